From an optimization exercise on the open Yosys and OpenROAD flow, aimed at small area; shortcuts taken in it are not production practice.
Where RTL was checked, it was by simulation tests only, not by an equivalence proof against the original.
Runs are listed by start time; runs that overlapped did not see each other's results, and the first one shown may already differ from the original design.
The series may have gaps, and a smaller design here may also do less where the tests do not look.
No functional check of the RTL was part of runs 2 and 4.

--- design/flow/run.sh ---
#!/bin/bash
# synth_recipe.tcl (not shown) runs the flow's synth.tcl, then flattens the netlist and writes it again
# the make line also repeats each setting of config.mk as NAME=value (left out here)
make -C /OpenROAD-flow-scripts/flow DESIGN_CONFIG=/design/flow/config.mk WORK_HOME=/design/flow/orfs CLKGATE_MAP_FILE= SYNTH_SCRIPT=/design/flow/synth_recipe.tcl finish
--- design/flow/config.mk ---
export PLATFORM = sky130hd
export DESIGN_NAME = PROCESSOR
export DESIGN_NICKNAME = PROCESSOR
export VERILOG_FILES = /design/flow/design.v
export SDC_FILE = /design/flow/constraint.sdc
export NUM_CORES = 4
export LEC_CHECK = 0
export CAP_MARGIN = 20
export CORE_MARGIN = 2
export CORE_UTILIZATION = 40
export SLEW_MARGIN = 20
--- design/flow/constraint.sdc ---
create_clock -name core_clock -period 12.0 [get_ports {clock}]
set_input_delay 2.4000 -clock core_clock [delete_from_list [all_inputs] [get_ports {clock}]]
set_output_delay 2.4000 -clock core_clock [all_outputs]
set_load 0.01 [all_outputs]
--- design/flow/design.v ---
module IFU(
    input clock,reset,
    input [31:0] Instruction_In,
    output [31:0] PC_Out,
    output [31:0] Instruction_Code
);
reg [31:0] PC;
    assign PC_Out = PC;
    assign Instruction_Code = Instruction_In;
    always @(posedge clock, posedge reset)
    begin
        if(reset == 1)  
        PC <= 0;
        else
        PC <= PC+4;   
    end
endmodule
module CONTROL(
    input [6:0] funct7,
    input [2:0] funct3,
    input [6:0] opcode,
    output reg [3:0] alu_control,
    output reg regwrite_control
);
    always @(*) begin
        if (opcode == 7'b0110011) begin  
            regwrite_control = 1;
            case (funct3)
                0: begin
                    if(funct7 == 0)
                    alu_control = 4'b0010;  
                    else if(funct7 == 32)
                    alu_control = 4'b0100;  
                    else
                    alu_control = 4'b0000;  
                end
                1: alu_control = 4'b0011;  
                2: alu_control = 4'b1000;  
                3: alu_control = 4'b1001;  
		4: alu_control = 4'b0111;  
                5: begin
                    if (funct7 == 32) begin
                        alu_control = 4'b1010;  
                    end else if(funct7 == 0) begin
                        alu_control = 4'b0101;  
                    end else begin
                        alu_control = 4'b0000;  
                    end
                end   
                6: alu_control = 4'b0001;  
                7: alu_control = 4'b0000;  
                default: alu_control = 4'b0000;  
            endcase
        end else begin
            alu_control = 0;
            regwrite_control = 0;
        end
    end
endmodule
module REG_FILE(
    input [4:0] read_reg_num1,
    input [4:0] read_reg_num2,
    input [4:0] write_reg,
    input [31:0] write_data,
    output reg [31:0] read_data1,
    output reg [31:0] read_data2,
    input regwrite,
    input clock,
    input reset
);
    reg [31:0] reg_memory [31:0];
    integer i;
    wire [31:0]actual_read1;
    wire [31:0]actual_read2;
    assign actual_read1 = (regwrite && (write_reg == read_reg_num1)) ? write_data : reg_memory[read_reg_num1];
    assign actual_read2 = (regwrite && (write_reg == read_reg_num2)) ? write_data : reg_memory[read_reg_num2];
    always @(posedge clock or posedge reset)
    begin
        if (reset) begin
            for (i = 0; i < 32; i = i + 1) begin
                reg_memory[i] <= i*i;
            end
            read_data1 <= 0;
            read_data2 <= 0;
        end
        else begin
            if (regwrite && (write_reg !=0)) begin
                reg_memory[write_reg] <= write_data;
            end
            read_data1 <= (read_reg_num1 == 0) ? 0 : actual_read1;
            read_data2 <= (read_reg_num2 == 0) ? 0 : actual_read2;
        end
    end
endmodule
module ALU (
    input [31:0] in1,in2, 
    input[3:0] alu_control,
    output reg [31:0] alu_result,
    output reg zero_flag
);
    always @(*)
    begin
        case(alu_control)
        4'b0000: alu_result = in1&in2; 
        4'b0001: alu_result = in1|in2; 
        4'b0010: alu_result = in1+in2; 
        4'b0100: alu_result = in1-in2; 
        4'b1000: alu_result = ($signed(in1) < $signed(in2)) ? 1 : 0;  
        4'b1001: alu_result = (in1 < in2) ? 1 : 0; 
        4'b1010: alu_result = $signed(in1)>>>in2[4:0]; 
        4'b0011: alu_result = in1<<in2[4:0]; 
        4'b0101: alu_result = in1>>in2[4:0]; 
        4'b0111: alu_result = in1^in2; 
        default: alu_result = 0;
        endcase
        zero_flag = (alu_result == 0) ? 1'b1 : 1'b0;
    end
endmodule
module DATAPATH(
    input [4:0]read_reg_num1,
    input [4:0]read_reg_num2,
    input [4:0]write_reg,
    input [3:0]alu_control,
    input regwrite,
    input clock,
    input reset,
    output zero_flag,
    output [31:0] result,
    output result_valid
);
    wire [31:0]read_data1;
    wire [31:0]read_data2;
    wire [31:0]write_data;
    reg [3:0] alu_control_reg;  
    reg       regwrite_reg;       
    reg [4:0] write_reg_reg;    
    always @(posedge clock or posedge reset) begin
        if (reset) begin
            alu_control_reg <= 0;
            regwrite_reg <=0;
            write_reg_reg <=0;
        end else begin
            alu_control_reg <= alu_control;
            regwrite_reg <= regwrite;
            write_reg_reg <= write_reg;
        end
    end
    REG_FILE reg_file_module(
    .read_reg_num1(read_reg_num1),
    .read_reg_num2(read_reg_num2),
    .write_reg(write_reg_reg),  
    .write_data(write_data),
    .read_data1(read_data1),
    .read_data2(read_data2),
    .regwrite(regwrite_reg),  
    .clock(clock),
    .reset(reset)
    );
    ALU alu_module(
        .in1(read_data1), 
        .in2(read_data2), 
        .alu_control(alu_control_reg),  
        .alu_result(write_data), 
        .zero_flag(zero_flag)
    );
    assign result = write_data;
    assign result_valid = regwrite_reg;
endmodule
`timescale 1ns/1ns
module PROCESSOR( 
    input clock, 
    input reset,
    input [31:0] instruction,
    output [31:0] pc,
    output result_valid,
    output [31:0] result,
    output zero
);
    wire [31:0] instruction_code;
    wire [3:0] alu_control;
    wire regwrite;
    IFU IFU_module(
        .clock(clock), 
        .reset(reset), 
        .Instruction_In(instruction),
        .PC_Out(pc),
        .Instruction_Code(instruction_code)
        );
    CONTROL control_module(
        .funct7(instruction_code[31:25]), 
        .funct3(instruction_code[14:12]), 
        .opcode(instruction_code[6:0]), 
        .alu_control(alu_control), 
        .regwrite_control(regwrite) 
        );
    DATAPATH datapath_module(
        .read_reg_num1(instruction_code[19:15]), 
        .read_reg_num2(instruction_code[24:20]), 
        .write_reg(instruction_code[11:7]), 
        .alu_control(alu_control), 
        .regwrite(regwrite), 
        .clock(clock), 
        .reset(reset), 
        .zero_flag(zero),
        .result(result),
        .result_valid(result_valid)
        );
endmodule
==> impl_metrics.csv, run 1 <==
group,metric,value,unit
placement,io_buffers,97,
critical_path,worstSetupEndpoint,"zero",
job,drv_cap,0,
sta,setup_tns,0,ns
yosys,yosysSeqAreaShare,45.62,%
yosys,synth-xor-area-share,0.6815,%
critical_path,path_cells,"buf_4 -> mux4_2 -> mux4_2 -> o21ai_1 -> a22oi_1 -> nor4_4 -> buf_4 -> nand4_1 -> nor4_1 -> nand4_1 -> nor4_2 -> clkdlybuf4s50_1",
yosys,ys.warnings.count,6,
critical_path,cp.arrival,7.40,ns
critical_path,max_stage_delay,1.02,ns
clock_network,post_cts_buffers,0,
critical_path,required,9.60,ns
detailed_routing,routed_wl,326400,um
clock_network,hold_buffers,0,
critical_path,worstReg2RegStart,"datapath_module.reg_file_module.read_data2[4]$_DFF_PP0_",
sta,tightestPinTransition,1.254,ns
sta,relSlewSlack,16.23,%
yosys,synth-main-ff-cell,"dfrtp_1",
detailed_routing,viasPerCell,7.160,
yosys,synth_top_family_by_area,"compound AO/OA/AOI/OAI gates",
die,ios,100,
die,die_x,392.6,um
global_route,antenna_found_initial,20,
layout,largest_reg_flops,992,
detailed_routing,drt-initial-drc-count,10800,
detailed_routing,wl_per_cell,37.94,um
clock_network,cts_tree,"done",
critical_path,cp.depth,12,
yosys,synth.most_common_cell,"dfrtp_1",
global_route,top_usage_layer,"met2",
yosys,synth_edf_count,0,
detailed_routing,route.detailed.drc,0,
layout,nNetsFinal,6606,
layout,fill_cells,14570,
yosys,ys_ff_latch,1096,
sta,hold_slack,0.4919,ns
sta,skew,0.08719,ns
critical_path,path_class,"flop to output pin",
run_status,status,"no timing/DRC/antenna violations",
clock_network,numCtsBuffers,116,
placement,gp_congestion,1.066,
yosys,synth_area_leaders,"dfrtp_1 (41%), a22oi_1 (6.2%), o21ai_0 (5.3%), a21oi_1 (5.3%), nand2_1 (4.5%)",
critical_path,worst_setup_path_start_kind,"flop",
yosys,synth.distinct_cells,103,
placement,hpwlAfterDp,192200,um
yosys,synth_compound_area_share,27.54,%
die,core_area,0.1500,sq mm
sta,hold_viol,0,
yosys,synth_fa_ha_area_share,2.159,%
layout,drive_above_1_share,11.92,%
global_route,use_met3,15.98,%
critical_path,crit_path_end_kind,"output pin",
layout,top_register,"datapath_module.reg_file_module.reg_memory",
die,die_h,392.6,um
critical_path,cp.buffers_inverters,3,
clock_network,cts_max_path_buffers,3,
yosys,synth_area_per_cell,8.992,sq um
sta,setup_viol,0,
critical_path,path_max_fanout,56,
critical_path,crit_slowest_cell,"dfrtp_4",
yosys,synth_simple_gate_area_share,14.39,%
yosys,synth_async_sr_flop_share,100.0,%
global_route,grtUsageMet2,58.58,%
detailed_routing,antenna_left,0,
detailed_routing,dr.pass1.iters,15,
critical_path,reg2reg_slack,5.85,ns
global_route,grt_max_degree,172,
global_route,use_met1,52.68,%
sta,maxSlewViolCount,0,
clock_network,cts.sinks,1096,
global_route,grt.overflow.total,0,
yosys,yosys.area.top_type_share,41.22,%
clock_network,clk_pin_slew,0.06,ns
clock_network,htreeDepth,3,
worst_hold_path,hold_path.class,"flop to flop",
layout,area.growth.synth_to_final,12.40,%
placement,pre_cts_ws,3.098,ns
clock_network,clk-insertion-delay-late,0.81,ns
die,initial_core_util,40.28,%
sta,fin_crit,9.804,ns
yosys,netlist_instances,6717,
die,rows,142,
global_route,track_usage,41.58,%
yosys,synth_top_area_cell,"dfrtp_1",
placement,placed_cells,8365,
yosys,synthMuxAreaShare,4.495,%
detailed_routing,num_vias,61600,
global_route,grt_pass1_vias,57830,
yosys,synth_commonest_cells,"dfrtp_1 (995), nand2_1 (718), nor2_1 (690), o21ai_0 (635), a21oi_1 (634)",
critical_path,critical_path.top_delay_family,"simple AND/OR/NAND/NOR gates",
clock_network,cts.repair.resized,0,
clock_network,root_buffer,"clkbuf_16",
critical_path,reg2reg_depth,14,
sta,fmax,102.0,MHz
sta,grt_setup_unrepaired,"no",
yosys,netlist_area,0.06040,sq mm
layout,reg_top3,"datapath_module.reg_file_module.reg_memory (992), datapath_module.reg_file_module.read_data1 (32), datapath_module.reg_file_module.read_data2 (32)",
sta,timing.final.ws_setup,2.196,ns
critical_path,worstSetupStartpoint,"datapath_module.reg_file_module.read_data2[0]$_DFF_PP0_",
critical_path,r2r_end,"datapath_module.reg_file_module.read_data2[30]$_DFF_PP0_",
die,die-area,0.1541,sq mm
sta,final.period_utilization,81.70,%
global_route,grt_pass1_wl,452700,um
layout,final_cells,8603,
==> cell usage in the layout (no fill, tap or decap), types with 101 or more instances in the layout <==
| cell | count |
|---|---|
| dfstp_2 | 101 |
| nand2_1 | 703 |
| ha_1 | 101 |
| dfrtp_1 | 990 |
| a22oi_1 | 499 |
| o21ai_0 | 635 |
| a221oi_1 | 217 |
| nand3_1 | 132 |
| buf_4 | 185 |
| inv_1 | 132 |
| nand4_1 | 152 |
| clkbuf_16 | 117 |
| nor2_1 | 622 |
| a21oi_1 | 630 |
| a22o_1 | 172 |
==> per-stage QoR <==
| step | utilization [%] | cell area [sq um] |
|---|---|---|
| 2_1_floorplan | - | 60410 |
| 3_3_place_gp | 42.47 | 63690 |
| 3_5_place_dp | 42.48 | 63700 |
| 4_1_cts | 45.21 | 67800 |
| 5_1_grt | 45.24 | 67850 |
| 6_report | 45.28 | 67890 |
==> kinds of logic after synthesis <==
group / count (synthesis)
other: 1
DFF: 1096
xor gates and xnor gates: 47
buffers and inverters: 796
muxes: 192
AOI/OAI and AO/OA: 2517
and+or+nand+nor: 1965
adders and majority gates: 103
==> worst register-to-register path: cells and delay by family (launching register included) <==
| family | cells | cell delay [ns] |
|---|---|---|
| adder cells (fa/ha/maj) | 1 | 0.75 |
| AND/OR/NAND/NOR | 1 | 0.13 |
| buffers and inverters | 4 | 1.20 |
| AO/OA/AOI/OAI | 8 | 3.41 |
| flip-flops | 1 | 0.44 |
==> worst min-delay path by stage <==
stage                      end  cells after the start  from  slack (ns)
after global placement    flop                      2  flop        0.47
after global routing      flop                      2  flop        0.50
after CTS                 flop                      2  flop        0.49
after floorplan           flop                      2  flop        0.46
after detailed placement  flop                      2  flop        0.48
final                     flop                      2  flop        0.49
==> cell type report <==
class	instances	area, sq um	area share (%)
multi-input combinational	4826	30610	45.08
sequential	1096	27560	40.60
clock buffer	162	3367	4.959
timing repair buffer	290	2527	3.723
tap	2016	2522	3.715
clock inverter	55	734.5	1.082
inverter	139	525.5	0.7740
antenna	19	47.55	0.07003
==> layer usage <==
layer | up-vias | wire length [um]
met3 | 1756 | 47310
met2 | 5386 | 132100
li1 | 24430 | -
met4 | 31 | 27340
met5 | - | 378
met1 | 30000 | 119300
Power of run 1 is not shown: the default activity estimate is doubtful for this run.
==> run 2: changes to the inputs <==
==> design/flow/design.v (replaced) <==
module IFU(
    input clock,
    input reset,
    output [31:0] pc
);
    reg [31:2] pc_q;
    assign pc = {pc_q, 2'b00};
    always @(posedge clock or posedge reset) begin
        if (reset) pc_q <= 30'd0;
        else       pc_q <= pc_q + 30'd1;
    end
endmodule
module CONTROL(
    input [31:0] instruction,
    output is_rtype,
    output [2:0] op3,
    output alt
);
    wire [2:0] f3 = instruction[14:12];
    wire [6:0] f7 = instruction[31:25];
    wire f7_ok = (f7 == 7'b0000000) || (f7 == 7'b0100000);
    wire to_and = ((f3 == 3'd0) || (f3 == 3'd5)) && !f7_ok;
    assign is_rtype = (instruction[6:0] == 7'b0110011);
    assign op3 = to_and ? 3'd7 : f3;
    assign alt = instruction[30];
endmodule
module RF_AO22(input a1, input a2, input b1, input b2, output y);
    assign y = (a1 & a2) | (b1 & b2);
endmodule
module RF_AOI222(input a1, input a2, input b1, input b2, input c1, input c2, output y);
    assign y = ~((a1 & a2) | (b1 & b2) | (c1 & c2));
endmodule
module RF_NAND2(input a, input b, output y);
    assign y = ~(a & b);
endmodule
module RF_RDBIT(input [31:1] sel, input [31:1] d, output y);
    wire [10:0] p;
    genvar j;
    generate
        for (j = 0; j < 10; j = j + 1) begin : g
            RF_AOI222 c(.a1(sel[3*j+1]), .a2(d[3*j+1]), .b1(sel[3*j+2]), .b2(d[3*j+2]),
                        .c1(sel[3*j+3]), .c2(d[3*j+3]), .y(p[j]));
        end
    endgenerate
    RF_NAND2 c31(.a(sel[31]), .b(d[31]), .y(p[10]));
    assign y = ~(&p);
endmodule
module REG_FILE(
    input clock,
    input init,
    input we,
    input [4:0] wa,
    input [31:0] wd,
    input [4:0] ra1,
    input [4:0] ra2,
    output [31:0] rd1,
    output [31:0] rd2
);
    wire [31:0] wd0 = wd & {32{~init}};
    wire [31:0] wd1 = wd | {32{init}};
    wire [31:1] sel1, sel2;
    wire [31:0] q [1:31];
    genvar i, b;
    generate
        for (i = 1; i < 32; i = i + 1) begin : x
            localparam [31:0] RV = i * i;
            wire wsel = init | (we && (wa == i));
            wire nsel = ~wsel;
            reg [31:0] r;
            wire [31:0] d;
            for (b = 0; b < 32; b = b + 1) begin : bt
                RF_AO22 m(.a1(wsel), .a2(RV[b] ? wd1[b] : wd0[b]), .b1(nsel), .b2(r[b]), .y(d[b]));
            end
            always @(posedge clock) r <= d;
            assign q[i] = r;
            assign sel1[i] = (ra1 == i);
            assign sel2[i] = (ra2 == i);
        end
        for (b = 0; b < 32; b = b + 1) begin : rb
            wire [31:1] col;
            for (i = 1; i < 32; i = i + 1) begin : c
                assign col[i] = q[i][b];
            end
            RF_RDBIT p1(.sel(sel1), .d(col), .y(rd1[b]));
            RF_RDBIT p2(.sel(sel2), .d(col), .y(rd2[b]));
        end
    endgenerate
endmodule
module ALU(
    input [31:0] a,
    input [31:0] b,
    input [2:0] op3,
    input alt,
    output reg [31:0] y,
    output zero
);
    wire sub = alt | op3[1];
    wire [33:0] s = {1'b0, a, 1'b1} + {1'b0, b ^ {32{sub}}, sub};
    wire [31:0] sum = s[32:1];
    wire cout = s[33];
    wire slt = (a[31] ^ b[31]) ? a[31] : sum[31];
    wire sltu = ~cout;
    wire left = ~op3[2];
    reg [31:0] a_rev, sr_rev;
    integer k;
    always @(*) for (k = 0; k < 32; k = k + 1) a_rev[k] = a[31-k];
    wire [31:0] x = left ? a_rev : a;
    wire fill = alt & a[31] & ~left;
    wire [63:0] xs = {{32{fill}}, x} >> b[4:0];
    wire [31:0] sr = xs[31:0];
    always @(*) for (k = 0; k < 32; k = k + 1) sr_rev[k] = sr[31-k];
    always @(*) begin
        case (op3)
            3'd0: y = sum;
            3'd1: y = sr_rev;
            3'd2: y = {31'd0, slt};
            3'd3: y = {31'd0, sltu};
            3'd4: y = a ^ b;
            3'd5: y = sr;
            3'd6: y = a | b;
            default: y = a & b;
        endcase
    end
    assign zero = (y == 32'd0);
endmodule
module DATAPATH(
    input clock,
    input reset,
    input is_rtype,
    input [2:0] op3,
    input alt,
    input [4:0] rs1,
    input [4:0] rs2,
    input [4:0] rd,
    output [31:0] result,
    output result_valid,
    output zero
);
    reg valid_q;
    reg init_q;
    always @(posedge clock or posedge reset) begin
        if (reset) begin
            valid_q <= 1'b0;
            init_q  <= 1'b1;
        end else begin
            valid_q <= is_rtype;
            init_q  <= 1'b0;
        end
    end
    reg [4:0] rs1_q, rs2_q, rd_q;
    reg [2:0] op3_q;
    reg alt_q;
    always @(posedge clock) begin
        rs1_q <= rs1;
        rs2_q <= rs2;
        rd_q  <= rd;
        op3_q <= op3;
        alt_q <= alt;
    end
    wire [31:0] a, b;
    REG_FILE rf(
        .clock(clock), .init(init_q),
        .we(valid_q), .wa(rd_q), .wd(result),
        .ra1(rs1_q), .ra2(rs2_q), .rd1(a), .rd2(b)
    );
    ALU alu(.a(a), .b(b), .op3(op3_q), .alt(alt_q), .y(result), .zero(zero));
    assign result_valid = valid_q;
endmodule
`timescale 1ns/1ns
module PROCESSOR(
    input clock,
    input reset,
    input [31:0] instruction,
    output [31:0] pc,
    output result_valid,
    output [31:0] result,
    output zero
);
    wire is_rtype, alt;
    wire [2:0] op3;
    IFU ifu(.clock(clock), .reset(reset), .pc(pc));
    CONTROL ctl(.instruction(instruction), .is_rtype(is_rtype), .op3(op3), .alt(alt));
    DATAPATH dp(
        .clock(clock), .reset(reset),
        .is_rtype(is_rtype), .op3(op3), .alt(alt),
        .rs1(instruction[19:15]), .rs2(instruction[24:20]), .rd(instruction[11:7]),
        .result(result), .result_valid(result_valid), .zero(zero)
    );
endmodule
--- a/design/flow/config.mk
+++ b/design/flow/config.mk
@@ -9,3 +9,5 @@
 export CORE_MARGIN = 2
 export CORE_UTILIZATION = 40
 export SLEW_MARGIN = 20
+export SYNTH_HIERARCHICAL = 1
+export SYNTH_MINIMUM_KEEP_SIZE = 0
==> impl_metrics.csv, run 2 <==
group,metric,value,unit
clock_network,cts_tree,"done",
layout,largest_reg_flops,992,
placement,placed_cells,6016,
sta,skew,0.05478,ns
layout,nNetsFinal,4728,
yosys,netlist_instances,4322,
layout,layout_commonest_cell,"dfxtp_1",
global_route,track_usage,36.81,%
clock_network,post_cts_buffers,0,
worst_hold_path,hold_path.class,"flop to flop",
layout,multi_input_area,0.02638,sq mm
detailed_routing,dr.pass1.iters,14,
detailed_routing,wl_per_cell,37.31,um
yosys,netlist_area,0.04723,sq mm
clock_network,cts_max_path_buffers,3,
detailed_routing,antenna_left,0,
yosys,ys_ff_latch,1043,
yosys,synth-main-ff-cell,"dfxtp_1",
layout,final_cell_mix,"dfxtp_1 (1010), a22o_1 (1000), a222oi_1 (641)",
layout,reg_top3,"dp.rf.x.r (992), ifu.pc_q (30)",
clock_network,numCtsBuffers,108,
yosys,synth_simple_gate_area_share,9.021,%
yosys,yosys.area.top_type_share,42.85,%
layout,fill_cells,10770,
global_route,grt_pass1_wl,330300,um
yosys,synthMuxAreaShare,3.020,%
clock_network,hold_buffers,0,
run_status,status,"no timing/DRC/antenna violations",
clock_network,clk_pin_slew,0.06,ns
clock_network,cts.sinks,1043,
sta,maxSlewViolCount,0,
critical_path,path_max_fanout,32,
die,initial_core_util,40.16,%
die,core_area,0.1176,sq mm
critical_path,path_class,"flop to output pin",
sta,setup_tns,0,ns
critical_path,crit_path_end_kind,"output pin",
yosys,synth_top_family_by_area,"compound AO/OA/AOI/OAI gates",
sta,fin_crit,11.44,ns
placement,io_buffers,97,
yosys,synth-xor-area-share,1.447,%
critical_path,cp.arrival,9.04,ns
yosys,synth_edf_count,0,
clock_network,clk-insertion-delay-late,0.73,ns
detailed_routing,routed_wl,232600,um
global_route,antenna_found_initial,28,
critical_path,required,9.60,ns
global_route,grt.overflow.total,0,
clock_network,root_buffer,"clkbuf_16",
yosys,synth.distinct_cells,100,
sta,tightestPinTransition,1.195,ns
yosys,synth.most_common_cell,"dfxtp_1",
die,ios,100,
clock_network,htreeDepth,3,
clock_network,cts.repair.resized,0,
sta,fmax,87.42,MHz
detailed_routing,route.detailed.drc,0,
yosys,synth_top_area_cell,"dfxtp_1",
critical_path,worst_setup_path_start_kind,"flop",
yosys,synth_area_per_cell,10.93,sq um
sta,grt_setup_unrepaired,"no",
yosys,synth_commonest_cells,"dfxtp_1 (1011), a22o_1 (1000), a222oi_1 (641), nand2_1 (171), nand4_1 (148)",
die,rows,126,
sta,final.period_utilization,95.32,%
layout,drive_above_1_share,12.27,%
yosys,yosysSeqAreaShare,44.55,%
yosys,synth_async_sr_flop_share,3.068,%
job,drv_cap,0,
critical_path,reg2reg_slack,3.81,ns
yosys,synth_area_leaders,"dfxtp_1 (43%), a22o_1 (19%), a222oi_1 (14%), ha_1 (2.6%), nand4_1 (2.0%)",
layout,area.growth.synth_to_final,18.34,%
placement,gp_congestion,1.024,
sta,hold_viol,0,
global_route,grt_max_degree,48,
yosys,ys.warnings.count,10,
layout,final_cells,6233,
yosys,synth_compound_area_share,37.68,%
die,die_x,347.6,um
die,die_h,347.6,um
layout,finalCoreUtilization,47.52,%
sta,relSlewSlack,20.14,%
detailed_routing,viasPerCell,7.668,
sta,setup_viol,0,
layout,top_register,"dp.rf.x.r",
die,die-area,0.1208,sq mm
detailed_routing,drt-initial-drc-count,11010,
placement,hpwlAfterDp,146800,um
layout,final-seq-area,0.02105,sq mm
global_route,grt_pass1_vias,44960,
yosys,synth_fa_ha_area_share,2.649,%
detailed_routing,num_vias,47790,
run 2: cell types whose count changed in the layout (fill, tap and decap cells not counted), moves of 533 or more:
cell | previous run | this run
a21oi_1 | 630 | 80
dfxtp_1 | 0 | 1010
o21ai_0 | 635 | 44
dfrtp_1 | 990 | 31
nor2_1 | 622 | 89
a222oi_1 | 63 | 641
a22o_1 | 172 | 1000
run 2: cell families after synthesis:
family | count (synthesis)
xor gates and xnor gates | 78
other | 2
adders and majority gates | 100
buffers and inverters | 180
AOI/OAI and AO/OA | 2030
and+or+nand+nor | 802
muxes | 87
DFF | 1043
run 2: per-layer routing:
metal | vias to the layer above | wire [um] | track usage (%)
met5 | - | 235 | 0
met4 | 32 | 18620 | 24.94
li1 | 19570 | - | -
met1 | 23200 | 85670 | 46.83
met2 | 4083 | 94130 | 52.53
met3 | 908 | 33910 | 12.35
run 2: per-module statistics from Yosys (local to each module, per instance), excerpt:
module / times used / cells / flops+latches / cell area, sq um
ALU: 1 / 995 / 0 / 7294
RF_RDBIT: 64 / 4 / 0 / 23.77
RF_AO22: 992 / 1 / 0 / 8.758
RF_NAND2: 64 / 1 / 0 / 3.754
DATAPATH: 1 / 23 / 21 / 439.2
RF_AOI222: 640 / 1 / 0 / 10.01
run 2: layout make-up:
type / instances / share of cell area (%)
Clock inverter: 59 / 1.460
Multi-Input combinational cell: 3100 / 47.20
Clock buffer: 142 / 5.460
Inverter: 77 / 0.5171
Antenna cell: 12 / 0.05373
Timing Repair Buffer: 264 / 4.218
Tap cell: 1536 / 3.439
Sequential cell: 1043 / 37.66
run 2: worst max-delay path: stages (launching register included):
cell and delay [ns]:
dfxtp_1 0.51, or3_1 0.59, nor2_4 0.85, a222oi_1 0.28, nand4_1 0.26, or3_2 0.65
buf_4 0.41, mux4_2 0.67, mux2i_1 0.62, mux4_2 0.40, nor3_1 0.06, a2111oi_0 0.68
a21oi_1 0.29, nor4_1 0.28, nand4_1 0.23, nor4_1 0.68, nand2_1 0.17, nor2_1 0.14
clkdlybuf4s50_1 0.53
run 2: worst paths after layout:
check                      cells after the start                    from                  endpoint
max in group asynchronous                      3                   reset     ifu.pc_q[4]$_DFF_PP0_
min                                            1  ifu.pc_q[31]$_DFF_PP0_    ifu.pc_q[31]$_DFF_PP0_
max reg2reg                                   19     dp.rs2_q[0]$_DFF_P_  dp.rf.x[6].r[31]$_DFF_P_
min reg2reg                                    1  ifu.pc_q[31]$_DFF_PP0_    ifu.pc_q[31]$_DFF_PP0_
min in group asynchronous                      2                   reset      dp.valid_q$_DFF_PP0_
max                                           18     dp.rs2_q[0]$_DFF_P_                      zero
run 2: per-stage QoR:
step	hold slack, ns	setup WS [ns]	instance area (sq um)
finish	0.4857	0.5610	55890
global route	0.5045	0.3625	55870
CTS	0.4958	0.8166	55750
detailed placement	0.4753	1.627	51880
global placement	0.4725	1.582	51790
floorplan	0.4599	2.677	47230
Power of run 2 is not shown: the default activity estimate is doubtful for this run.
==> run 3: changes to the inputs <==
--- a/design/flow/design.v
+++ b/design/flow/design.v
@@ -5,24 +5,49 @@
 );
     reg [31:2] pc_q;
     assign pc = {pc_q, 2'b00};
+    wire [31:2] nxt;
+    wire [31:3] t;             
+    assign nxt[2] = ~pc_q[2];
+    assign t[3] = pc_q[2];
+    genvar i;
+    generate
+        for (i = 3; i < 31; i = i + 1) begin : inc
+            C_HA h(.a(pc_q[i]), .b(t[i]), .s(nxt[i]), .c(t[i+1]));
+        end
+    endgenerate
+    assign nxt[31] = pc_q[31] ^ t[31];
     always @(posedge clock or posedge reset) begin
         if (reset) pc_q <= 30'd0;
-        else       pc_q <= pc_q + 30'd1;
+        else       pc_q <= nxt;
     end
 endmodule
 module CONTROL(
     input [31:0] instruction,
     output is_rtype,
-    output [2:0] op3,
-    output alt
+    output reg sub,
+    output reg [2:0] k
 );
     wire [2:0] f3 = instruction[14:12];
     wire [6:0] f7 = instruction[31:25];
-    wire f7_ok = (f7 == 7'b0000000) || (f7 == 7'b0100000);
-    wire to_and = ((f3 == 3'd0) || (f3 == 3'd5)) && !f7_ok;
+    wire f7_zero = (f7 == 7'b0000000);
+    wire f7_alt  = (f7 == 7'b0100000);
     assign is_rtype = (instruction[6:0] == 7'b0110011);
-    assign op3 = to_and ? 3'd7 : f3;
-    assign alt = instruction[30];
+    always @(*) begin
+        sub = 1'b0;
+        k = 3'd6;                                    
+        case (f3)
+            3'd0: if (f7_zero) k = 3'd0;             
+                  else if (f7_alt) begin sub = 1'b1; k = 3'd0; end   
+            3'd1: k = 3'd1;                          
+            3'd2: begin sub = 1'b1; k = 3'd1; end    
+            3'd3: begin sub = 1'b1; k = 3'd2; end    
+            3'd4: k = 3'd4;                          
+            3'd5: if (f7_zero) k = 3'd2;             
+                  else if (f7_alt) k = 3'd3;         
+            3'd6: k = 3'd5;                          
+            default: k = 3'd6;                       
+        endcase
+    end
 endmodule
 module RF_AO22(input a1, input a2, input b1, input b2, output y);
     assign y = (a1 & a2) | (b1 & b2);
@@ -86,49 +111,123 @@
         end
     endgenerate
 endmodule
+module C_HA(input a, input b, output s, output c);       
+    assign s = a ^ b;
+    assign c = a & b;
+endmodule
+module C_XOR2(input a, input b, output y);   assign y = a ^ b;       endmodule
+module C_XNOR2(input a, input b, output y);  assign y = ~(a ^ b);    endmodule
+module C_NAND2(input a, input b, output y);  assign y = ~(a & b);    endmodule
+module C_NAND2B(input an, input b, output y); assign y = an | ~b;    endmodule
+module C_A21OI(input a1, input a2, input b1, output y); assign y = ~((a1 & a2) | b1); endmodule
+module C_O21AI(input a1, input a2, input b1, output y); assign y = ~((a1 | a2) & b1); endmodule
+module C_A22OI(input a1, input a2, input b1, input b2, output y); assign y = ~((a1 & a2) | (b1 & b2)); endmodule
+module C_O22AI(input a1, input a2, input b1, input b2, output y); assign y = ~((a1 | a2) & (b1 | b2)); endmodule
+module C_A222OI(input a1, input a2, input b1, input b2, input c1, input c2, output y);
+    assign y = ~((a1 & a2) | (b1 & b2) | (c1 & c2));
+endmodule
+module C_INV(input a, output y);          assign y = ~a;          endmodule
+module C_NOR2(input a, input b, output y); assign y = ~(a | b);    endmodule
+module C_AO22(input a1, input a2, input b1, input b2, output y); assign y = (a1 & a2) | (b1 & b2); endmodule
+module C_MUX2I(input a0, input a1, input s, output y); assign y = ~(s ? a1 : a0); endmodule
 module ALU(
     input [31:0] a,
     input [31:0] b,
-    input [2:0] op3,
-    input alt,
-    output reg [31:0] y,
+    input sub,
+    input [2:0] k,
+    output [31:0] y,
     output zero
 );
-    wire sub = alt | op3[1];
-    wire [33:0] s = {1'b0, a, 1'b1} + {1'b0, b ^ {32{sub}}, sub};
-    wire [31:0] sum = s[32:1];
-    wire cout = s[33];
-    wire slt = (a[31] ^ b[31]) ? a[31] : sum[31];
-    wire sltu = ~cout;
-    wire left = ~op3[2];
-    reg [31:0] a_rev, sr_rev;
-    integer k;
-    always @(*) for (k = 0; k < 32; k = k + 1) a_rev[k] = a[31-k];
-    wire [31:0] x = left ? a_rev : a;
-    wire fill = alt & a[31] & ~left;
-    wire [63:0] xs = {{32{fill}}, x} >> b[4:0];
-    wire [31:0] sr = xs[31:0];
-    always @(*) for (k = 0; k < 32; k = k + 1) sr_rev[k] = sr[31-k];
-    always @(*) begin
-        case (op3)
-            3'd0: y = sum;
-            3'd1: y = sr_rev;
-            3'd2: y = {31'd0, slt};
-            3'd3: y = {31'd0, sltu};
-            3'd4: y = a ^ b;
-            3'd5: y = sr;
-            3'd6: y = a | b;
-            default: y = a & b;
-        endcase
-    end
-    assign zero = (y == 32'd0);
+    wire en_sum  = (k == 3'd0);
+    wire en_sl   = ~sub & (k == 3'd1);
+    wire en_sr   = ~sub & (k[2:1] == 2'b01);
+    wire sra     = ~sub & (k == 3'd3);
+    wire en_slt  = sub & (k == 3'd1);
+    wire en_sltu = sub & (k == 3'd2);
+    wire cP      = ~sub & ((k == 3'd4) | (k == 3'd5));   
+    wire cG      = ~sub & ((k == 3'd5) | (k == 3'd6));   
+    wire cPn = ~cP, cGn = ~cG;
+    wire [31:0] bx;
+    wire [31:0] pp, gg;         
+    wire [16:0] c;              
+    wire [32:17] c0, c1;        
+    wire [31:0] s;
+    wire [31:16] s0, s1;
+    assign c[0] = sub;
+    wire nc16 = ~c[16];
+    genvar i;
+    generate
+        for (i = 0; i < 32; i = i + 1) begin : ad
+            C_XOR2 xb(.a(b[i]), .b(sub), .y(bx[i]));
+            if (i % 2 == 0) begin : ev
+                C_HA h(.a(a[i]), .b(bx[i]), .s(pp[i]), .c(gg[i]));
+            end else begin : od
+                C_XNOR2 hp(.a(a[i]), .b(bx[i]), .y(pp[i]));
+                C_NAND2 hg(.a(a[i]), .b(bx[i]), .y(gg[i]));
+            end
+            if (i < 16) begin : lo
+                if (i % 2 == 0) begin : ev
+                    C_A21OI cc(.a1(pp[i]), .a2(c[i]), .b1(gg[i]), .y(c[i+1]));
+                end else begin : od
+                    C_O21AI cc(.a1(pp[i]), .a2(c[i]), .b1(gg[i]), .y(c[i+1]));
+                end
+                C_XOR2 sx(.a(pp[i]), .b(c[i]), .y(s[i]));
+            end else if (i == 16) begin : b16
+                C_INV  k0(.a(gg[16]), .y(c0[17]));
+                C_NOR2 k1(.a(pp[16]), .b(gg[16]), .y(c1[17]));
+                C_XOR2 sx(.a(pp[16]), .b(c[16]), .y(s[16]));
+            end else begin : hi
+                if (i % 2 == 0) begin : ev
+                    C_A21OI k0(.a1(pp[i]), .a2(c0[i]), .b1(gg[i]), .y(c0[i+1]));
+                    C_A21OI k1(.a1(pp[i]), .a2(c1[i]), .b1(gg[i]), .y(c1[i+1]));
+                end else begin : od
+                    C_O21AI k0(.a1(pp[i]), .a2(c0[i]), .b1(gg[i]), .y(c0[i+1]));
+                    C_O21AI k1(.a1(pp[i]), .a2(c1[i]), .b1(gg[i]), .y(c1[i+1]));
+                end
+                C_XOR2 x0(.a(pp[i]), .b(c0[i]), .y(s0[i]));
+                C_XOR2 x1(.a(pp[i]), .b(c1[i]), .y(s1[i]));
+                C_AO22 sl(.a1(c[16]), .a2(s1[i]), .b1(nc16), .b2(s0[i]), .y(s[i]));
+            end
+        end
+    endgenerate
+    wire cout = c[16] ? c1[32] : c0[32];
+    wire lt = en_slt ? ((a[31] ^ b[31]) ? a[31] : s[31]) : ~cout;
+    wire fill = sra & a[31];
+    wire [31:0] r0, r1, r2, r3, r4, r5;
+    generate
+        for (i = 0; i < 32; i = i + 1) begin : sh
+            C_MUX2I m0(.a0(a[i]), .a1(a[31-i]), .s(en_sl), .y(r0[i]));     
+            C_MUX2I m1(.a0(r0[i]), .a1(i + 1  < 32 ? r0[i+1]  : ~fill), .s(b[0]), .y(r1[i]));  
+            C_MUX2I m2(.a0(r1[i]), .a1(i + 2  < 32 ? r1[i+2]  :  fill), .s(b[1]), .y(r2[i]));  
+            C_MUX2I m3(.a0(r2[i]), .a1(i + 4  < 32 ? r2[i+4]  : ~fill), .s(b[2]), .y(r3[i]));  
+            C_MUX2I m4(.a0(r3[i]), .a1(i + 8  < 32 ? r3[i+8]  :  fill), .s(b[3]), .y(r4[i]));  
+            C_MUX2I m5(.a0(r4[i]), .a1(i + 16 < 32 ? r4[i+16] : ~fill), .s(b[4]), .y(r5[i]));  
+        end
+    endgenerate
+    wire [31:0] z, w;
+    generate
+        for (i = 0; i < 32; i = i + 1) begin : rs
+            C_A222OI t(.a1(en_sum), .a2(s[i]), .b1(en_sr), .b2(r5[i]), .c1(en_sl), .c2(r5[31-i]), .y(z[i]));
+            if (i == 0) begin : b0
+                assign y[0] = ~z[0] | (cP & pp[0]) | (cG & gg[0]) | ((en_slt | en_sltu) & lt);
+            end else if (i % 2 == 0) begin : ev
+                C_A22OI l(.a1(cP), .a2(pp[i]), .b1(cG), .b2(gg[i]), .y(w[i]));    
+                C_NAND2 o(.a(z[i]), .b(w[i]), .y(y[i]));
+            end else begin : od
+                C_O22AI l(.a1(cPn), .a2(pp[i]), .b1(cGn), .b2(gg[i]), .y(w[i]));  
+                C_NAND2B o(.an(w[i]), .b(z[i]), .y(y[i]));
+            end
+        end
+    endgenerate
+    assign w[0] = 1'b0;
+    assign zero = ~|y;
 endmodule
 module DATAPATH(
     input clock,
     input reset,
     input is_rtype,
-    input [2:0] op3,
-    input alt,
+    input sub,
+    input [2:0] k,
     input [4:0] rs1,
     input [4:0] rs2,
     input [4:0] rd,
@@ -148,14 +247,14 @@
         end
     end
     reg [4:0] rs1_q, rs2_q, rd_q;
-    reg [2:0] op3_q;
-    reg alt_q;
+    reg sub_q;
+    reg [2:0] k_q;
     always @(posedge clock) begin
         rs1_q <= rs1;
         rs2_q <= rs2;
         rd_q  <= rd;
-        op3_q <= op3;
-        alt_q <= alt;
+        sub_q <= sub;
+        k_q   <= k;
     end
     wire [31:0] a, b;
     REG_FILE rf(
@@ -163,7 +262,7 @@
         .we(valid_q), .wa(rd_q), .wd(result),
         .ra1(rs1_q), .ra2(rs2_q), .rd1(a), .rd2(b)
     );
-    ALU alu(.a(a), .b(b), .op3(op3_q), .alt(alt_q), .y(result), .zero(zero));
+    ALU alu(.a(a), .b(b), .sub(sub_q), .k(k_q), .y(result), .zero(zero));
     assign result_valid = valid_q;
 endmodule
 `timescale 1ns/1ns
@@ -176,13 +275,13 @@
     output [31:0] result,
     output zero
 );
-    wire is_rtype, alt;
-    wire [2:0] op3;
+    wire is_rtype, sub;
+    wire [2:0] k;
     IFU ifu(.clock(clock), .reset(reset), .pc(pc));
-    CONTROL ctl(.instruction(instruction), .is_rtype(is_rtype), .op3(op3), .alt(alt));
+    CONTROL ctl(.instruction(instruction), .is_rtype(is_rtype), .sub(sub), .k(k));
     DATAPATH dp(
         .clock(clock), .reset(reset),
-        .is_rtype(is_rtype), .op3(op3), .alt(alt),
+        .is_rtype(is_rtype), .sub(sub), .k(k),
         .rs1(instruction[19:15]), .rs2(instruction[24:20]), .rd(instruction[11:7]),
         .result(result), .result_valid(result_valid), .zero(zero)
     );
==> design/flow/config.mk (replaced) <==
export PLATFORM = sky130hd
export DESIGN_NAME = PROCESSOR
export DESIGN_NICKNAME = PROCESSOR
export VERILOG_FILES = /design/flow/design.v
export SDC_FILE = /design/flow/constraint.sdc
export NUM_CORES = 4
export LEC_CHECK = 0
export CAP_MARGIN = 0
export CORE_MARGIN = 2
export CORE_UTILIZATION = 45
export CTS_BUF_LIST = sky130_fd_sc_hd__clkbuf_4
export CTS_CLUSTER_DIAMETER = 40
export CTS_CLUSTER_SIZE = 8
export SLEW_MARGIN = 0
export SYNTH_HIERARCHICAL = 1
export SYNTH_MINIMUM_KEEP_SIZE = 0
==> impl_metrics.csv, run 3 <==
group,metric,value,unit
critical_path,crit_slowest_cell,"or3_2",
detailed_routing,wl_per_cell,38.56,um
yosys,yosysSeqAreaShare,47.60,%
sta,setup_viol,0,
global_route,grt_pass1_vias,41600,
job,drv_cap,0,
layout,final_cell_mix,"a22o_1 (1007), dfxtp_1 (1004), a222oi_1 (672)",
detailed_routing,drt-initial-drc-count,11470,
critical_path,cpMostUsedCell,"a21oi_2",
sta,setup_tns,0,ns
layout,top_register,"dp.rf.x.r",
layout,reg_top3,"dp.rf.x.r (992), ifu.pc_q (30)",
clock_network,numCtsBuffers,166,
die,ios,100,
worst_hold_path,hold_path.class,"flop to flop",
detailed_routing,num_vias,44690,
critical_path,cp.arrival,9.38,ns
die,die-area,0.1008,sq mm
die,rows,114,
sta,fin_crit,11.78,ns
global_route,antenna_found_initial,14,
yosys,synth.most_common_cell,"dfxtp_1",
global_route,grtUsageMet2,56.10,%
die,core_area,0.09699,sq mm
yosys,synth_async_sr_flop_share,3.068,%
sta,skew,0.1056,ns
yosys,synth_commonest_cells,"dfxtp_1 (1011), a22o_1 (1007), a222oi_1 (672), mux2i_1 (192), nand4_1 (130)",
layout,layout_commonest_cell,"a22o_1",
global_route,use_met3,13.94,%
global_route,grt.overflow.total,0,
global_route,grt_max_degree,60,
layout,fill_cells,8618,
clock_network,cts_max_path_buffers,3,
run_status,status,"no timing/DRC/antenna violations",
yosys,synth_edf_count,0,
layout,nNetsFinal,4295,
detailed_routing,dr.pass1.iters,17,
critical_path,path_class,"flop to output pin",
yosys,ys_ff_latch,1043,
sta,final.period_utilization,98.19,%
placement,hpwlAfterDp,133800,um
detailed_routing,route.detailed.drc,0,
yosys,ys.warnings.count,10,
yosys,netlist_area,0.04421,sq mm
detailed_routing,antenna_left,0,
sta,timing.final.ws_setup,0.2173,ns
detailed_routing,viasPerCell,8.003,
die,die_h,317.4,um
layout,area.growth.synth_to_final,15.61,%
clock_network,htreeDepth,4,
die,die_x,317.4,um
sta,relSlewSlack,14.05,%
global_route,track_usage,40.61,%
yosys,synth_area_leaders,"dfxtp_1 (46%), a22o_1 (20%), a222oi_1 (15%), mux2i_1 (4.3%), nand4_1 (1.8%)",
yosys,synth_top_area_cell,"dfxtp_1",
sta,hold_viol,0,
yosys,synth-main-ff-cell,"dfxtp_1",
layout,drive_above_1_share,15.11,%
placement,gp_congestion,1.058,
placement,io_buffers,97,
clock_network,clk-insertion-delay-late,1.24,ns
critical_path,required,9.60,ns
clock_network,clk_pin_slew,0.09,ns
clock_network,root_buffer,"clkbuf_4",
yosys,synth.distinct_cells,55,
yosys,netlist_instances,3796,
placement,pre_cts_ws,0.8935,ns
detailed_routing,routed_wl,215300,um
yosys,yosys.area.top_type_share,45.78,%
global_route,top_usage_layer,"met2",
yosys,synth_area_per_cell,11.65,sq um
critical_path,path_max_fanout,31,
critical_path,crit_path_end_kind,"output pin",
clock_network,cts_tree,"done",
global_route,use_met1,52.85,%
clock_network,cts.sinks,1043,
critical_path,max_stage_delay,0.61,ns
layout,largest_reg_flops,992,
critical_path,worst_setup_path_start_kind,"flop",
global_route,grt_pass1_wl,303100,um
die,initial_core_util,45.58,%
sta,maxSlewViolCount,0,
sta,fmax,84.87,MHz
sta,tightestPinTransition,1.286,ns
==> run 3: routing by layer <==
layer,vias up,wire length [um]
li1,18040,-
met2,4289,84960
met5,-,122
met4,14,17560
met3,900,33080
met1,21450,79580
==> run 3: cells by family (layout without fill, tap and decap cells) <==
| kind of cell | after synthesis | count (layout) | synth area share (%) |
|---|---|---|---|
| adders and majority gates | 45 | 45 | 1.268 |
| AOI/OAI and AO/OA | 1830 | 1830 | 37.61 |
| and+or+nand+nor | 541 | 542 | 6.753 |
| DFF | 1043 | 1043 | 47.60 |
| other | 2 | 17 | 0.01699 |
| buffers and inverters | 45 | 541 | 0.4585 |
| xor gates and xnor gates | 97 | 97 | 1.922 |
| muxes | 193 | 193 | 4.373 |
==> run 3: final timing paths <==
kind                       slack (ns)                   from  depth (start not counted)                  endpoint
min                              0.45  ifu.pc_q[2]$_DFF_PP0_                          1     ifu.pc_q[2]$_DFF_PP0_
min in group asynchronous        1.36                  reset                          2      dp.valid_q$_DFF_PP0_
min reg2reg                      0.45  ifu.pc_q[2]$_DFF_PP0_                          1     ifu.pc_q[2]$_DFF_PP0_
max reg2reg                      4.09    dp.rs2_q[0]$_DFF_P_                         30  dp.rf.x[21].r[0]$_DFF_P_
max                              0.22    dp.rs2_q[0]$_DFF_P_                         33                      zero
max in group asynchronous        9.47                  reset                          2    ifu.pc_q[27]$_DFF_PP0_
==> run 3: per-stage QoR <==
stage | instances | utilization [%] | hold slack (ns) | cell area (sq um)
3_3_place_gp | 5303 | 50.25 | 0.4439 | 48740
5_1_grt | 5578 | 52.68 | 0.4670 | 51100
3_5_place_dp | 5303 | 50.25 | 0.4390 | 48740
2_1_floorplan | 3797 | - | 0.4205 | 44210
4_1_cts | 5552 | 52.38 | 0.4527 | 50800
6_report | 5584 | 52.70 | 0.4533 | 51110
==> run 3: repair_timing <==
action / in CTS / in global routing
endpoints found under the hold margin: 0 / 0
endpoints found under the setup margin: 1 / 1
buffers inserted: 3 / 17
gates cloned: 1 / 1
pin swaps: 0 / 7
hold buffers: 0 / 0
resized for setup: 18 / 32
==> run 3: layout make-up <==
| class | instances | area, sq um | area share, % |
|---|---|---|---|
| clock buffers | 195 | 1464 | 2.864 |
| well taps | 1276 | 1597 | 3.124 |
| repair inverters | 1 | 7.507 | 0.01469 |
| flip-flops and latches | 1043 | 21060 | 41.20 |
| clock inverters | 50 | 520.5 | 1.018 |
| inverters | 11 | 45.04 | 0.08813 |
| diodes | 14 | 35.03 | 0.06854 |
| repair buffers | 284 | 2410 | 4.715 |
| multi-input cells | 2710 | 23980 | 46.91 |
==> run 3: Yosys stat by module (local to each module, per instance), excerpt <==
module | cells inside | times used | cell area, sq um | flops+latches
C_AO22 | 1 | 15 | 8.758 | 0
RF_RDBIT | 4 | 64 | 23.77 | 0
C_NAND2 | 1 | 31 | 3.754 | 0
CONTROL | 19 | 1 | 132.6 | 0
RF_NAND2 | 1 | 64 | 3.754 | 0
IFU | 37 | 1 | 793.3 | 30
C_A222OI | 1 | 32 | 10.01 | 0
C_A22OI | 1 | 15 | 12.51 | 0
C_O22AI | 1 | 16 | 6.256 | 0
C_INV | 1 | 1 | 3.754 | 0
REG_FILE | 1226 | 1 | 21190 | 992
C_A21OI | 1 | 22 | 8.758 | 0
C_HA | 1 | 44 | 12.51 | 0
DATAPATH | 23 | 1 | 439.2 | 21
==> run 3: worst max-delay path, delay by kind of cell, from the launching register on <==
kind / cells / cell delay, ns
AO/OA/AOI/OAI: 18 / 3.52
buffers and inverters: 5 / 1.44
adder cells (fa/ha/maj): 1 / 0.37
XOR/XNOR: 1 / 0.17
AND/OR/NAND/NOR: 8 / 2.07
flip-flops: 1 / 0.57
Power of run 3 is not shown: the default activity estimate is doubtful for this run.
==> run 4: changes to the inputs <==
--- a/design/flow/design.v
+++ b/design/flow/design.v
@@ -52,12 +52,24 @@
 module RF_AO22(input a1, input a2, input b1, input b2, output y);
     assign y = (a1 & a2) | (b1 & b2);
 endmodule
+module RF_AOI22(input a1, input a2, input b1, input b2, output y);
+    assign y = ~((a1 & a2) | (b1 & b2));
+endmodule
 module RF_AOI222(input a1, input a2, input b1, input b2, input c1, input c2, output y);
     assign y = ~((a1 & a2) | (b1 & b2) | (c1 & c2));
 endmodule
 module RF_NAND2(input a, input b, output y);
     assign y = ~(a & b);
 endmodule
+module RF_NOR2(input a, input b, output y);
+    assign y = ~(a | b);
+endmodule
+module RF_A21OI(input a1, input a2, input b1, output y);
+    assign y = ~((a1 & a2) | b1);
+endmodule
+module RF_O21AI(input a1, input a2, input b1, output y);
+    assign y = ~((a1 | a2) & b1);
+endmodule
 module RF_RDBIT(input [31:1] sel, input [31:1] d, output y);
     wire [10:0] p;
     genvar j;
@@ -79,37 +91,92 @@
     input [4:0] ra1,
     input [4:0] ra2,
     output [31:0] rd1,
-    output [31:0] rd2
+    output [31:0] rd2_raw,
+    output pb
 );
-    wire [31:0] wd0 = wd & {32{~init}};
-    wire [31:0] wd1 = wd | {32{init}};
-    wire [31:1] sel1, sel2;
+    function has_rv;
+        input integer b, h, v;
+        integer k;
+        begin
+            has_rv = 0;
+            for (k = (h ? 16 : 1); k < (h ? 32 : 16); k = k + 1)
+                if (((k * k) >> b) % 2 == v) has_rv = 1;
+        end
+    endfunction
+    reg par;
+    always @(posedge clock) par <= ~(par | init);
+    wire ninit = ~init;
+    wire [31:0] nwp = ~(wd ^ {32{par}});
+    wire [31:0] wa0 [0:1];      
+    wire [31:0] wa1 [0:1];      
+    wire [3:0] pa1n, pa2n, wpa, wpan;
+    wire [7:0] pb1n, pb2n, wpb, wpbn;
+    genvar i, b, h;
+    generate
+        for (i = 0; i < 4; i = i + 1) begin : pda
+            assign pa1n[i] = ~(ra1[1:0] == i);
+            assign pa2n[i] = ~(ra2[1:0] == i);
+            assign wpa[i]  = we & (wa[1:0] == i);
+            assign wpan[i] = ~wpa[i];
+        end
+        for (i = 0; i < 8; i = i + 1) begin : pdb
+            assign pb1n[i] = ~(ra1[4:2] == i);
+            assign pb2n[i] = ~(ra2[4:2] == i);
+            assign wpb[i]  = (wa[4:2] == i);
+            assign wpbn[i] = ~wpb[i];
+        end
+        for (h = 0; h < 2; h = h + 1) begin : wh
+            for (b = 0; b < 32; b = b + 1) begin : wb
+                if (has_rv(b, h, 0)) begin : z
+                    RF_NAND2 c(.a(nwp[b]), .b(ninit), .y(wa0[h][b]));
+                end else begin : zn
+                    assign wa0[h][b] = 1'b0;
+                end
+                if (has_rv(b, h, 1)) begin : o
+                    RF_NOR2 c(.a(nwp[b]), .b(init), .y(wa1[h][b]));
+                end else begin : on
+                    assign wa1[h][b] = 1'b0;
+                end
+            end
+        end
+    endgenerate
+    wire [31:1] sel1 [0:1];
+    wire [31:1] sel2 [0:1];
     wire [31:0] q [1:31];
-    genvar i, b;
     generate
         for (i = 1; i < 32; i = i + 1) begin : x
             localparam [31:0] RV = i * i;
-            wire wsel = init | (we && (wa == i));
-            wire nsel = ~wsel;
+            localparam integer H = i / 16;
             reg [31:0] r;
             wire [31:0] d;
-            for (b = 0; b < 32; b = b + 1) begin : bt
-                RF_AO22 m(.a1(wsel), .a2(RV[b] ? wd1[b] : wd0[b]), .b1(nsel), .b2(r[b]), .y(d[b]));
+            for (h = 0; h < 2; h = h + 1) begin : hf
+                wire wsel, nsel;
+                RF_O21AI ws(.a1(wpan[i % 4]), .a2(wpbn[i / 4]), .b1(ninit), .y(wsel));
+                RF_A21OI ns(.a1(wpa[i % 4]), .a2(wpb[i / 4]), .b1(init), .y(nsel));
+                RF_NOR2 s1(.a(pa1n[i % 4]), .b(pb1n[i / 4]), .y(sel1[h][i]));
+                RF_NOR2 s2(.a(pa2n[i % 4]), .b(pb2n[i / 4]), .y(sel2[h][i]));
+                for (b = 16 * h; b < 16 * h + 16; b = b + 1) begin : bt
+                    RF_AOI22 m(.a1(wsel), .a2(RV[b] ? wa1[H][b] : wa0[H][b]), .b1(nsel), .b2(r[b]), .y(d[b]));
+                end
             end
             always @(posedge clock) r <= d;
             assign q[i] = r;
-            assign sel1[i] = (ra1 == i);
-            assign sel2[i] = (ra2 == i);
         end
+    endgenerate
+    wire [31:0] raw1;
+    generate
         for (b = 0; b < 32; b = b + 1) begin : rb
             wire [31:1] col;
             for (i = 1; i < 32; i = i + 1) begin : c
                 assign col[i] = q[i][b];
             end
-            RF_RDBIT p1(.sel(sel1), .d(col), .y(rd1[b]));
-            RF_RDBIT p2(.sel(sel2), .d(col), .y(rd2[b]));
+            RF_RDBIT p1(.sel(sel1[b / 16]), .d(col), .y(raw1[b]));
+            RF_RDBIT p2(.sel(sel2[b / 16]), .d(col), .y(rd2_raw[b]));
         end
     endgenerate
+    wire pa = par & (ra1 != 5'd0);
+    assign pb = par & (ra2 != 5'd0);
+    assign rd1 = raw1 ^ {32{pa}};
 endmodule
 module C_HA(input a, input b, output s, output c);       
     assign s = a ^ b;
@@ -129,10 +196,13 @@
 module C_INV(input a, output y);          assign y = ~a;          endmodule
 module C_NOR2(input a, input b, output y); assign y = ~(a | b);    endmodule
 module C_AO22(input a1, input a2, input b1, input b2, output y); assign y = (a1 & a2) | (b1 & b2); endmodule
+module C_O21A(input a1, input a2, input b1, output y); assign y = (a1 | a2) & b1; endmodule
+module C_AOI22(input a1, input a2, input b1, input b2, output y); assign y = ~((a1 & a2) | (b1 & b2)); endmodule
 module C_MUX2I(input a0, input a1, input s, output y); assign y = ~(s ? a1 : a0); endmodule
 module ALU(
     input [31:0] a,
-    input [31:0] b,
+    input [31:0] b_raw,      
+    input pb,
     input sub,
     input [2:0] k,
     output [31:0] y,
@@ -147,35 +217,40 @@
     wire cP      = ~sub & ((k == 3'd4) | (k == 3'd5));   
     wire cG      = ~sub & ((k == 3'd5) | (k == 3'd6));   
     wire cPn = ~cP, cGn = ~cG;
+    wire subx = sub ^ pb;
+    wire [4:0] shamt = b_raw[4:0] ^ {5{pb}};
+    wire b31 = b_raw[31] ^ pb;
     wire [31:0] bx;
     wire [31:0] pp, gg;         
-    wire [16:0] c;              
-    wire [32:17] c0, c1;        
-    wire [31:0] s;
-    wire [31:16] s0, s1;
+    wire [32:0] c;              
+    wire [32:0] c0, c1;         
+    wire [31:0] s, s0, s1;
+    wire [3:1] ncb;             
     assign c[0] = sub;
-    wire nc16 = ~c[16];
     genvar i;
     generate
         for (i = 0; i < 32; i = i + 1) begin : ad
-            C_XOR2 xb(.a(b[i]), .b(sub), .y(bx[i]));
+            C_XOR2 xb(.a(b_raw[i]), .b(subx), .y(bx[i]));
             if (i % 2 == 0) begin : ev
                 C_HA h(.a(a[i]), .b(bx[i]), .s(pp[i]), .c(gg[i]));
             end else begin : od
                 C_XNOR2 hp(.a(a[i]), .b(bx[i]), .y(pp[i]));
                 C_NAND2 hg(.a(a[i]), .b(bx[i]), .y(gg[i]));
             end
-            if (i < 16) begin : lo
+            if (i < 8) begin : lo
                 if (i % 2 == 0) begin : ev
                     C_A21OI cc(.a1(pp[i]), .a2(c[i]), .b1(gg[i]), .y(c[i+1]));
                 end else begin : od
                     C_O21AI cc(.a1(pp[i]), .a2(c[i]), .b1(gg[i]), .y(c[i+1]));
                 end
                 C_XOR2 sx(.a(pp[i]), .b(c[i]), .y(s[i]));
-            end else if (i == 16) begin : b16
-                C_INV  k0(.a(gg[16]), .y(c0[17]));
-                C_NOR2 k1(.a(pp[16]), .b(gg[16]), .y(c1[17]));
-                C_XOR2 sx(.a(pp[16]), .b(c[16]), .y(s[16]));
+                if (i == 7) begin : nx
+                    C_O21A ns(.a1(pp[i]), .a2(c[i]), .b1(gg[i]), .y(ncb[1]));
+                end
+            end else if (i % 8 == 0) begin : bk
+                C_INV  k0(.a(gg[i]), .y(c0[i+1]));
+                C_NOR2 k1(.a(pp[i]), .b(gg[i]), .y(c1[i+1]));
+                C_XOR2 sx(.a(pp[i]), .b(c[i]), .y(s[i]));
             end else begin : hi
                 if (i % 2 == 0) begin : ev
                     C_A21OI k0(.a1(pp[i]), .a2(c0[i]), .b1(gg[i]), .y(c0[i+1]));
@@ -186,22 +261,28 @@
                 end
                 C_XOR2 x0(.a(pp[i]), .b(c0[i]), .y(s0[i]));
                 C_XOR2 x1(.a(pp[i]), .b(c1[i]), .y(s1[i]));
-                C_AO22 sl(.a1(c[16]), .a2(s1[i]), .b1(nc16), .b2(s0[i]), .y(s[i]));
+                C_AO22 sl(.a1(c[i - i % 8]), .a2(s1[i]), .b1(ncb[i/8]), .b2(s0[i]), .y(s[i]));
+                if (i % 8 == 7) begin : co
+                    C_AO22 cs(.a1(c[i-7]), .a2(c1[i+1]), .b1(ncb[i/8]), .b2(c0[i+1]), .y(c[i+1]));
+                    if (i < 31) begin : nx
+                        C_AOI22 ns(.a1(c[i-7]), .a2(c1[i+1]), .b1(ncb[i/8]), .b2(c0[i+1]), .y(ncb[i/8+1]));
+                    end
+                end
             end
         end
     endgenerate
-    wire cout = c[16] ? c1[32] : c0[32];
-    wire lt = en_slt ? ((a[31] ^ b[31]) ? a[31] : s[31]) : ~cout;
+    wire cout = c[32];
+    wire lt = en_slt ? ((a[31] ^ b31) ? a[31] : s[31]) : ~cout;
     wire fill = sra & a[31];
     wire [31:0] r0, r1, r2, r3, r4, r5;
     generate
         for (i = 0; i < 32; i = i + 1) begin : sh
             C_MUX2I m0(.a0(a[i]), .a1(a[31-i]), .s(en_sl), .y(r0[i]));     
-            C_MUX2I m1(.a0(r0[i]), .a1(i + 1  < 32 ? r0[i+1]  : ~fill), .s(b[0]), .y(r1[i]));  
-            C_MUX2I m2(.a0(r1[i]), .a1(i + 2  < 32 ? r1[i+2]  :  fill), .s(b[1]), .y(r2[i]));  
-            C_MUX2I m3(.a0(r2[i]), .a1(i + 4  < 32 ? r2[i+4]  : ~fill), .s(b[2]), .y(r3[i]));  
-            C_MUX2I m4(.a0(r3[i]), .a1(i + 8  < 32 ? r3[i+8]  :  fill), .s(b[3]), .y(r4[i]));  
-            C_MUX2I m5(.a0(r4[i]), .a1(i + 16 < 32 ? r4[i+16] : ~fill), .s(b[4]), .y(r5[i]));  
+            C_MUX2I m1(.a0(r0[i]), .a1(i + 1  < 32 ? r0[i+1]  : ~fill), .s(shamt[0]), .y(r1[i]));  
+            C_MUX2I m2(.a0(r1[i]), .a1(i + 2  < 32 ? r1[i+2]  :  fill), .s(shamt[1]), .y(r2[i]));  
+            C_MUX2I m3(.a0(r2[i]), .a1(i + 4  < 32 ? r2[i+4]  : ~fill), .s(shamt[2]), .y(r3[i]));  
+            C_MUX2I m4(.a0(r3[i]), .a1(i + 8  < 32 ? r3[i+8]  :  fill), .s(shamt[3]), .y(r4[i]));  
+            C_MUX2I m5(.a0(r4[i]), .a1(i + 16 < 32 ? r4[i+16] : ~fill), .s(shamt[4]), .y(r5[i]));  
         end
     endgenerate
     wire [31:0] z, w;
@@ -256,13 +337,14 @@
         sub_q <= sub;
         k_q   <= k;
     end
-    wire [31:0] a, b;
+    wire [31:0] a, b_raw;
+    wire pb;
     REG_FILE rf(
         .clock(clock), .init(init_q),
         .we(valid_q), .wa(rd_q), .wd(result),
-        .ra1(rs1_q), .ra2(rs2_q), .rd1(a), .rd2(b)
+        .ra1(rs1_q), .ra2(rs2_q), .rd1(a), .rd2_raw(b_raw), .pb(pb)
     );
-    ALU alu(.a(a), .b(b), .sub(sub_q), .k(k_q), .y(result), .zero(zero));
+    ALU alu(.a(a), .b_raw(b_raw), .pb(pb), .sub(sub_q), .k(k_q), .y(result), .zero(zero));
     assign result_valid = valid_q;
 endmodule
 `timescale 1ns/1ns
==> design/flow/flow/run.sh (new file) <==
#!/bin/bash
# The standard layout (standard.sh), with these changes:
#  - after the standard synthesis, every combinational cell is given its
#    smallest-area drive strength (downsize.py); the later repair steps size up
#    what timing, slew and load need;
#  - ports are buffered with buf_1 cells;
#  - the clock tree uses a clkbuf_16 root and clkbuf_4 cells, clusters of up
#    to 8 flip-flops, and no dummy loads.
set -euo pipefail
here=$(pwd)
export BUFFER_PORTS_ARGS="-buffer_cell sky130_fd_sc_hd__buf_1"
export CTS_ARGS="-sink_clustering_enable -repair_clock_nets -dont_use_dummy_load -buf_list sky130_fd_sc_hd__clkbuf_4 -root_buf sky130_fd_sc_hd__clkbuf_16 -sink_clustering_size 8 -sink_clustering_max_diameter 40"
bash standard.sh synth > "$here/synth.log" 2>&1
results="$here/orfs/results/$FLOW_PLATFORM/PROCESSOR/base"
lib="$FLOW_HOME/platforms/$FLOW_PLATFORM/lib/sky130_fd_sc_hd__tt_025C_1v80.lib"
python3 "$here/flow/downsize.py" "$lib" "$results/1_2_yosys.v" > "$here/downsize.log" 2>&1
touch "$results/1_2_yosys.v"
bash standard.sh > "$here/layout.log" 2>&1
==> design/flow/flow/downsize.py (new file) <==
#!/usr/bin/env python3
"""Give every combinational cell of a synthesized netlist the smallest-area
variant of its function (same cell name but for the drive-strength suffix).
Flip-flops and tie cells are left as they are. Later repair steps resize the
cells that timing or slew need stronger. Usage: downsize.py LIB NETLIST"""
import re, sys, collections

lib_path, net_path = sys.argv[1], sys.argv[2]
lib = open(lib_path).read()
area = {}
for m in re.finditer(r'cell\s*\(\s*"?(\w+)"?\s*\)\s*\{.*?area\s*:\s*([\d.]+)', lib, re.S):
    area[m.group(1)] = float(m.group(2))
dont_use = re.compile(r'(probe|lpflow|df|dl|edf|sdf|sedf|conb|tap|fill|decap|diode)')

variants = collections.defaultdict(list)
for name, a in area.items():
    m = re.match(r'(sky130_fd_sc_hd__\w+?)_(\d+)$', name)
    if m and not dont_use.search(m.group(1)):
        variants[m.group(1)].append((a, int(m.group(2)), name))

text = open(net_path).read()
changed = collections.Counter()

out = []
for line in text.split('\n'):
    m = re.match(r'^(\s*)(sky130_fd_sc_hd__\w+)(\s+\S+\s*\(.*)$', line)
    if m:
        cell = m.group(2)
        mm = re.match(r'(sky130_fd_sc_hd__\w+?)_(\d+)$', cell)
        if mm and mm.group(1) in variants:
            best = min(variants[mm.group(1)])[2]
            if best != cell and area[best] < area[cell]:
                changed[(cell, best)] += 1
                line = m.group(1) + best + m.group(3)
    out.append(line)
open(net_path, 'w').write('\n'.join(out))
saved = 0.0
for (a, b), n in sorted(changed.items()):
    saved += n * (area[a] - area[b])
    print(f'{n:5d}  {a} -> {b}')
print(f'area saved: {saved:.1f} um2')
==> design/flow/standard.sh (new file) <==
#!/bin/bash
# synth_recipe.tcl (not shown) runs the flow's synth.tcl, then flattens the netlist and writes it again
# the make line also repeats each setting of config.mk as NAME=value (left out here)
make -C /OpenROAD-flow-scripts/flow DESIGN_CONFIG=/design/flow/config.mk WORK_HOME=/design/flow/orfs CLKGATE_MAP_FILE= SYNTH_SCRIPT=/design/flow/synth_recipe.tcl "${@:-finish}"
--- a/design/flow/config.mk
+++ b/design/flow/config.mk
@@ -8,9 +8,7 @@
 export CAP_MARGIN = 0
 export CORE_MARGIN = 2
 export CORE_UTILIZATION = 45
-export CTS_BUF_LIST = sky130_fd_sc_hd__clkbuf_4
-export CTS_CLUSTER_DIAMETER = 40
-export CTS_CLUSTER_SIZE = 8
+export GPL_TIMING_DRIVEN = 0
 export SLEW_MARGIN = 0
 export SYNTH_HIERARCHICAL = 1
 export SYNTH_MINIMUM_KEEP_SIZE = 0
removed: design/flow/run.sh
==> impl_metrics.csv, run 4 <==
group,metric,value,unit
clock_network,cts.sinks,1044,
critical_path,crit_path_end_kind,"output pin",
sta,skew,0.1325,ns
critical_path,critical_path.top_delay_family,"compound AO/OA/AOI/OAI gates",
sta,fmax,85.55,MHz
detailed_routing,routed_wl,214200,um
yosys,netlist_instances,4048,
layout,area.growth.synth_to_final,10.21,%
sta,grt_setup_unrepaired,"no",
global_route,track_usage,40.91,%
layout,fill_cells,9121,
critical_path,required,9.60,ns
sta,hold_slack,0.4633,ns
clock_network,cts_max_path_buffers,3,
placement,hpwlAfterDp,143800,um
layout,drive_above_1_share,8.085,%
detailed_routing,num_vias,44740,
sta,tightestPinTransition,1.597,ns
layout,final_cell_mix,"dfxtp_1 (1012), a22oi_1 (1008), a222oi_1 (672)",
clock_network,htreeDepth,4,
critical_path,path_cells,"nand3_1 -> nor2_2 -> a222oi_1 -> nand4_1 -> or3_1 -> xnor2_1 -> ha_1 -> a21oi_1 -> o21ai_1 -> a21oi_1 -> o21ai_1 -> a21oi_1 -> o21ai_1 -> a21oi_1 -> o21ai_2 -> a22oi_2 -> a22oi_1 -> a22o_1 -> a222oi_1 -> nand2b_1 -> nor4_1 -> nand4_1 -> nor3_1 -> buf_1",
clock_network,numCtsBuffers,163,
die,ios,100,
sta,relSlewSlack,-6.610,%
layout,finalCoreUtilization,50.12,%
die,initial_core_util,45.48,%
critical_path,path_max_fanout,16,
placement,gp_congestion,1.080,
layout,final_cells,5638,
layout,layout_commonest_cell,"dfxtp_1",
layout,largest_reg_flops,992,
layout,nNetsFinal,4434,
clock_network,clk_pin_slew,0.08,ns
detailed_routing,route.detailed.drc,0,
clock_network,root_buffer,"clkbuf_16",
die,die_x,316.6,um
die,core_area,0.09671,sq mm
critical_path,max_stage_delay,0.80,ns
sta,maxSlewViolCount,66,
detailed_routing,viasPerCell,7.935,
die,die_h,316.6,um
global_route,grt_max_degree,79,
placement,placed_cells,5451,
critical_path,cp.buffers_inverters,1,
yosys,ys.warnings.count,10,
detailed_routing,drt-initial-drc-count,10010,
placement,io_buffers,97,
worst_hold_path,hold_path.class,"flop to flop",
die,rows,114,
global_route,grt_pass1_vias,40450,
die,die-area,0.1002,sq mm
layout,top_register,"dp.rf.x.r",
critical_path,cpMostUsedCell,"a21oi_1",
critical_path,path_class,"flop to output pin",
run_status,failed_checks,"capacitance limit, slew limit",
global_route,antenna_found_initial,19,
sta,hold_viol,0,
sta,final.period_utilization,97.41,%
job,drv_cap,8,
clock_network,clk-insertion-delay-late,0.80,ns
yosys,synth_area_per_cell,10.86,sq um
clock_network,hold_buffers,0,
critical_path,worst_setup_path_start_kind,"flop",
clock_network,cts_tree,"done",
yosys,netlist_area,0.04398,sq mm
global_route,grt.overflow.total,0,
sta,setup_viol,0,
global_route,grt_pass1_wl,296400,um
sta,fin_crit,11.69,ns
detailed_routing,dr.pass1.iters,11,
layout,reg_top3,"dp.rf.x.r (992), ifu.pc_q (30)",
detailed_routing,antenna_left,0,
detailed_routing,wl_per_cell,37.98,um
critical_path,crit_slowest_cell,"nand3_1",
critical_path,cp.arrival,9.29,ns
run_status,status,"failed layout checks",
==> run 4: through the flow <==
step           TNS [ns]  area [sq um]  worst slack (ns)
6_report              0         48470            0.3106
4_1_cts               0         48040            0.2249
3_5_place_dp          0         46790            0.3962
3_3_place_gp     -5.034         45940            -1.197
5_1_grt               0         48460          0.003719
2_1_floorplan         0         43980             1.851
==> run 4: what timing repair did <==
item                       CTS  global route
setup endpoints to repair    1             1
buffers inserted             0             8
pin swaps                    0             2
gates resized for setup      4            31
==> run 4: final cells by class <==
cell class	instances	area (sq um)	share of cell area, %
Clock buffer	163	1241	2.561
Tap cell	1276	1597	3.294
Inverter	24	92.59	0.1910
Multi-Input combinational cell	2970	23360	48.19
Buffer	11	42.54	0.08777
Timing Repair Buffer	142	1055	2.176
Antenna cell	8	20.02	0.04130
Sequential cell	1044	21070	43.46
==> run 4: worst paths after layout <==
kind | from | to | slack, ns | cells past startpoint
setup / recovery | dp.rs1_q[2]$_DFF_P_ | zero | 0.31 | 24
hold / removal | ifu.pc_q[31]$_DFF_PP0_ | ifu.pc_q[31]$_DFF_PP0_ | 0.46 | 1
setup reg to reg | dp.rs1_q[2]$_DFF_P_ | dp.rf.x[31].r[0]$_DFF_P_ | 2.63 | 24
hold reg to reg | ifu.pc_q[31]$_DFF_PP0_ | ifu.pc_q[31]$_DFF_PP0_ | 0.46 | 1
max in group asynchronous | reset | ifu.pc_q[28]$_DFF_PP0_ | 9.37 | 2
min in group asynchronous | reset | dp.valid_q$_DFF_PP0_ | 1.47 | 2
==> run 4: layer usage <==
| layer | share of wire (%) | track usage [%] | wire length, um |
|---|---|---|---|
| met1 | 37 | 52.68 | 79500 |
| met5 | 0.13 | 0.8523 | 268 |
| met3 | 14 | 13.62 | 29000 |
| met4 | 8.2 | 28.93 | 17580 |
| met2 | 41 | 57.19 | 87800 |
Power of run 4 is not shown: the default activity estimate is doubtful for this run.
==> run 5: changes to the inputs <==
--- a/design/flow/design.v
+++ b/design/flow/design.v
@@ -116,13 +116,13 @@
         for (i = 0; i < 4; i = i + 1) begin : pda
             assign pa1n[i] = ~(ra1[1:0] == i);
             assign pa2n[i] = ~(ra2[1:0] == i);
-            assign wpa[i]  = we & (wa[1:0] == i);
+            assign wpa[i]  = init | (we & (wa[1:0] == i));
             assign wpan[i] = ~wpa[i];
         end
         for (i = 0; i < 8; i = i + 1) begin : pdb
             assign pb1n[i] = ~(ra1[4:2] == i);
             assign pb2n[i] = ~(ra2[4:2] == i);
-            assign wpb[i]  = (wa[4:2] == i);
+            assign wpb[i]  = init | (wa[4:2] == i);
             assign wpbn[i] = ~wpb[i];
         end
         for (h = 0; h < 2; h = h + 1) begin : wh
@@ -151,8 +151,8 @@
             wire [31:0] d;
             for (h = 0; h < 2; h = h + 1) begin : hf
                 wire wsel, nsel;
-                RF_O21AI ws(.a1(wpan[i % 4]), .a2(wpbn[i / 4]), .b1(ninit), .y(wsel));
-                RF_A21OI ns(.a1(wpa[i % 4]), .a2(wpb[i / 4]), .b1(init), .y(nsel));
+                RF_NOR2  ws(.a(wpan[i % 4]), .b(wpbn[i / 4]), .y(wsel));
+                RF_NAND2 ns(.a(wpa[i % 4]), .b(wpb[i / 4]), .y(nsel));
                 RF_NOR2 s1(.a(pa1n[i % 4]), .b(pb1n[i / 4]), .y(sel1[h][i]));
                 RF_NOR2 s2(.a(pa2n[i % 4]), .b(pb2n[i / 4]), .y(sel2[h][i]));
                 for (b = 16 * h; b < 16 * h + 16; b = b + 1) begin : bt
@@ -198,6 +198,7 @@
 module C_AO22(input a1, input a2, input b1, input b2, output y); assign y = (a1 & a2) | (b1 & b2); endmodule
 module C_O21A(input a1, input a2, input b1, output y); assign y = (a1 | a2) & b1; endmodule
 module C_AOI22(input a1, input a2, input b1, input b2, output y); assign y = ~((a1 & a2) | (b1 & b2)); endmodule
+module C_ENSL(input sub, input [2:0] k, output y); assign y = ~sub & (k == 3'd1); endmodule
 module C_MUX2I(input a0, input a1, input s, output y); assign y = ~(s ? a1 : a0); endmodule
 module ALU(
     input [31:0] a,
@@ -209,7 +210,9 @@
     output zero
 );
     wire en_sum  = (k == 3'd0);
-    wire en_sl   = ~sub & (k == 3'd1);
+    wire en_sl, en_sl_r;       
+    C_ENSL esl0(.sub(sub), .k(k), .y(en_sl));
+    C_ENSL esl1(.sub(sub), .k(k), .y(en_sl_r));
     wire en_sr   = ~sub & (k[2:1] == 2'b01);
     wire sra     = ~sub & (k == 3'd3);
     wire en_slt  = sub & (k == 3'd1);
@@ -218,7 +221,7 @@
     wire cG      = ~sub & ((k == 3'd5) | (k == 3'd6));   
     wire cPn = ~cP, cGn = ~cG;
     wire subx = sub ^ pb;
-    wire [4:0] shamt = b_raw[4:0] ^ {5{pb}};
+    wire [4:0] shamt [0:1];
     wire b31 = b_raw[31] ^ pb;
     wire [31:0] bx;
     wire [31:0] pp, gg;         
@@ -227,7 +230,7 @@
     wire [31:0] s, s0, s1;
     wire [3:1] ncb;             
     assign c[0] = sub;
-    genvar i;
+    genvar i, j;
     generate
         for (i = 0; i < 32; i = i + 1) begin : ad
             C_XOR2 xb(.a(b_raw[i]), .b(subx), .y(bx[i]));
@@ -273,22 +276,29 @@
     endgenerate
     wire cout = c[32];
     wire lt = en_slt ? ((a[31] ^ b31) ? a[31] : s[31]) : ~cout;
+    generate
+        for (i = 0; i < 2; i = i + 1) begin : sa
+            for (j = 0; j < 5; j = j + 1) begin : sb
+                C_XOR2 x(.a(b_raw[j]), .b(pb), .y(shamt[i][j]));
+            end
+        end
+    endgenerate
     wire fill = sra & a[31];
     wire [31:0] r0, r1, r2, r3, r4, r5;
     generate
         for (i = 0; i < 32; i = i + 1) begin : sh
             C_MUX2I m0(.a0(a[i]), .a1(a[31-i]), .s(en_sl), .y(r0[i]));     
-            C_MUX2I m1(.a0(r0[i]), .a1(i + 1  < 32 ? r0[i+1]  : ~fill), .s(shamt[0]), .y(r1[i]));  
-            C_MUX2I m2(.a0(r1[i]), .a1(i + 2  < 32 ? r1[i+2]  :  fill), .s(shamt[1]), .y(r2[i]));  
-            C_MUX2I m3(.a0(r2[i]), .a1(i + 4  < 32 ? r2[i+4]  : ~fill), .s(shamt[2]), .y(r3[i]));  
-            C_MUX2I m4(.a0(r3[i]), .a1(i + 8  < 32 ? r3[i+8]  :  fill), .s(shamt[3]), .y(r4[i]));  
-            C_MUX2I m5(.a0(r4[i]), .a1(i + 16 < 32 ? r4[i+16] : ~fill), .s(shamt[4]), .y(r5[i]));  
+            C_MUX2I m1(.a0(r0[i]), .a1(i + 1  < 32 ? r0[i+1]  : ~fill), .s(shamt[i / 16][0]), .y(r1[i]));  
+            C_MUX2I m2(.a0(r1[i]), .a1(i + 2  < 32 ? r1[i+2]  :  fill), .s(shamt[i / 16][1]), .y(r2[i]));  
+            C_MUX2I m3(.a0(r2[i]), .a1(i + 4  < 32 ? r2[i+4]  : ~fill), .s(shamt[i / 16][2]), .y(r3[i]));  
+            C_MUX2I m4(.a0(r3[i]), .a1(i + 8  < 32 ? r3[i+8]  :  fill), .s(shamt[i / 16][3]), .y(r4[i]));  
+            C_MUX2I m5(.a0(r4[i]), .a1(i + 16 < 32 ? r4[i+16] : ~fill), .s(shamt[i / 16][4]), .y(r5[i]));  
         end
     endgenerate
     wire [31:0] z, w;
     generate
         for (i = 0; i < 32; i = i + 1) begin : rs
-            C_A222OI t(.a1(en_sum), .a2(s[i]), .b1(en_sr), .b2(r5[i]), .c1(en_sl), .c2(r5[31-i]), .y(z[i]));
+            C_A222OI t(.a1(en_sum), .a2(s[i]), .b1(en_sr), .b2(r5[i]), .c1(en_sl_r), .c2(r5[31-i]), .y(z[i]));
             if (i == 0) begin : b0
                 assign y[0] = ~z[0] | (cP & pp[0]) | (cG & gg[0]) | ((en_slt | en_sltu) & lt);
             end else if (i % 2 == 0) begin : ev
==> impl_metrics.csv, run 5 <==
group,metric,value,unit
clock_network,clk-insertion-delay-late,0.82,ns
yosys,netlist_area,0.04393,sq mm
clock_network,htreeDepth,4,
placement,gp_congestion,1.118,
die,rows,114,
clock_network,cts_tree,"done",
die,die-area,0.1001,sq mm
layout,area.growth.synth_to_final,9.341,%
placement,io_buffers,97,
clock_network,root_buffer,"clkbuf_16",
placement,pre_cts_ws,0.2620,ns
yosys,synth_area_per_cell,10.80,sq um
sta,grt_setup_unrepaired,"no",
sta,relSlewSlack,-5.741,%
layout,largest_reg_flops,992,
critical_path,required,9.60,ns
die,die_x,316.5,um
sta,timing.final.ws_setup,0.3913,ns
critical_path,path_max_fanout,16,
sta,hold_slack,0.4603,ns
detailed_routing,routed_wl,209700,um
global_route,grt_max_degree,40,
sta,final.period_utilization,96.74,%
critical_path,path_class,"flop to output pin",
layout,nNetsFinal,4446,
die,die_h,316.5,um
run_status,failed_checks,"capacitance limit, slew limit",
detailed_routing,route.detailed.drc,0,
layout,drive_above_1_share,6.734,%
detailed_routing,num_vias,44600,
global_route,grt_pass1_vias,40010,
global_route,grt_pass1_wl,289300,um
yosys,ys.warnings.count,11,
critical_path,worst_setup_path_start_kind,"flop",
layout,reg_top3,"dp.rf.x.r (992), ifu.pc_q (30)",
detailed_routing,antenna_left,0,
clock_network,cts_max_path_buffers,3,
critical_path,crit_path_end_kind,"output pin",
detailed_routing,drt-initial-drc-count,9666,
run_status,status,"failed layout checks",
die,core_area,0.09671,sq mm
job,drv_cap,10,
sta,hold_viol,0,
sta,tightestPinTransition,1.582,ns
sta,fmax,86.14,MHz
critical_path,cp.arrival,9.21,ns
sta,fin_crit,11.61,ns
sta,maxSlewViolCount,152,
detailed_routing,dr.pass1.iters,17,
sta,setup_viol,0,
placement,hpwlAfterDp,143500,um
clock_network,clk_pin_slew,0.09,ns
clock_network,cts.sinks,1044,
layout,layout_commonest_cell,"dfxtp_1",
clock_network,numCtsBuffers,166,
global_route,track_usage,39.87,%
worst_hold_path,hold_path.class,"flop to flop",
detailed_routing,viasPerCell,7.886,
die,initial_core_util,45.43,%
global_route,antenna_found_initial,10,
yosys,netlist_instances,4067,
die,ios,100,
layout,final_cell_mix,"dfxtp_1 (1012), a22oi_1 (1008), a222oi_1 (672)",
clock_network,hold_buffers,0,
sta,skew,0.1392,ns
global_route,grt.overflow.total,0,
detailed_routing,wl_per_cell,37.09,um
layout,top_register,"dp.rf.x.r",
-- run 5: area by class of cell --
cell class / count / area [sq um]
fillers: 9108 / 48670
multi-input cells: 2989 / 23130
flip-flops and latches: 1044 / 21060
well taps: 1276 / 1597
clock buffers: 166 / 1264
repair buffers: 132 / 825.8
inverters: 25 / 93.84
plain buffers: 10 / 37.54
diodes: 13 / 32.53
-- run 5: repair_timing --
action	CTS	global route
setup buffers	3	3
endpoints found under the setup margin	1	2
gates resized for setup	9	54
endpoints found under the hold margin	0	0
-- run 5: path summary, 6_finish.rpt --
kind,start,end,slack (ns),depth (start not counted)
max,dp.rs2_q[0]$_DFF_P_,zero,0.39,24
min,ifu.pc_q[2]$_DFF_PP0_,ifu.pc_q[2]$_DFF_PP0_,0.46,1
max reg2reg,dp.rs2_q[0]$_DFF_P_,dp.rf.x[7].r[0]$_DFF_P_,2.96,24
min reg2reg,ifu.pc_q[2]$_DFF_PP0_,ifu.pc_q[2]$_DFF_PP0_,0.46,1
max in group asynchronous,reset,ifu.pc_q[24]$_DFF_PP0_,9.17,2
min in group asynchronous,reset,dp.valid_q$_DFF_PP0_,1.69,2
-- run 5: critical path, stage by stage (launching register included) --
cell	delay [ns]
dfxtp_1	0.46
nand2_2	0.61
nor2_1	1.28
a222oi_1	0.35
nand4_1	0.22
or3_1	0.38
xor2_1	0.31
ha_1	0.33
a21oi_1	0.24
o21ai_1	0.14
a21oi_1	0.22
o21ai_1	0.14
a21oi_1	0.23
o21ai_1	0.15
a21oi_1	0.31
o21ai_2	0.23
a22oi_2	0.53
a22oi_1	0.33
a22o_1	0.30
a222oi_1	0.32
nand2b_1	0.22
nor4_1	0.35
nand4_1	0.21
a2111oi_0	0.35
buf_1	0.19
-- run 5: metrics by stage --
stage          cell area [sq um]  utilization, %  setup TNS (ns)  std cells
2_1_floorplan              43940               -               0       4068
3_3_place_gp               45900           47.46          -7.803       5441
3_5_place_dp               46460           48.05               0       5469
4_1_cts                    47790           49.42               0       5638
5_1_grt                    48020           49.66               0       5648
6_report                   48040           49.67               0       5655
-- run 5: metal layers --
| metal | vias to the layer above | part of all wire [%] | track usage, % |
|---|---|---|---|
| met5 | - | 0.084 | 1.657 |
| met2 | 3630 | 41 | 55.78 |
| met4 | 8 | 7.9 | 27.36 |
| met1 | 21800 | 37 | 51.46 |
| met3 | 657 | 14 | 13.45 |
| li1 | 18500 | - | - |
Power of run 5 is not shown: the default activity estimate is doubtful for this run.
==> run 6: changes to the inputs <==
--- a/design/flow/config.mk
+++ b/design/flow/config.mk
@@ -5,10 +5,10 @@
 export SDC_FILE = /design/flow/constraint.sdc
 export NUM_CORES = 4
 export LEC_CHECK = 0
-export CAP_MARGIN = 0
+export CAP_MARGIN = 20
 export CORE_MARGIN = 2
 export CORE_UTILIZATION = 45
 export GPL_TIMING_DRIVEN = 0
-export SLEW_MARGIN = 0
+export SLEW_MARGIN = 20
 export SYNTH_HIERARCHICAL = 1
 export SYNTH_MINIMUM_KEEP_SIZE = 0
==> impl_metrics.csv, run 6 <==
group,metric,value,unit
global_route,antenna_found_initial,11,
detailed_routing,num_vias,44570,
die,die_h,316.5,um
die,die-area,0.1001,sq mm
die,die_x,316.5,um
sta,hold_slack,0.4532,ns
critical_path,cp.arrival,9.40,ns
sta,fmax,84.76,MHz
global_route,grt_pass1_wl,289100,um
layout,drive_above_1_share,10.37,%
layout,fill_cells,9030,
layout,stdcell_area,0.04857,sq mm
placement,io_buffers,97,
critical_path,required,9.60,ns
clock_network,numCtsBuffers,164,
yosys,netlist_area,0.04393,sq mm
layout,final_cell_mix,"dfxtp_1 (1012), a22oi_1 (1008), a222oi_1 (672)",
layout,layout_commonest_cell,"dfxtp_1",
layout,nNetsFinal,4458,
yosys,ys.warnings.count,11,
detailed_routing,dr.pass1.iters,12,
global_route,grt_pass1_vias,40080,
sta,grt_setup_unrepaired,"no",
critical_path,crit_path_end_kind,"output pin",
sta,maxSlewViolCount,0,
clock_network,clk_pin_slew,0.08,ns
layout,area.growth.synth_to_final,10.55,%
job,drv_cap,0,
critical_path,path_max_fanout,16,
die,ios,100,
sta,relSlewSlack,15.59,%
critical_path,crit_slowest_cell,"xnor2_1",
clock_network,hold_buffers,0,
sta,hold_viol,0,
yosys,synth_area_per_cell,10.80,sq um
detailed_routing,viasPerCell,7.863,
detailed_routing,antenna_left,0,
sta,setup_viol,0,
clock_network,htreeDepth,4,
clock_network,cts.sinks,1044,
worst_hold_path,hold_path.class,"flop to flop",
detailed_routing,route.detailed.drc,0,
critical_path,max_stage_delay,0.84,ns
placement,dpl-instance-area,0.04703,sq mm
critical_path,path_cells,"or3_1 -> nor2_2 -> a222oi_1 -> nand4_1 -> or3_1 -> xnor2_1 -> xnor2_1 -> o21ai_1 -> a21oi_1 -> o21ai_1 -> a21oi_1 -> o21ai_1 -> a21oi_1 -> o21ai_2 -> a22o_1 -> a22oi_1 -> a22o_1 -> a222oi_1 -> nand2_1 -> nor4_1 -> nand4_1 -> a2111oi_0 -> buf_1",
placement,hpwlAfterDp,144500,um
clock_network,cts_max_path_buffers,3,
detailed_routing,drt-initial-drc-count,9403,
layout,final-seq-area,0.02106,sq mm
detailed_routing,routed_wl,209800,um
global_route,grt_max_degree,40,
placement,gp_congestion,1.118,
critical_path,reg2reg_depth,23,
sta,final.period_utilization,98.31,%
sta,tightestPinTransition,1.262,ns
detailed_routing,wl_per_cell,37.01,um
layout,multi_input_area,0.02351,sq mm
layout,reg_top3,"dp.rf.x.r (992), ifu.pc_q (30)",
critical_path,path_class,"flop to output pin",
yosys,netlist_instances,4067,
critical_path,worst_setup_path_start_kind,"flop",
global_route,track_usage,39.84,%
layout,largest_reg_flops,992,
layout,top_register,"dp.rf.x.r",
run_status,status,"no timing/DRC/antenna violations",
clock_network,root_buffer,"clkbuf_16",
clock_network,clk-insertion-delay-late,0.84,ns
clock_network,cts_tree,"done",
die,rows,114,
worst_hold_path,holdPathStages,1,
sta,skew,0.1167,ns
die,core_area,0.09671,sq mm
global_route,grt.overflow.total,0,
sta,fin_crit,11.80,ns
die,initial_core_util,45.43,%
==> run 6: routing by layer <==
layer	part of all wire [%]	track usage, %
met3	14	13.03
met5	0.032	0
met1	37	51.37
met4	8.0	28.24
met2	41	55.85
==> run 6: cell type report <==
cell class,count,area share [%]
Multi-Input combinational cell,2989,48.41
Inverter,25,0.1984
Timing Repair Buffer,146,2.015
Buffer,10,0.07729
Clock buffer,164,2.571
Antenna cell,14,0.07213
Tap cell,1276,3.287
Sequential cell,1044,43.36
==> run 6: per-stage QoR <==
| stage | setup slack [ns] | util [%] | instances | setup TNS [ns] |
|---|---|---|---|---|
| 6_report | 0.2024 | 50.22 | 5668 | 0 |
| 5_1_grt | 0.004097 | 50.20 | 5660 | 0 |
| 4_1_cts | 0.03148 | 49.96 | 5645 | 0 |
| 3_5_place_dp | 0.6374 | 48.63 | 5479 | 0 |
| 3_3_place_gp | -1.353 | 47.46 | 5441 | -7.803 |
| 2_1_floorplan | 1.503 | - | 4068 | 0 |
==> run 6: worst max-delay path: cells and delay by family (launching register included) <==
| kind | cells | cell delay [ns] |
|---|---|---|
| XOR/XNOR | 2 | 1.10 |
| AND/OR/NAND/NOR | 7 | 2.75 |
| AO/OA/AOI/OAI | 13 | 4.03 |
| flip-flops | 1 | 0.55 |
| buffers and inverters | 1 | 0.19 |
==> run 6: final timing paths <==
check | slack (ns) | end | from
worst min-delay path | 0.45 | ifu.pc_q[2]$_DFF_PP0_ | ifu.pc_q[2]$_DFF_PP0_
worst max-delay path | 0.20 | zero | dp.rs1_q[4]$_DFF_P_
max in group asynchronous | 9.68 | ifu.pc_q[20]$_DFF_PP0_ | reset
worst max register to register | 2.76 | dp.rf.x[23].r[0]$_DFF_P_ | dp.rs1_q[4]$_DFF_P_
min in group asynchronous | 1.74 | dp.valid_q$_DFF_PP0_ | reset
worst min register to register | 0.45 | ifu.pc_q[2]$_DFF_PP0_ | ifu.pc_q[2]$_DFF_PP0_
==> run 6: timing repair <==
action	CTS	global route
buffers inserted	2	9
gates resized for setup	3	18
setup endpoints to repair	1	1
Power of run 6 is not shown: the default activity estimate is doubtful for this run.
==> run 7: changes to the inputs <==
--- a/design/flow/design.v
+++ b/design/flow/design.v
@@ -199,6 +199,8 @@
 module C_O21A(input a1, input a2, input b1, output y); assign y = (a1 | a2) & b1; endmodule
 module C_AOI22(input a1, input a2, input b1, input b2, output y); assign y = ~((a1 & a2) | (b1 & b2)); endmodule
 module C_ENSL(input sub, input [2:0] k, output y); assign y = ~sub & (k == 3'd1); endmodule
+module C_NOR4(input a, input b, input c, input d, output y); assign y = ~(a | b | c | d); endmodule
+module C_AND3(input a, input b, input c, output y); assign y = a & b & c; endmodule
 module C_MUX2I(input a0, input a1, input s, output y); assign y = ~(s ? a1 : a0); endmodule
 module ALU(
     input [31:0] a,
@@ -311,7 +313,12 @@
         end
     endgenerate
     assign w[0] = 1'b0;
-    assign zero = ~|y;
+    wire nz_mid = |y[23:1];
+    wire [2:0] z_hi;
+    C_NOR4 zh0(.a(y[24]), .b(y[25]), .c(y[26]), .d(y[27]), .y(z_hi[0]));
+    C_NOR4 zh1(.a(y[28]), .b(y[29]), .c(y[30]), .d(y[31]), .y(z_hi[1]));
+    C_NOR2 zh2(.a(y[0]), .b(nz_mid), .y(z_hi[2]));
+    C_AND3 zf(.a(z_hi[0]), .b(z_hi[1]), .c(z_hi[2]), .y(zero));
 endmodule
 module DATAPATH(
     input clock,
==> impl_metrics.csv, run 7 <==
group,metric,value,unit
placement,gp_congestion,1.104,
sta,maxSlewViolCount,0,
critical_path,required,9.60,ns
layout,final_cells,5672,
sta,final.period_utilization,97.38,%
detailed_routing,antenna_left,0,
placement,placed_cells,5479,
clock_network,clk-insertion-delay-late,0.84,ns
critical_path,worst_setup_path_start_kind,"flop",
yosys,netlist_instances,4066,
global_route,track_usage,40.56,%
clock_network,clk_pin_slew,0.08,ns
detailed_routing,route.detailed.drc,0,
clock_network,cts_max_path_buffers,3,
global_route,antenna_found_initial,15,
global_route,grt.overflow.total,0,
die,core_area,0.09671,sq mm
detailed_routing,viasPerCell,7.883,
layout,stdcell_area,0.04856,sq mm
detailed_routing,routed_wl,212100,um
placement,hpwlAfterDp,145600,um
layout,largest_reg_flops,992,
layout,area.growth.synth_to_final,10.55,%
layout,final_cell_mix,"dfxtp_1 (1012), a22oi_1 (1009), a222oi_1 (672)",
sta,fin_crit,11.69,ns
clock_network,cts_tree,"done",
placement,dpl-instance-area,0.04710,sq mm
sta,hold_slack,0.4567,ns
detailed_routing,num_vias,44710,
critical_path,path_max_fanout,16,
sta,skew,0.1556,ns
die,die_x,316.5,um
sta,tightestPinTransition,1.246,ns
layout,nNetsFinal,4459,
sta,fmax,85.57,MHz
critical_path,crit_path_end_kind,"output pin",
layout,layout_commonest_cell,"dfxtp_1",
layout,drive_above_1_share,10.30,%
die,initial_core_util,45.43,%
yosys,netlist_area,0.04393,sq mm
sta,timing.final.ws_setup,0.3141,ns
global_route,grt_pass1_vias,40480,
critical_path,path_class,"flop to output pin",
sta,relSlewSlack,16.65,%
yosys,synth_area_per_cell,10.80,sq um
sta,setup_viol,0,
detailed_routing,wl_per_cell,37.39,um
placement,pre_cts_ws,1.072,ns
clock_network,root_buffer,"clkbuf_16",
clock_network,htreeDepth,4,
detailed_routing,dr.pass1.iters,15,
clock_network,numCtsBuffers,167,
die,die_h,316.5,um
clock_network,cts.sinks,1044,
run_status,status,"no timing/DRC/antenna violations",
job,drv_cap,0,
clock_network,hold_buffers,0,
critical_path,cp.arrival,9.29,ns
global_route,grt_pass1_wl,294500,um
yosys,ys.warnings.count,11,
global_route,grt_max_degree,38,
die,rows,114,
die,die-area,0.1001,sq mm
die,ios,100,
worst_hold_path,hold_path.class,"flop to flop",
layout,reg_top3,"dp.rf.x.r (992), ifu.pc_q (30)",
sta,hold_viol,0,
layout,top_register,"dp.rf.x.r",
placement,io_buffers,97,
detailed_routing,drt-initial-drc-count,9766,
==> run 7: layout make-up <==
cell class | count | area, sq um
Clock buffer | 167 | 1271
Timing Repair Buffer | 145 | 972.2
Antenna cell | 17 | 42.54
Multi-Input combinational cell | 2989 | 23490
Buffer | 10 | 37.54
Inverter | 24 | 92.59
Tap cell | 1276 | 1597
Sequential cell | 1044 | 21060
Fill cell | 9049 | 48140
==> run 7: path summary, 6_finish.rpt <==
| path | depth (start not counted) | startpoint | end | slack [ns] |
|---|---|---|---|---|
| worst max register to register | 24 | dp.rs1_q[3]$_DFF_P_ | dp.rf.x[24].r[0]$_DFF_P_ | 2.34 |
| max in group asynchronous | 2 | reset | ifu.pc_q[23]$_DFF_PP0_ | 9.80 |
| worst min-delay path | 1 | ifu.pc_q[2]$_DFF_PP0_ | ifu.pc_q[2]$_DFF_PP0_ | 0.46 |
| min in group asynchronous | 2 | reset | dp.valid_q$_DFF_PP0_ | 1.61 |
| worst min register to register | 1 | ifu.pc_q[2]$_DFF_PP0_ | ifu.pc_q[2]$_DFF_PP0_ | 0.46 |
| worst max-delay path | 23 | dp.rs1_q[3]$_DFF_P_ | zero | 0.31 |
==> run 7: worst max-delay path, cell delays in order (launching register included) <==
cell	delay (ns)
dfxtp_1	0.56
or3b_2	0.59
nor2_2	0.32
a222oi_1	0.85
nand4_1	0.18
or3_1	0.51
xnor2_1	0.58
ha_1	0.38
a21oi_1	0.23
o21ai_1	0.14
a21oi_1	0.22
o21ai_1	0.14
a21oi_1	0.21
o21ai_1	0.13
a21oi_1	0.27
o21ai_1	0.34
a22oi_1	0.81
a22oi_1	0.40
a22o_1	0.32
a222oi_1	0.31
nand2b_1	0.27
nor4_1	0.34
and3_1	0.18
buf_1	0.15
==> run 7: stage by stage <==
step,util (%),setup TNS (ns)
after global placement,47.46,-6.735
after detailed placement,48.70,0
final,50.22,0
after floorplan,-,0
after CTS,50.02,0
after global routing,50.19,-0.02586
==> run 7: timing repair <==
item                       4_1_cts  5_1_grt
buffers inserted                 0        8
gates resized for setup          0        9
setup endpoints to repair        0        3
==> run 7: metal layers <==
metal	global-route usage, %	routed length, um
met3	13.50	28670
met4	27.24	16160
met5	2.225	325
met1	52.18	79440
met2	57.28	87480
Power of run 7 is not shown: the default activity estimate is doubtful for this run.
==> run 8: changes to the inputs <==
--- a/design/flow/flow/run.sh
+++ b/design/flow/flow/run.sh
@@ -5,11 +5,11 @@
 #    what timing, slew and load need;
 #  - ports are buffered with buf_1 cells;
 #  - the clock tree uses a clkbuf_16 root and clkbuf_4 cells, clusters of up
-#    to 8 flip-flops, and no dummy loads.
+#    to 9 flip-flops, and no dummy loads.
 set -euo pipefail
 here=$(pwd)
 export BUFFER_PORTS_ARGS="-buffer_cell sky130_fd_sc_hd__buf_1"
-export CTS_ARGS="-sink_clustering_enable -repair_clock_nets -dont_use_dummy_load -buf_list sky130_fd_sc_hd__clkbuf_4 -root_buf sky130_fd_sc_hd__clkbuf_16 -sink_clustering_size 8 -sink_clustering_max_diameter 40"
+export CTS_ARGS="-sink_clustering_enable -repair_clock_nets -dont_use_dummy_load -buf_list sky130_fd_sc_hd__clkbuf_4 -root_buf sky130_fd_sc_hd__clkbuf_16 -sink_clustering_size 9 -sink_clustering_max_diameter 40"
 bash standard.sh synth > "$here/synth.log" 2>&1
 results="$here/orfs/results/$FLOW_PLATFORM/PROCESSOR/base"
 lib="$FLOW_HOME/platforms/$FLOW_PLATFORM/lib/sky130_fd_sc_hd__tt_025C_1v80.lib"
==> impl_metrics.csv, run 8 <==
group,metric,value,unit
sta,fmax,85.94,MHz
worst_hold_path,hold_path.class,"flop to flop",
layout,final_cell_mix,"dfxtp_1 (1012), a22oi_1 (1008), a222oi_1 (672)",
layout,fill_cells,9050,
global_route,grt_pass1_vias,40310,
layout,finalCoreUtilization,50.13,%
critical_path,r2r_end,"dp.rf.x[23].r[0]$_DFF_P_",
die,ios,100,
die,die-area,0.1001,sq mm
worst_hold_path,holdPathStages,1,
detailed_routing,route.detailed.drc,0,
yosys,netlist_instances,4066,
worst_hold_path,hold_end,"ifu.pc_q[2]$_DFF_PP0_",
layout,layout_commonest_cell,"dfxtp_1",
yosys,netlist_area,0.04393,sq mm
global_route,antenna_found_initial,11,
global_route,track_usage,40.49,%
detailed_routing,antenna_left,0,
critical_path,cp.arrival,9.24,ns
die,die_x,316.5,um
sta,fin_crit,11.64,ns
layout,reg_top3,"dp.rf.x.r (992), ifu.pc_q (30)",
layout,area.growth.synth_to_final,10.36,%
critical_path,worstReg2RegStart,"dp.rs2_q[0]$_DFF_P_",
global_route,use_met1,52.33,%
sta,final.period_utilization,96.97,%
sta,grt_setup_unrepaired,"no",
layout,final-seq-area,0.02106,sq mm
detailed_routing,dr.pass1.iters,13,
layout,drive_above_1_share,10.13,%
worst_hold_path,min-delay-start,"ifu.pc_q[2]$_DFF_PP0_",
global_route,grtUsageMet2,57.15,%
placement,hpwlAfterDp,145600,um
placement,io_buffers,97,
global_route,top_usage_layer,"met2",
die,die_h,316.5,um
critical_path,path_class,"flop to output pin",
layout,multi_input_area,0.02349,sq mm
sta,skew,0.1597,ns
global_route,grt_max_degree,38,
detailed_routing,wl_per_cell,37.47,um
clock_network,clk_pin_slew,0.09,ns
detailed_routing,viasPerCell,7.887,
global_route,grt.overflow.total,0,
sta,maxSlewViolCount,0,
detailed_routing,num_vias,44620,
clock_network,cts_max_path_buffers,3,
layout,nNetsFinal,4451,
detailed_routing,routed_wl,212000,um
sta,tightestPinTransition,1.288,ns
yosys,ys.warnings.count,11,
placement,gp_congestion,1.104,
job,drv_cap,0,
die,core_area,0.09671,sq mm
die,rows,114,
yosys,synth_area_per_cell,10.80,sq um
critical_path,reg2reg_depth,23,
critical_path,path_max_fanout,16,
sta,hold_viol,0,
sta,setup_viol,0,
clock_network,htreeDepth,4,
layout,largest_reg_flops,992,
critical_path,worst_setup_path_start_kind,"flop",
run_status,status,"no timing/DRC/antenna violations",
clock_network,cts.sinks,1044,
critical_path,crit_path_end_kind,"output pin",
global_route,grt_pass1_wl,294200,um
critical_path,reg2reg_slack,2.29,ns
die,initial_core_util,45.43,%
clock_network,hold_buffers,0,
layout,top_register,"dp.rf.x.r",
global_route,use_met3,13.82,%
clock_network,root_buffer,"clkbuf_16",
clock_network,clk-insertion-delay-late,0.83,ns
sta,relSlewSlack,13.78,%
critical_path,required,9.60,ns
clock_network,numCtsBuffers,160,
detailed_routing,drt-initial-drc-count,9708,
clock_network,cts_tree,"done",
## run 8: cell count changes in the layout (fill, tap and decap cells not counted), sizes merged
| cell | delta |
|---|---|
| clkbuf | -7 |
| diode | -7 |
| buf | -1 |
## run 8: critical path, stage by stage (launching register included)
cell and delay, ns:
dfxtp_1 0.36, nand2_2 0.88, nor2_2 0.39, a222oi_1 0.74
nand4_1 0.56, or3_1 0.75, xor2_1 0.25, xnor2_1 0.21
o21ai_1 0.24, a21oi_1 0.14, o21ai_1 0.22, a21oi_1 0.13
o21ai_1 0.21, a21oi_1 0.15, o21ai_1 0.70, a22o_1 0.54
a22oi_1 0.34, a22o_1 0.31, a222oi_1 0.31, nand2b_1 0.28
nor4_1 0.35, and3_1 0.19, buf_1 0.15
## run 8: metrics by stage
step	setup WS [ns]	hold slack [ns]	cells	instance area [sq um]	TNS [ns]
detailed placement	1.072	0.4438	5479	47100	0
global route	0.07038	0.4719	5652	48470	0
floorplan	1.869	0.4176	4067	43930	0
CTS	0.1753	0.4625	5639	48320	0
global placement	-1.066	0.4448	5440	45900	-6.735
finish	0.3634	0.4596	5657	48480	0
## run 8: cell type report
cell class                      count  area share (%)
Inverter                           24          0.1910
Antenna cell                       10         0.05161
Sequential cell                  1044           43.44
Tap cell                         1276           3.293
Multi-Input combinational cell   2989           48.44
Timing Repair Buffer              144           1.990
Clock buffer                      160           2.514
Buffer                             10         0.07742
## run 8: worst max-delay path by stage
| stage | start | to | slack, ns | cells after the start |
|---|---|---|---|---|
| 3_3_place_gp | dp.rf.par$_DFF_P_ | zero | -1.07 | 24 |
| 4_1_cts | dp.rs1_q[4]$_DFF_P_ | zero | 0.18 | 23 |
| 5_1_grt | dp.rs1_q[3]$_DFF_P_ | zero | 0.07 | 25 |
| 2_1_floorplan | dp.k_q[0]$_DFF_P_ | zero | 1.87 | 14 |
| 3_5_place_dp | dp.rs1_q[4]$_DFF_P_ | zero | 1.07 | 23 |
| 6_report | dp.rs2_q[0]$_DFF_P_ | zero | 0.36 | 22 |
## run 8: layer usage
layer	share of wire, %	up-vias
met4	7.5	6
li1	-	18510
met2	41	3736
met1	37	21710
met5	0.071	-
met3	14	656
## run 8: what timing repair did
action                     in CTS  in global routing
setup endpoints to repair       0                  6
resized for setup               0                  8
buffers inserted                0                  7
Power of run 8 is not shown: the default activity estimate is doubtful for this run.
==> run 9: changes to the inputs <==
--- a/design/flow/flow/run.sh
+++ b/design/flow/flow/run.sh
@@ -5,11 +5,11 @@
 #    what timing, slew and load need;
 #  - ports are buffered with buf_1 cells;
 #  - the clock tree uses a clkbuf_16 root and clkbuf_4 cells, clusters of up
-#    to 9 flip-flops, and no dummy loads.
+#    to 10 flip-flops, and no dummy loads.
 set -euo pipefail
 here=$(pwd)
 export BUFFER_PORTS_ARGS="-buffer_cell sky130_fd_sc_hd__buf_1"
-export CTS_ARGS="-sink_clustering_enable -repair_clock_nets -dont_use_dummy_load -buf_list sky130_fd_sc_hd__clkbuf_4 -root_buf sky130_fd_sc_hd__clkbuf_16 -sink_clustering_size 9 -sink_clustering_max_diameter 40"
+export CTS_ARGS="-sink_clustering_enable -repair_clock_nets -dont_use_dummy_load -buf_list sky130_fd_sc_hd__clkbuf_4 -root_buf sky130_fd_sc_hd__clkbuf_16 -sink_clustering_size 10 -sink_clustering_max_diameter 40"
 bash standard.sh synth > "$here/synth.log" 2>&1
 results="$here/orfs/results/$FLOW_PLATFORM/PROCESSOR/base"
 lib="$FLOW_HOME/platforms/$FLOW_PLATFORM/lib/sky130_fd_sc_hd__tt_025C_1v80.lib"
==> impl_metrics.csv, run 9 <==
group,metric,value,unit
clock_network,cts_tree,"done",
global_route,grt.overflow.total,0,
die,core_area,0.09671,sq mm
detailed_routing,viasPerCell,7.882,
yosys,netlist_instances,4066,
critical_path,path_class,"flop to output pin",
placement,hpwlAfterDp,145600,um
worst_hold_path,min-delay-start,"ifu.pc_q[2]$_DFF_PP0_",
die,ios,100,
clock_network,cts_max_path_buffers,3,
critical_path,cp.buffers_inverters,1,
layout,fill_cells,9061,
layout,largest_reg_flops,992,
worst_hold_path,hold_end,"ifu.pc_q[2]$_DFF_PP0_",
sta,grt_setup_unrepaired,"no",
critical_path,worstReg2RegStart,"dp.rs2_q[0]$_DFF_P_",
detailed_routing,drt-initial-drc-count,9606,
yosys,netlist_area,0.04393,sq mm
detailed_routing,wl_per_cell,37.45,um
critical_path,cp.arrival,9.32,ns
sta,timing.final.ws_setup,0.2769,ns
clock_network,clk_pin_slew,0.10,ns
yosys,synth_area_per_cell,10.80,sq um
layout,top_register,"dp.rf.x.r",
critical_path,critical_path.top_delay_family,"compound AO/OA/AOI/OAI gates",
critical_path,worst_setup_path_start_kind,"flop",
yosys,ys.warnings.count,11,
detailed_routing,route.detailed.drc,0,
die,rows,114,
clock_network,cts.sinks,1044,
layout,layout_commonest_cell,"dfxtp_1",
critical_path,crit_slowest_cell,"a222oi_1",
layout,nNetsFinal,4444,
layout,drive_above_1_share,9.968,%
placement,pre_cts_ws,1.072,ns
sta,setup_tns,0,ns
clock_network,numCtsBuffers,152,
global_route,antenna_found_initial,11,
placement,gp_congestion,1.104,
clock_network,root_buffer,"clkbuf_16",
critical_path,crit_path_end_kind,"output pin",
critical_path,path_cells,"or2_2 -> nor2_2 -> a222oi_1 -> nand4_1 -> or3_1 -> xor2_1 -> ha_1 -> a21oi_1 -> o21ai_1 -> a21oi_1 -> o21ai_1 -> a21oi_1 -> o21ai_1 -> a21oi_1 -> o21ai_2 -> a22oi_1 -> a22oi_1 -> a22o_1 -> a222oi_1 -> nand2b_1 -> nor4_1 -> and3_1 -> buf_1",
placement,io_buffers,97,
critical_path,r2r_end,"dp.rf.x[4].r[0]$_DFF_P_",
layout,area.growth.synth_to_final,10.22,%
clock_network,htreeDepth,4,
critical_path,path_max_fanout,16,
sta,skew,0.1795,ns
die,die-area,0.1001,sq mm
sta,hold_viol,0,
run_status,status,"no timing/DRC/antenna violations",
sta,fmax,85.30,MHz
global_route,use_met3,13.79,%
critical_path,reg2reg_slack,2.28,ns
detailed_routing,antenna_left,0,
clock_network,clk-insertion-delay-late,0.86,ns
detailed_routing,dr.pass1.iters,14,
critical_path,reg2reg_depth,24,
global_route,grt_pass1_vias,40190,
critical_path,required,9.60,ns
die,die_x,316.5,um
sta,setup_viol,0,
sta,fin_crit,11.72,ns
die,initial_core_util,45.43,%
detailed_routing,routed_wl,211600,um
sta,relSlewSlack,15.23,%
sta,tightestPinTransition,1.267,ns
layout,finalCoreUtilization,50.07,%
global_route,grt_max_degree,38,
global_route,top_usage_layer,"met2",
global_route,grt_pass1_wl,293400,um
global_route,track_usage,40.40,%
sta,maxSlewViolCount,0,
critical_path,cpMostUsedCell,"a21oi_1",
global_route,use_met1,52.00,%
sta,final.period_utilization,97.69,%
die,die_h,316.5,um
detailed_routing,num_vias,44540,
job,drv_cap,0,
layout,reg_top3,"dp.rf.x.r (992), ifu.pc_q (30)",
worst_hold_path,holdPathStages,1,
global_route,grtUsageMet2,57.36,%
critical_path,max_stage_delay,0.89,ns
layout,final_cell_mix,"dfxtp_1 (1012), a22oi_1 (1009), a222oi_1 (672)",
worst_hold_path,hold_path.class,"flop to flop",
==> run 9: cell count changes in the layout (fill, tap and decap cells not counted), sizes merged <==
cell    delta
clkbuf     -8
buf        +1
diode      +1
==> run 9: per-layer routing <==
| layer | part of all wire [%] | up-vias | wire length, um |
|---|---|---|---|
| li1 | - | 18500 | - |
| met1 | 37 | 21620 | 78370 |
| met2 | 41 | 3726 | 87300 |
| met3 | 14 | 685 | 29910 |
| met4 | 7.6 | 6 | 15990 |
| met5 | 0.017 | - | 37 |
==> run 9: area by class of cell <==
| cell class | instances | area (sq um) | share of cell area, % |
|---|---|---|---|
| Buffer | 10 | 37.54 | 0.07752 |
| Multi-Input combinational cell | 2989 | 23480 | 48.48 |
| Antenna cell | 11 | 27.53 | 0.05685 |
| Sequential cell | 1044 | 21060 | 43.49 |
| Tap cell | 1276 | 1597 | 3.297 |
| Timing Repair Buffer | 145 | 972.2 | 2.008 |
| Inverter | 24 | 92.59 | 0.1912 |
| Clock buffer | 152 | 1159 | 2.393 |
==> run 9: worst max-delay path by stage <==
stage / from / end / slack (ns) / cells after the start
floorplan: dp.k_q[0]$_DFF_P_ / zero / 1.87 / 14
global route: dp.rs1_q[3]$_DFF_P_ / zero / 0.08 / 23
CTS: dp.rs1_q[4]$_DFF_P_ / zero / 0.17 / 23
finish: dp.rs2_q[0]$_DFF_P_ / zero / 0.28 / 23
global placement: dp.rf.par$_DFF_P_ / zero / -1.07 / 24
detailed placement: dp.rs1_q[4]$_DFF_P_ / zero / 1.07 / 23
==> run 9: what timing repair did <==
| item | CTS | global route |
|---|---|---|
| hold buffers | 0 | 0 |
| setup endpoints to repair | 0 | 2 |
| gates resized for setup | 0 | 6 |
| buffers inserted | 0 | 8 |
==> run 9: worst reg2reg max path: cells and delay by family (launching register included) <==
kind	cells	cell delay, ns
compound gates	15	4.79
flops	1	0.43
fa+ha+maj	1	0.33
xor+xnor	2	1.26
simple gates	6	2.73
==> run 9: stage by stage <==
stage | hold WS [ns] | instance area, sq um | instances
floorplan | 0.4176 | 43930 | 4067
global placement | 0.4448 | 45900 | 5440
detailed placement | 0.4438 | 47100 | 5479
CTS | 0.4599 | 48260 | 5631
global route | 0.4719 | 48410 | 5646
finish | 0.4568 | 48420 | 5651
Power of run 9 is not shown: the default activity estimate is doubtful for this run.

[afterwards: timing with drivers on the ports]
The results above use ideal ports. As a check the final layouts listed here were re-extracted and re-timed, cells and wires unchanged. Step 1, drivers: a clkbuf_16 drives clock and a buf_2 each remaining input, both assumed. Step 2 also shifts input and output timing later by t, the mid clock arrival at the registers, as if the neighbouring blocks saw the same clock. Slacks: ideal ports / drivers / drivers and shift; pairs: ideal ports / drivers.
| run | shift t [ns] | setup slack, ns | worst setup path at the end |
|---|---|---|---|
| run 1 | 0.845 | 2.196 / 2.117 / 2.962 | register to output |
| run 2 | 0.780 | 0.561 / 0.487 / 1.266 | register to output |
| run 3 | 1.262 | 0.217 / 0.143 / 1.405 | register to output |
| run 4 | 0.804 | 0.311 / 0.240 / 1.044 | register to output |
| run 5 | 0.827 | 0.391 / 0.319 / 1.146 | register to output |
| run 6 | 0.852 | 0.202 / 0.128 / 0.979 | register to output |
| run 7 | 0.845 | 0.314 / 0.235 / 1.080 | register to output |
| run 8 | 0.828 | 0.363 / 0.289 / 1.117 | register to output |
| run 9 | 0.851 | 0.277 / 0.198 / 1.048 | register to output |
